Background: an optimization exercise with open tools, aiming at small area. Do not read the settings as production practice.
RTL that was checked went through simulation tests only; none was proved equivalent to the original.
Order is by start time. A run may have started before the one above it ended, and the first run may already hold edits.
Not every run is shown, and edits may drop behaviour that the tests do not exercise.
No functional check of the RTL was part of runs 3, 4, 6 and 9.
No driver is modelled on the clock port, so clocking that relies on it looks cheaper here than on a real chip.
Power is estimated from default activity; no workload was simulated.

==> design.v <==
`timescale 1ns / 1ps
module ClockDivider(input CLK_IN,input RST,output reg CLK_OUT,output RISE,output FALL);
    parameter DIVISOR = 28'd1000;
    localparam WIDTH = $clog2(DIVISOR);
    reg[WIDTH-1:0] counter;
    wire next_out = ( counter < DIVISOR >> 1 )? 1'b1 : 1'b0;
    assign RISE = next_out & ~CLK_OUT;
    assign FALL = ~next_out & CLK_OUT;
    always @(posedge CLK_IN)
    begin
        if (RST)
        begin
            counter <= {WIDTH{1'b0}};
            CLK_OUT <= 1'b0;
        end
        else
        begin
        counter <= counter + 1'b1;    
        if(counter >= ( DIVISOR-1 ) )  
            counter <= {WIDTH{1'b0}};          
        CLK_OUT <= next_out;  
        end
    end
endmodule
`timescale 1ns / 1ps
module ClockDividerc(input CLK_IN,input RST,output reg CLK_OUT,output RISE,output FALL);
    parameter DIVISOR = 28'd10;
    localparam WIDTH = $clog2(DIVISOR);
    reg[WIDTH-1:0] counter;
    wire next_out = ( counter < DIVISOR >> 1 )? 1'b1 : 1'b0;
    assign RISE = next_out & ~CLK_OUT;
    assign FALL = ~next_out & CLK_OUT;
    always @(posedge CLK_IN)
    begin
        if (RST)
        begin
            counter <= {WIDTH{1'b0}};
            CLK_OUT <= 1'b0;
        end
        else
        begin
        counter <= counter + 1'b1;    
        if(counter >= ( DIVISOR-1 ) )  
            counter <= {WIDTH{1'b0}};          
        CLK_OUT <= next_out;  
        end
    end
endmodule
`timescale 1ns / 1ps
module Graphic_processor(in,clkin,rst,ledr,ledc);
input clkin;
input rst;
input wire [11:0]in;
wire [2:0]x[3:0];
assign x[0] = in[11:9]; 
assign x[1] = in[8:6]; 
assign x[2] = in[2:0]; 
assign x[3] = in[5:3]; 
output reg [7:0]ledr;
output reg [7:0]ledc;
reg [2:0]counter;
wire clkout, clkout_rise, clkout_fall;
ClockDividerc d1(clkin,rst,clkout,clkout_rise,clkout_fall);
always@(posedge clkin)
begin
    if (rst)
    begin
        ledc <= 8'b00000000;
        counter <= 3'd0;
    end
    else if (clkout_rise)
    begin
    case(counter)
    3'd0: ledc <= 8'b10000000;
    3'd1: ledc <= 8'b01000000;
    3'd2: ledc <= 8'b00100000;
    3'd3: ledc <= 8'b00010000;
    3'd4: ledc <= 8'b00001000;
    3'd5: ledc <= 8'b00000100;
    3'd6: ledc <= 8'b00000010;
    3'd7: ledc <= 8'b00000001;
    endcase
    if (counter == 3'd7)
    begin
        counter <= 3'd0;
    end
    else
    begin
        counter <= counter + 3'd1;
    end
    end
end
always@(posedge clkin)
begin
    if (rst)
        ledr <= 8'b11111111;
    else if (clkout_rise)
    case(counter)
        3'd0:
        begin ledr <= 8'b11111111;
            ledr[x[0]-1] <= 0;
            ledr[x[0]] <= 0;
            ledr[x[0]+1] <= 0;
            if (x[3] == 3'd0)
                ledr[x[2]] <= 0;
        end
        3'd1:
        begin ledr <= 8'b11111111;
            if (x[3] == 3'd1)
                ledr[x[2]] <= 0;
        end
        3'd2:
        begin ledr <= 8'b11111111;
            if (x[3] == 3'd2)
                ledr[x[2]] <= 0;
        end
        3'd3:
        begin ledr <= 8'b11111111;
            if (x[3] == 3'd3)
                ledr[x[2]] <= 0;
        end
        3'd4:
        begin ledr <= 8'b11111111;
            if (x[3] == 3'd4)
                ledr[x[2]] <= 0;
        end
        3'd5:
        begin ledr <= 8'b11111111;
            if (x[3] == 3'd5)
                ledr[x[2]] <= 0;
        end
        3'd6:
        begin ledr <= 8'b11111111;
            if (x[3] == 3'd6)
                ledr[x[2]] <= 0;
        end
        3'd7:
        begin ledr <= 8'b11111111;
            ledr[x[1]-1] <= 0;
            ledr[x[1]] <= 0;
            ledr[x[1]+1] <= 0;
            if (x[3] == 3'd7)
                ledr[x[2]] <= 0;
        end
    endcase
end
endmodule
`timescale 1ns / 1ps
module BCD(In,out);
input [3:0]In;
output reg[6:0]out;
always@(In)
begin
case(In)
4'd0: out <= 7'b0000001;
4'd1: out <= 7'b1001111;
4'd2: out <= 7'b0010010;
4'd3: out <= 7'b0000110;
4'd4: out <= 7'b1001100;
4'd5: out <= 7'b0100100;
4'd6: out <= 7'b0100000;
4'd7: out <= 7'b0001111;
4'd8: out <= 7'b0000000;
4'd9: out <= 7'b0000100;
default: out <= 7'b0000100;
endcase
end
endmodule
module ping_pong(up1,up2,down1,down2,start,rst,clkin,ledr,ledc,clkout,outs,en);
input up1,up2,down1,down2,start;
input rst;
input clkin;
output clkout;
reg [11:0]ploc;
reg vx;
reg [1:0]vy;
reg [3:0]score1;
reg [3:0]score2;
output reg [6:0]outs;
output reg [3:0]en;
reg res;
wire clkouts, clkouts_rise, clkouts_fall;
ClockDividerc C2(clkin, rst, clkouts, clkouts_rise, clkouts_fall);
reg resetb;
wire [6:0]ou1,ou2;
BCD B1(score1 , ou1);
BCD B2(score2, ou2);
always@(posedge clkin)
begin
if (rst)
begin
    en <= 4'b1111;
    outs <= 7'b1111111;
    res <= 0;
end
else if (clkouts_rise)
begin
if (res == 0)
begin
    en <= 4'b0111;
    outs <= ou1;
    res <= 1;
end
else if(res == 1)
begin
    en <= 4'b1110;
    outs <= ou2;
    res <= 0;
end
end
end
output [7:0]ledr,ledc;
wire clkout, clkout_rise, clkout_fall;
Graphic_processor G1(ploc,clkin,rst,ledr,ledc);
ClockDivider C1(clkin,rst,clkout,clkout_rise,clkout_fall);
always@(posedge clkin)
begin
    if (rst)
        ploc <= 12'b001001100100;
    else if (clkout_rise)
    begin
    if (start == 1 )
    begin
        if (down1 == 1 & up1 == 1)
        begin
            ploc[11:9] <= ploc[11:9];  
        end
        else
        begin
            if ((down1 == 1) & (ploc[11:9] != 3'd6))
            begin
                ploc[11:9] <= ploc[11:9]+3'd1;           
            end
            if ((up1 == 1) & (ploc[11:9] != 3'd1))
            begin
                ploc[11:9] <= ploc[11:9]-3'd1;         
            end
         end
        if (down2 == 1 & up2 == 1)
        begin
            ploc[8:6] <= ploc[8:6]; 
        end
        else 
        begin 
            if ((down2 == 1) & (ploc[8:6] != 3'd6))
            begin
                ploc[8:6] <= ploc[8:6]+3'd1;
            end
            if ((up2 == 1) & (ploc[8:6] != 3'd1))
            begin
                ploc[8:6] <= ploc[8:6]-3'd1;        
            end
        end
     end
    if ((start == 1) & (resetb==0))
    begin
        if(vx == 0)
        begin
            ploc[5:3] <= ploc[5:3] +1;
        end
        else
        begin 
            ploc[5:3] <= ploc[5:3] - 1;
        end
        if(vy == 2'd0)  
        begin
            ploc[2:0] <= ploc[2:0] +1;
        end
        else if(vy == 2'd1)  
        begin
            ploc[2:0] <= ploc[2:0]-1;
        end
        else
        begin 
            ploc[2:0] <= ploc[2:0];
        end
    end
    else if((start ==1) & (resetb == 1) )
    begin
    ploc[5] <= 0;
    ploc[4]  <= 1;
    ploc[3]  <=1;
    ploc[2]  <=0;
    ploc[1]  <=1;
    ploc[0]  <=1;
    end
    end
end
always@(posedge clkin)
begin
    if (rst)
    begin
        vx <= 1;
        vy <= 2'd2;
        score1 <= 4'd0;
        score2 <= 4'd0;
        resetb <= 0;
    end
    else if (clkout_fall)
    begin
    if (ploc[5:3]== 3'd6)
    begin
        if ((ploc[2:0] == ploc[8:6]) & (ploc[2:0]!= 3'd0) & (ploc[2:0]!= 3'd7))
         begin 
            vy <= 2'd2;
            vx <= 1; 
         end
         else if ((ploc[2:0] == ploc[8:6]+1)& (ploc[2:0]!= 3'd0) & (ploc[2:0]!= 3'd7))
         begin 
            vy <= 2'd0;
            vx <= 1; 
         end
         else if ((ploc[2:0] == ploc[8:6]-1) & (ploc[2:0]!= 3'd0) & (ploc[2:0]!= 3'd7))
         begin 
            vy <= 2'd1;
            vx <= 1; 
         end
         else
         begin
            vx <= 0;
         end
    end
    else 
    if(ploc[5:3]== 3'd1)
    begin
        if ((ploc[2:0] == ploc[11:9]) & (ploc[2:0]!= 3'd0) & (ploc[2:0]!= 3'd7))
         begin 
            vy <= 2'd2;
            vx <= 0;
         end
         else if ((ploc[2:0] == ploc[11:9]+1) & (ploc[2:0]!= 3'd0) & (ploc[2:0]!= 3'd7))
         begin 
            vy <= 2'd0;
            vx <= 0;
         end
         else if ((ploc[2:0] == ploc[11:9]-1) & (ploc[2:0]!= 3'd0) & (ploc[2:0]!= 3'd7))
         begin 
            vy <= 2'd1;
            vx <= 0;
         end
         else
         begin
            vx <= 1;
         end
    end
    if (resetb == 0)
    begin
        if(ploc[5:3]== 3'd7)
        begin
            score1 <= score1+1;
            vx <= 1;
            resetb <=1;
        end
        else if(ploc[5:3]== 3'd0)
        begin
            score2 <= score2+1;
            vx <= 0;
           resetb <= 1;
        end
    end
    else if((resetb == 1))
    begin
    resetb <= 0;
    end
    if(ploc[2:0] == 3'd0)
    begin
        vy <= 2'd0;
    end 
    if(ploc[2:0] == 3'd7)
    begin
        vy <= 2'd1;
    end 
    end
end
endmodule
==> run.sh <==
#!/bin/bash
# synth_recipe.tcl (not shown) runs the flow's synth.tcl, then flattens the netlist and writes it again
# the make line also repeats each setting of config.mk as NAME=value (left out here)
make -C /OpenROAD-flow-scripts/flow DESIGN_CONFIG=/design/flow/config.mk WORK_HOME=/design/flow/orfs CLKGATE_MAP_FILE= SYNTH_SCRIPT=/design/flow/synth_recipe.tcl finish
==> config.mk <==
export PLATFORM = sky130hd
export DESIGN_NAME = ping_pong
export DESIGN_NICKNAME = ping_pong
export VERILOG_FILES = /design/flow/design.v
export SDC_FILE = /design/flow/constraint.sdc
export NUM_CORES = 4
export LEC_CHECK = 0
export CAP_MARGIN = 20
export CORE_MARGIN = 2
export CORE_UTILIZATION = 40
export SLEW_MARGIN = 20
==> constraint.sdc <==
create_clock -name core_clock -period 8.0 [get_ports {clkin}]
set_input_delay 1.6000 -clock core_clock [delete_from_list [all_inputs] [get_ports {clkin}]]
set_output_delay 1.6000 -clock core_clock [all_outputs]
set_load 0.01 [all_outputs]
==> results of run 1 <==
-- cells by family (layout without fill, tap and decap cells) --
group / count (synthesis) / count (layout)
simple gates: 283 / 283
buf+inv: 88 / 95
flops: 88 / 88
xor+xnor: 41 / 41
other cells: 1 / 2
mux: 15 / 15
compound gates: 192 / 192
fa+ha+maj: 67 / 67
-- cell usage in the layout (no fill, tap or decap), drive strengths merged, types with 5 or more instances in the layout --
cell type / instances
dfxtp: 88
nor2: 78
ha: 65
nand2: 61
a21oi: 48
inv: 47
nand3: 32
o21ai: 32
clkdlybuf4s50: 31
xnor2: 30
nor3: 22
nand2b: 20
nor2b: 15
mux2i: 15
a211oi: 12
a211o: 12
xor2: 11
clkbuf: 10
and3: 8
a21o: 7
o31ai: 7
a31oi: 7
o211ai: 7
nand4: 6
or3: 6
a22oi: 6
and2: 6
o22ai: 5
or2: 5
a2111oi: 5
a221oi: 5
-- critical path: stages, from the launching register on --
cell     delay, ns
dfxtp_1       0.74
inv_1         0.23
ha_1          0.39
xnor2_1       0.57
nand3_1       0.19
inv_1         0.09
ha_1          0.28
nor4b_1       0.34
nand3_1       0.13
a21o_1        0.20
or4_1         0.51
a21oi_1       0.18
o31ai_1       0.09
-- flip-flops by register name, indices dropped and copies added, names as in the netlist, 7 cells and up --
| name | flops |
|---|---|
| C1.counter | 10 |
| G1.ledc | 8 |
| G1.ledr | 8 |
| ou1 | 7 |
| ou2 | 7 |
| outs | 7 |
| ploc | 12 |
-- power by group --
part | switching (mW) | internal (mW)
registers | 0.0316 | 0.461
logic | 0.171 | 0.124
clock network | 0.196 | 0.255
-- how the worst max path moves through the flow --
| stage | from | to |
|---|---|---|
| after floorplan | rst | ou1[2] |
| after global placement | ploc[9] | G1.ledr[2] |
| after detailed placement | ploc[9] | G1.ledr[2] |
| after CTS | ploc[9] | G1.ledr[2] |
| after global routing | ploc[9] | G1.ledr[2] |
| final | ploc[9] | G1.ledr[2] |
-- area by class of cell --
class / instances / area, um^2
fillers: 1499 / 8284
flip-flops and latches: 88 / 1762
multi-input cells: 600 / 4135
inverters: 45 / 168.9
well taps: 211 / 264.0
repair buffers: 34 / 330.3
clock inverters: 6 / 75.07
clock buffers: 10 / 239.0
-- per-stage QoR --
step / worst slack [ns] / area (um^2)
final: 3.919 / 6974
after global routing: 3.531 / 6974
after CTS: 3.958 / 6974
after detailed placement: 3.948 / 6660
after global placement: 4.226 / 6660
after floorplan: 4.441 / 6254
-- per-layer routing --
layer,wire (um),share of wire
met1,7566,0.45
met2,8092,0.48
met3,811,0.048
met4,306,0.018
met5,0,0
==> impl_metrics.sql, run 1 <==
INSERT INTO impl_metrics (metric_group, metric, value, unit) VALUES
('run_status', 'run_status', 'complete, no violations', ''),
('sta', 'min_period', '4.081', 'ns'),
('drt', 'drtPass1Iterations', '9', ''),
('sta', 'hold_viol_final', '0', ''),
('synthesis', 'yosys.cell_types.count', '74', ''),
('pwr', 'worst_ir_drop_vdd', '0.1352', 'mV'),
('synthesis', 'synthCells', '775', ''),
('synthesis', 'synth_top_area_cell', 'dfxtp_1', ''),
('synthesis', 'synthXorXnorAreaFrac', '0.05866', ''),
('drt', 'totalWireLength', '16780', 'um'),
('min_path', 'min-delay-path-class', 'reg -> reg', ''),
('die', 'top_level_port_count', '35', ''),
('sta', 'max_slew_margin', '0.4290', ''),
('worst_setup_path', 'worstPathRequired', '8.21', 'ns'),
('finish', 'area_growth', '11.59', '%'),
('cts', 'clock_sink_count', '88', ''),
('global_route', 'grt_use_met3', '0.03784', ''),
('pwr', 'p_per_area', '177.6', 'nW/um^2'),
('drt', 'via_per_inst', '5.643', ''),
('cts', 'bufs_on_longest_clock_path', '2', ''),
('worst_setup_path', 'timing.rr.start', 'ploc[9]', ''),
('min_path', 'hold-path-cell-count', '1', ''),
('worst_setup_path', 'crit_path_start_kind', 'flop', ''),
('synthesis', 'syn_area', '6250', 'um^2'),
('synthesis', 'synth_largest_type_area_fraction', '0.2819', ''),
('min_path', 'min_to', 'C1.counter[0]', ''),
('die', 'placement_rows', '45', ''),
('global_route', 'grt_pass1_vias', '5500', ''),
('synthesis', 'dominant_combinational_cell_family_by_area_after_synthesis', 'simple AND/OR/NAND/NOR gates', ''),
('sta', 'rsz0062_at_grt', 'no', ''),
('die', 'die_area', '16640', 'um^2'),
('place', 'finalWeightedCongestion', '0.9344', ''),
('drt', 'avgRoutedWirePerCell', '16.88', 'um'),
('global_route', 'gr_met1_demand_resource', '0.2651', ''),
('synthesis', 'seq_area_frac_synth', '0.2819', ''),
('worst_setup_path', 'critPathArrivalTime', '4.29', 'ns'),
('synthesis', 'synth_most_common_cell', 'dfxtp_1', ''),
('sta', 'setup_total_negative_slack', '0', 'ns'),
('worst_setup_path', 'end_kind', 'flop', ''),
('global_route', 'first_pass_grt_wire_length', '27410', 'um'),
('drt', 'drc', '0', ''),
('synthesis', 'avgSynthCellArea', '8.064', 'um^2'),
('drt', 'detail_route.iter0.violations', '433', ''),
('pwr', 'report.power.total', '1.239', 'mW'),
('synthesis', 'postSynthRegisterBits', '88', ''),
('sta', 'hold-worst-slack', '0.4511', 'ns'),
('worst_setup_path', 'worst-path-max-fanout', '18', ''),
('global_route', 'grt.total_usage', '0.2077', ''),
('synthesis', 'async_reset_ff_frac', '0', ''),
('synthesis', 'synthSimpleGateAreaFrac', '0.2244', ''),
('cts', 'number_of_buffers_added_to_fix_hold_violations_after_cts', '0', ''),
('place', 'port-buffer-count', '32', ''),
('cts', 'post_cts_buffers', '0', ''),
('place', 'placed_cells_incl_taps', '978', ''),
('finish', 'final-instance-count-excl-fill', '994', ''),
('sta', 'min_period_over_period', '0.5102', ''),
('worst_setup_path', 'worst-setup-path-type', 'reg -> reg', ''),
('synthesis', 'netlist_top_cells_count', 'dfxtp_1 (88), nor2_1 (78), ha_1 (65), nand2_1 (61), a21oi_1 (48)', ''),
('sta', 'report.final.setup_viol', '0', ''),
('finish', 'final_stage_net_count', '852', ''),
('die', 'coreArea', '15260', 'um^2'),
('synthesis', 'synth_enable_flop_cells', '0', ''),
('sta', 'worstMarginPinSlew', '0.8565', 'ns'),
('worst_setup_path', 'regToRegSetupSlack', '3.92', 'ns'),
('finish', 'final_layout_size_suffix_gt1_frac', '0.04598', ''),
('cts', 'cts-root-buf', 'clkbuf_16', ''),
('cts', 'cts_buffers', '9', ''),
('die', 'dieHeight', '129.0', 'um'),
('synthesis', 'synth_area_leaders', 'dfxtp_1 (28%), ha_1 (13%), nor2_1 (4.7%)', ''),
('place', 'dp_hpwl', '12340', 'um'),
('pwr', 'leak', '2.809', 'nW');
==> run 2: changes to the inputs <==
==> design.v (replaced) <==
module ping_pong(up1,up2,down1,down2,start,rst,clkin,ledr,ledc,clkout,outs,en);
input up1,up2,down1,down2,start;
input rst;
input clkin;
output clkout;
output [6:0] outs;
output [3:0] en;
output [7:0] ledr, ledc;
reg       started;       
reg [3:0] dcnt;          
reg [2:0] col;           
reg       clkout;        
reg [5:0] gcnt;          
wire dstep = (dcnt == 4'd0);
wire gwrap = (gcnt == 6'd49);
wire g0    = (gcnt == 6'd0);
wire cap   = dstep & ~clkout & gwrap;    
wire grise = dstep &  clkout & g0;       
wire gfall = dstep & ~clkout & g0;       
always @(posedge clkin) begin
    if (rst) begin
        started <= 1'b0;
        dcnt    <= 4'd0;
        col     <= 3'd7;
        clkout  <= 1'b0;
        gcnt    <= 6'd49;
    end else begin
        started <= 1'b1;
        dcnt    <= (dcnt == 4'd9) ? 4'd0 : dcnt + 4'd1;
        if (dstep) begin
            col <= col + 3'd1;
            if (gwrap) begin
                gcnt   <= 6'd0;
                clkout <= ~clkout;
            end else
                gcnt <= gcnt + 6'd1;
        end
    end
end
reg s_u1, s_d1, s_u2, s_d2, s_st;
always @(posedge clkin)
    if (cap) begin
        s_u1 <= up1; s_d1 <= down1; s_u2 <= up2; s_d2 <= down2; s_st <= start;
    end
reg [2:0] p1, p2;    
reg [2:0] bx, by;    
reg       vx;
reg [1:0] vy;
reg [3:0] score1, score2;
reg       resetb;
always @(posedge clkin) begin
    if (rst) begin
        p1 <= 3'd1; p2 <= 3'd1;
        bx <= 3'd4; by <= 3'd4;
    end else if (grise & s_st) begin
        if (!(s_d1 & s_u1)) begin
            if (s_d1 & (p1 != 3'd6)) p1 <= p1 + 3'd1;
            if (s_u1 & (p1 != 3'd1)) p1 <= p1 - 3'd1;
        end
        if (!(s_d2 & s_u2)) begin
            if (s_d2 & (p2 != 3'd6)) p2 <= p2 + 3'd1;
            if (s_u2 & (p2 != 3'd1)) p2 <= p2 - 3'd1;
        end
        if (!resetb) begin
            bx <= vx ? bx - 3'd1 : bx + 3'd1;
            if (vy == 2'd0) by <= by + 3'd1;
            else if (vy == 2'd1) by <= by - 3'd1;
        end else begin
            bx <= 3'd3; by <= 3'd3;
        end
    end
end
wire edge_row = (by == 3'd0) | (by == 3'd7);
always @(posedge clkin) begin
    if (rst) begin
        vx <= 1'b1;
        vy <= 2'd2;
        score1 <= 4'd0;
        score2 <= 4'd0;
        resetb <= 1'b0;
    end else if (gfall) begin
        if (bx == 3'd6) begin
            if ((by == p2) & ~edge_row) begin vy <= 2'd2; vx <= 1'b1; end
            else if ((by == p2 + 3'd1) & ~edge_row) begin vy <= 2'd0; vx <= 1'b1; end
            else if ((by == p2 - 3'd1) & ~edge_row) begin vy <= 2'd1; vx <= 1'b1; end
            else vx <= 1'b0;
        end else if (bx == 3'd1) begin
            if ((by == p1) & ~edge_row) begin vy <= 2'd2; vx <= 1'b0; end
            else if ((by == p1 + 3'd1) & ~edge_row) begin vy <= 2'd0; vx <= 1'b0; end
            else if ((by == p1 - 3'd1) & ~edge_row) begin vy <= 2'd1; vx <= 1'b0; end
            else vx <= 1'b1;
        end
        if (!resetb) begin
            if (bx == 3'd7) begin
                score1 <= score1 + 4'd1; vx <= 1'b1; resetb <= 1'b1;
            end else if (bx == 3'd0) begin
                score2 <= score2 + 4'd1; vx <= 1'b0; resetb <= 1'b1;
            end
        end else
            resetb <= 1'b0;
        if (by == 3'd0) vy <= 2'd0;
        if (by == 3'd7) vy <= 2'd1;
    end
end
wire [3:0] sc = col[0] ? score2 : score1;
reg  [6:0] seg;
always @(*) begin
    case (sc)
    4'd0: seg = 7'b0000001;
    4'd1: seg = 7'b1001111;
    4'd2: seg = 7'b0010010;
    4'd3: seg = 7'b0000110;
    4'd4: seg = 7'b1001100;
    4'd5: seg = 7'b0100100;
    4'd6: seg = 7'b0100000;
    4'd7: seg = 7'b0001111;
    4'd8: seg = 7'b0000000;
    default: seg = 7'b0000100;
    endcase
end
assign outs = started ? seg : 7'b1111111;
assign en   = started ? (col[0] ? 4'b1110 : 4'b0111) : 4'b1111;
assign ledc = started ? (8'b10000000 >> col) : 8'b00000000;
wire [7:0] prow1 = (8'b00000111 << (p1 - 3'd1));
wire [7:0] prow2 = (8'b00000111 << (p2 - 3'd1));
wire [7:0] ball  = (bx == col) ? (8'b00000001 << by) : 8'b00000000;
wire [7:0] lit   = ball | ((col == 3'd0) ? prow1 : 8'b0) | ((col == 3'd7) ? prow2 : 8'b0);
assign ledr = started ? ~lit : 8'b11111111;
endmodule
==> run 2 against run 1 <==
  * Global-route usage is 4.5 points lower
  * Via count shrank 48%
  * Largest power group unchanged
  * Final cell count shrank 44%
  * Sequential share of layout area down 2.5 points
  * Highest routed layer unchanged
  * Flip-flop and latch count decreased by 44
  * Synthesized cell count fell by 45%
  * Still clean
  * Count of clock-buffer cells in the layout fell by 3
  * Largest cell class unchanged
  * Non-clock buffer count is 1 lower
  * First-iteration DRC count down 49%
  * Wire length down 55%
==> impl_metrics.sql, run 2 <==
INSERT INTO impl_metrics (metric_group, metric, value, unit) VALUES
('synthesis', 'synth_enable_flop_cells', '5', ''),
('synthesis', 'synthCells', '427', ''),
('cts', 'number_of_buffers_added_to_fix_hold_violations_after_cts', '0', ''),
('die', 'coreArea', '8806', 'um^2'),
('synthesis', 'synth_most_common_cell', 'ha_1', ''),
('finish', 'final_cell_area', '4086', 'um^2'),
('sta', 'worstMarginPinSlew', '0.8398', 'ns'),
('cts', 'clock_tree_from_tritoncts', 'done', ''),
('die', 'dieHeight', '99.52', 'um'),
('pwr', 'worst_ir_drop_vdd', '0.08823', 'mV'),
('worst_setup_path', 'critPathArrivalTime', '2.81', 'ns'),
('run_status', 'run_status', 'complete, no violations', ''),
('global_route', 'first_pass_grt_wire_length', '13230', 'um'),
('sta', 'rsz0062_at_grt', 'no', ''),
('drt', 'via_per_inst', '5.320', ''),
('cts', 'clock_sink_count', '44', ''),
('worst_setup_path', 'reg2reg_depth', '9', ''),
('worst_setup_path', 'regToRegEndpoint', 'vy[1]', ''),
('drt', 'detail_route.iter0.violations', '222', ''),
('drt', 'ant_nets', '0', ''),
('sta', 'max_freq', '0.2268', 'GHz'),
('finish', 'final_stage_net_count', '493', ''),
('synthesis', 'ys_warn_count', '1', ''),
('cts', 'bufs_on_longest_clock_path', '2', ''),
('synthesis', 'netlist_top_cells_count', 'ha_1 (41), nand2_1 (40), dfxtp_1 (39), nor2_1 (33), inv_1 (31)', ''),
('worst_setup_path', 'timing.rr.start', 'p1[0]', ''),
('cts', 'cts_buffers', '5', ''),
('worst_setup_path', 'worst-path-max-fanout', '13', ''),
('synthesis', 'synth_area_leaders', 'dfxtp_1 (21%), ha_1 (14%), edfxtp_1 (4.1%)', ''),
('die', 'die_area', '9904', 'um^2'),
('finish', 'largest_register', 'gcnt', ''),
('synthesis', 'syn_area', '3650', 'um^2'),
('cts', 'post_cts_buffers', '0', ''),
('place', 'dp_hpwl', '5772', 'um'),
('min_path', 'min_to', 'vy[0]', ''),
('synthesis', 'ys.flop_type', 'dfxtp_1', ''),
('finish', 'num-fill-cells', '869', ''),
('worst_setup_path', 'worstPathRequired', '6.40', 'ns'),
('finish', 'layout.cells.most_common', 'ha_1', ''),
('sta', 'min_period_over_period', '0.5513', ''),
('sta', 'slew_violations', '0', ''),
('synthesis', 'yosys.cell_types.count', '80', ''),
('drt', 'overall_via_count_from_detail_route', '2942', ''),
('finish', 'largest_register_ff_count', '6', ''),
('synthesis', 'seq_area_frac_synth', '0.2551', ''),
('global_route', 'antenna_found_initial', '0', ''),
('min_path', 'min-delay-path-class', 'reg -> reg', ''),
('sta', 'setup_total_negative_slack', '0', 'ns'),
('drt', 'avgRoutedWirePerCell', '13.75', 'um'),
('drt', 'totalWireLength', '7606', 'um'),
('die', 'top_level_port_count', '35', ''),
('worst_setup_path', 'worst-setup-path-type', 'reg -> out', ''),
('cts', 'insertion_delay_of_the_later_clocked_pin_in_the_worst_skew_pair', '0.30', 'ns'),
('sta', 'min_period', '4.410', 'ns'),
('drt', 'drc', '0', ''),
('cts', 'cts_resizes', '0', ''),
('sta', 'max_slew_margin', '0.4241', ''),
('die', 'die_w', '99.52', 'um'),
('finish', 'fin_util', '0.4641', ''),
('worst_setup_path', 'crit_path_start_kind', 'flop', ''),
('min_path', 'hold-path-cell-count', '2', ''),
('die', 'initial_utilization', '0.4145', ''),
('global_route', 'grt_start_max_net_pins', '30', ''),
('worst_setup_path', 'timing.critical_path.slowest_cell_delay', '0.60', 'ns'),
('place', 'port-buffer-count', '32', ''),
('global_route', 'overflow', '0', ''),
('cts', 'cts-root-buf', 'clkbuf_8', ''),
('finish', 'final_layout_size_suffix_gt1_frac', '0.07191', ''),
('synthesis', 'avgSynthCellArea', '8.547', 'um^2'),
('place', 'finalWeightedCongestion', '0.8355', ''),
('cts', 'clock_transition_at_the_register_clock_pins_on_the_worst_setup_and_hold_paths_after_cts', '0.09', 'ns'),
('sta', 'report.final.setup_viol', '0', ''),
('global_route', 'grt.total_usage', '0.1623', ''),
('synthesis', 'postSynthRegisterBits', '44', ''),
('synthesis', 'synth_top_area_cell', 'dfxtp_1', ''),
('global_route', 'grt_pass1_vias', '2765', ''),
('min_path', 'holdCritStartpoint', 'vy[0]', ''),
('synthesis', 'synth_largest_type_area_fraction', '0.2139', ''),
('cts', 'ctsHtreeMaxLevel', '2', ''),
('worst_setup_path', 'cp_cell_sequence', 'inv_1 -> ha_1 -> inv_1 -> ha_1 -> nand2_1 -> a21boi_0 -> o221ai_1 -> nand2_1 -> clkdlybuf4s50_1', ''),
('die', 'placement_rows', '34', ''),
('worst_setup_path', 'timing.critical_path.slowest_stage_cell', 'dfxtp_1', ''),
('sta', 'skew', '0.002907', 'ns'),
('place', 'detailed_place.area', '3970', 'um^2'),
('pwr', 'p_per_area', '140.7', 'nW/um^2'),
('worst_setup_path', 'regToRegSetupSlack', '5.08', 'ns'),
('sta', 'hold_viol_final', '0', ''),
('finish', 'area_growth', '11.96', '%'),
('worst_setup_path', 'end_kind', 'primary output', ''),
('finish', 'mostFrequentLayoutCells', 'ha_1 (41), nand2_1 (40), dfxtp_1 (39), nor2_1 (33), clkdlybuf4s50_1 (32)', ''),
('pwr', 'leak', '1.619', 'nW'),
('synthesis', 'async_reset_ff_frac', '0', ''),
('drt', 'drtPass1Iterations', '4', ''),
('job', 'reported_max_cap_violation_count', '0', ''),
('finish', 'antenna-diode-count', '0', '');
==> run 2: cell types whose count changed after synthesis, sizes merged, moves of 21 or more <==
cell / change
dfxtp: -49
nor2: -44
a21oi: -31
ha: -24
nand3: -23
clkbuf: -21
==> run 2: logic make-up after synthesis <==
group / Yosys count / synth area share
xor gates and xnor gates: 28 / 0.06719
muxes: 11 / 0.03051
adders and majority gates: 42 / 0.1460
and+or+nand+nor: 159 / 0.2554
buffers and inverters: 55 / 0.07199
DFF: 44 / 0.2551
AOI/OAI and AO/OA: 87 / 0.1728
other: 1 / 0.001027
==> run 2: final cells by class <==
cell class	count	area (um^2)	share of cell area
Multi-Input combinational cell	329	2460	0.6020
Clock inverter	1	8.758	0.002143
Clock buffer	7	107.6	0.02633
Sequential cell	44	930.9	0.2278
Timing Repair Buffer	33	327.8	0.08022
Tap cell	108	135.1	0.03307
Inverter	31	116.4	0.02848
==> run 2: power breakdown <==
group | switching, mW | internal, mW | leakage (nW) | total [mW]
Sequential | 0.0311 | 0.245 | 0.364 | 0.276
Clock | 0.0804 | 0.0896 | 0.0596 | 0.170
Combinational | 0.0637 | 0.0653 | 1.20 | 0.129
==> run 2: how the worst max path moves through the flow <==
stage               cells past startpoint   from  slack, ns      end
detailed placement                      9  p2[0]       3.93  ledr[4]
global placement                        9  p2[0]       3.98  ledr[4]
global route                            9  p2[0]       3.37  ledr[4]
CTS                                     9  p2[0]       3.60  ledr[4]
floorplan                              10  p2[0]       4.55  ledr[7]
finish                                  9  p1[0]       3.59  ledr[5]
==> run 2: metal layers <==
layer	vias to the layer above	track usage	part of all wire
met4	0	0.04742	0.018
met2	47	0.2568	0.44
met1	1363	0.2278	0.51
met3	13	0.02670	0.029
li1	1519	-	-
met5	-	0	0
==> run 2: worst max-delay path: cells and delay by family (launching register included) <==
| family | cells | cell delay [ns] |
|---|---|---|
| compound gates | 2 | 0.33 |
| fa+ha+maj | 2 | 0.57 |
| buf+inv | 3 | 0.76 |
| flops | 1 | 0.60 |
| simple gates | 2 | 0.23 |
==> run 2: metrics by stage <==
stage	hold WS [ns]	power [mW]	setup slack, ns	std cells
final	0.5021	0.5750	3.590	553
after global routing	0.5405	0.6110	3.367	553
after CTS	0.5116	0.5831	3.597	553
after detailed placement	0.4962	0.4107	3.927	545
after global placement	0.4871	0.4078	3.982	545
after floorplan	0.4650	0.3632	4.555	428
==> run 3: changes to the inputs <==
--- a/design.v
+++ b/design.v
@@ -72,4 +72,10 @@
 end
 wire edge_row = (by == 3'd0) | (by == 3'd7);
+wire [2:0] ps   = bx[2] ? p2 : p1;         
+wire [2:0] dy   = by - ps;
+wire hit0 = (dy == 3'd0) & ~edge_row;
+wire hitp = (dy == 3'd1) & ~edge_row;
+wire hitm = (dy == 3'd7) & ~edge_row;
+wire side = (bx == 3'd6) | (bx == 3'd1);
 always @(posedge clkin) begin
     if (rst) begin
@@ -80,14 +86,9 @@
         resetb <= 1'b0;
     end else if (gfall) begin
-        if (bx == 3'd6) begin
-            if ((by == p2) & ~edge_row) begin vy <= 2'd2; vx <= 1'b1; end
-            else if ((by == p2 + 3'd1) & ~edge_row) begin vy <= 2'd0; vx <= 1'b1; end
-            else if ((by == p2 - 3'd1) & ~edge_row) begin vy <= 2'd1; vx <= 1'b1; end
-            else vx <= 1'b0;
-        end else if (bx == 3'd1) begin
-            if ((by == p1) & ~edge_row) begin vy <= 2'd2; vx <= 1'b0; end
-            else if ((by == p1 + 3'd1) & ~edge_row) begin vy <= 2'd0; vx <= 1'b0; end
-            else if ((by == p1 - 3'd1) & ~edge_row) begin vy <= 2'd1; vx <= 1'b0; end
-            else vx <= 1'b1;
+        if (side) begin
+            if (hit0) vy <= 2'd2;
+            else if (hitp) vy <= 2'd0;
+            else if (hitm) vy <= 2'd1;
+            vx <= bx[2] ^ ~(hit0 | hitp | hitm);
         end
         if (!resetb) begin
@@ -122,8 +123,8 @@
 assign en   = started ? (col[0] ? 4'b1110 : 4'b0111) : 4'b1111;
 assign ledc = started ? (8'b10000000 >> col) : 8'b00000000;
-wire [7:0] prow1 = (8'b00000111 << (p1 - 3'd1));
-wire [7:0] prow2 = (8'b00000111 << (p2 - 3'd1));
+wire [2:0] pd    = col[0] ? p2 : p1;     
+wire [7:0] prow  = (8'b00000111 << (pd - 3'd1));
 wire [7:0] ball  = (bx == col) ? (8'b00000001 << by) : 8'b00000000;
-wire [7:0] lit   = ball | ((col == 3'd0) ? prow1 : 8'b0) | ((col == 3'd7) ? prow2 : 8'b0);
+wire [7:0] lit   = ball | (((col == 3'd0) | (col == 3'd7)) ? prow : 8'b0);
 assign ledr = started ? ~lit : 8'b11111111;
 endmodule
==> flow/run.sh (new file) <==
#!/bin/bash
# Layout flow: the standard synthesis, then the combinational logic of the
# synthesized netlist is re-mapped by ABC for area (flip-flops are kept as the
# standard synthesis made them, same instances, names and cells), then the
# standard ORFS flow from floorplan to finish. Each tool logs to its own file.
set -euo pipefail
R=orfs/results/sky130hd/ping_pong/base
L=orfs/logs/sky130hd/ping_pong/base

bash standard.sh synth > log_1_standard_synth.txt 2>&1
cp $R/1_2_yosys.v synth_standard.v

# same dont-use list that the standard synthesis gave ABC
DONTUSE=$(grep -m1 -oE '^abc .*' $L/1_2_yosys.log | grep -oE -- '-dont_use [^ ]+' | tr '\n' ' ')
LIB=$FLOW_HOME/platforms/sky130hd/lib/sky130_fd_sc_hd__tt_025C_1v80.lib
ABCSCRIPT=$(cat flow/abc_script.txt)
cat > reabc.ys <<EOS
read_liberty -ignore_miss_func $LIB
read_verilog synth_standard.v
hierarchy -top $FLOW_TOP
setattr -mod -set blackbox 1 sky130_fd_sc_hd__df* sky130_fd_sc_hd__edf* sky130_fd_sc_hd__sdf* sky130_fd_sc_hd__dl* sky130_fd_sc_hd__conb_1
flatten
opt -purge
abc -liberty $LIB $DONTUSE -script $ABCSCRIPT
opt_clean -purge
hilomap -singleton -hicell sky130_fd_sc_hd__conb_1 HI -locell sky130_fd_sc_hd__conb_1 LO
splitnets
opt_clean -purge
tee -o reabc_stat.txt stat -liberty $LIB
write_verilog -noattr -nohex -nodec synth_reabc.v
EOS
yosys -l log_2_reabc_yosys.txt -q -s reabc.ys > /dev/null 2>&1

# equivalence of the re-mapped netlist with the standard one (flip-flops as black boxes)
cat > equiv.ys <<EOS
read_liberty -ignore_miss_func $LIB
read_verilog synth_standard.v
rename $FLOW_TOP gold
read_verilog synth_reabc.v
rename $FLOW_TOP gate
flatten gold gate
opt_clean
equiv_make gold gate equiv
hierarchy -top equiv
equiv_simple -undef
equiv_induct -undef
equiv_status -assert
EOS
yosys -l log_3_equiv_yosys.txt -q -s equiv.ys > /dev/null 2>&1

cp synth_reabc.v $R/1_2_yosys.v
touch $R/1_2_yosys.v
bash standard.sh finish "BUFFER_PORTS_ARGS=-buffer_cell sky130_fd_sc_hd__buf_1" > log_4_standard_finish.txt 2>&1
==> flow/abc_script.txt (new file) <==
+strash;&get,-n;&deepsyn,-T,30;&put;dch,-f;amap
==> standard.sh (new file) <==
#!/bin/bash
# synth_recipe.tcl (not shown) runs the flow's synth.tcl, then flattens the netlist and writes it again
# the make line also repeats each setting of config.mk as NAME=value (left out here)
make -C /OpenROAD-flow-scripts/flow DESIGN_CONFIG=/design/flow/config.mk WORK_HOME=/design/flow/orfs CLKGATE_MAP_FILE= SYNTH_SCRIPT=/design/flow/synth_recipe.tcl "${@:-finish}"
removed: run.sh
==> run 3 against run 2 <==
  * Setup slack better by 0.025 ns
  * Clock power is 18% lower
  * Fmax is 0.57% higher
  * Wire length is 34% lower
  * Combinational power is 43% lower
  * Count of clock-buffer cells in the layout is 2 lower
  * Sequential share of layout area is 13 points higher
  * Via count is 24% lower
  * Global-route usage is 1.6 points higher
  * Largest cell class unchanged
==> impl_metrics.sql, run 3 <==
INSERT INTO impl_metrics (metric_group, metric, value, unit) VALUES
('die', 'die_area', '6250', 'um^2'),
('worst_setup_path', 'worst-path-max-fanout', '11', ''),
('cts', 'insertion_delay_of_the_later_clocked_pin_in_the_worst_skew_pair', '0.30', 'ns'),
('sta', 'worstMarginPinSlew', '0.5971', 'ns'),
('synthesis', 'avgSynthCellArea', '7.246', 'um^2'),
('finish', 'area_growth', '13.94', '%'),
('worst_setup_path', 'regToRegSetupSlack', '4.55', 'ns'),
('die', 'dieHeight', '79.06', 'um'),
('cts', 'clock_transition_at_the_register_clock_pins_on_the_worst_setup_and_hold_paths_after_cts', '0.09', 'ns'),
('worst_setup_path', 'critPathArrivalTime', '2.79', 'ns'),
('finish', 'sequential_cell_area', '930.9', 'um^2'),
('drt', 'ant_nets', '0', ''),
('worst_setup_path', 'critical_path.most_common_cell', 'clkinv_1', ''),
('global_route', 'overflow', '0', ''),
('cts', 'cts-root-buf', 'clkbuf_8', ''),
('worst_setup_path', 'crit_path_start_kind', 'flop', ''),
('cts', 'number_of_buffers_added_to_fix_hold_violations_after_cts', '0', ''),
('global_route', 'grt.total_usage', '0.1786', ''),
('worst_setup_path', 'worst-setup-path-type', 'reg -> out', ''),
('finish', 'largest_register', 'gcnt', ''),
('sta', 'skew', '0.01109', 'ns'),
('finish', 'multi_input_combinational_cell_area', '1120', 'um^2'),
('synthesis', 'synthCells', '311', ''),
('global_route', 'grt_pass1_vias', '1989', ''),
('synthesis', 'ys_warn_count', '1', ''),
('drt', 'avgRoutedWirePerCell', '11.89', 'um'),
('cts', 'cts_resizes', '0', ''),
('worst_setup_path', 'cp_cell_sequence', 'clkinv_1 -> nor2_1 -> clkinv_1 -> nor3_1 -> a22oi_1 -> o21ai_0 -> clkinv_1 -> a221oi_1 -> buf_1', ''),
('cts', 'cts_buffers', '5', ''),
('job', 'reported_max_cap_violation_count', '0', ''),
('global_route', 'grt.met2_usage', '0.2729', ''),
('die', 'coreArea', '5473', 'um^2'),
('pwr', 'switchingPower', '137.0', 'uW'),
('sta', 'hold-worst-slack', '0.4641', 'ns'),
('worst_setup_path', 'worstPathRequired', '6.40', 'ns'),
('global_route', 'global_route.peak_usage_layer', 'met2', ''),
('worst_setup_path', 'end_kind', 'primary output', ''),
('cts', 'ctsHtreeMaxLevel', '2', ''),
('worst_setup_path', 'regToRegEndpoint', 'score1[3]', ''),
('place', 'port-buffer-count', '32', ''),
('finish', 'mostFrequentLayoutCells', 'nor2_1 (64), clkinv_1 (55), dfxtp_1 (39), buf_1 (32), o21ai_0 (26)', ''),
('sta', 'max_slew_margin', '0.5983', ''),
('pwr', 'sequentialPowerShare', '0.537', ''),
('global_route', 'antenna_found_initial', '0', ''),
('drt', 'via_per_inst', '5.228', ''),
('pwr', 'leak', '0.8221', 'nW'),
('sta', 'slew_violations', '0', ''),
('die', 'top_level_port_count', '35', ''),
('drt', 'overall_via_count_from_detail_route', '2222', ''),
('drt', 'drc', '0', ''),
('worst_setup_path', 'timing.critical_path.slowest_stage_cell', 'dfxtp_1', ''),
('place', 'dp_hpwl', '3799', 'um'),
('drt', 'detail_route.iter0.violations', '125', ''),
('worst_setup_path', 'timing.rr.start', 'dcnt[0]', ''),
('global_route', 'gr_met1_demand_resource', '0.2512', ''),
('cts', 'clock_tree_from_tritoncts', 'done', ''),
('finish', 'antenna-diode-count', '0', ''),
('pwr', 'p_per_area', '179.6', 'nW/um^2'),
('sta', 'hold_viol_final', '0', ''),
('worst_setup_path', 'cp-startpoint', 'col[0]', ''),
('synthesis', 'syn_area', '2253', 'um^2'),
('finish', 'final_stage_net_count', '359', ''),
('pwr', 'worst_ir_drop_vdd', '0.08832', 'mV'),
('sta', 'setup_total_negative_slack', '0', 'ns'),
('cts', 'clock_sink_count', '44', ''),
('global_route', 'grt_use_met3', '0.03523', ''),
('place', 'finalWeightedCongestion', '0.8377', ''),
('die', 'placement_rows', '27', ''),
('finish', 'final_layout_size_suffix_gt1_frac', '0.02550', ''),
('die', 'die_w', '79.06', 'um'),
('drt', 'drtPass1Iterations', '4', ''),
('pwr', 'p_int', '324.2', 'uW'),
('finish', 'largest_register_ff_count', '6', ''),
('global_route', 'grt_start_max_net_pins', '23', ''),
('sta', 'min_period', '4.385', 'ns'),
('worst_setup_path', 'reg2reg_depth', '11', ''),
('worst_setup_path', 'timing.critical_path.slowest_cell_delay', '0.48', 'ns'),
('sta', 'report.final.setup_viol', '0', ''),
('drt', 'totalWireLength', '5054', 'um'),
('finish', 'layout.cells.most_common', 'nor2_1', ''),
('sta', 'rsz0062_at_grt', 'no', ''),
('finish', 'num-fill-cells', '602', ''),
('cts', 'bufs_on_longest_clock_path', '2', ''),
('pwr', 'sw_frac_of_total', '0.2970', ''),
('run_status', 'run_status', 'complete, no violations', ''),
('die', 'initial_utilization', '0.4118', ''),
('pwr', 'power_frac_clock', '0.303', ''),
('sta', 'min_period_over_period', '0.5482', ''),
('cts', 'post_cts_buffers', '0', ''),
('worst_setup_path', 'worst_setup_path_endpoint', 'ledr[3]', ''),
('sta', 'max_freq', '0.2280', 'GHz'),
('pwr', 'combPwrFrac', '0.159', ''),
('global_route', 'first_pass_grt_wire_length', '8976', 'um'),
('min_path', 'min-delay-path-class', 'reg -> reg', '');
[run 3: how the worst min path moves through the flow]
stage / start / end / cells after the start
2_1_floorplan: dcnt[0] / dcnt[0] / 1
3_3_place_gp: dcnt[0] / dcnt[0] / 1
3_5_place_dp: dcnt[0] / dcnt[0] / 1
4_1_cts: gcnt[3] / gcnt[3] / 2
5_1_grt: dcnt[0] / dcnt[0] / 1
6_report: dcnt[0] / dcnt[0] / 1
[run 3: layout make-up]
type                       instances  area share
inverter                          55     0.08041
sequential                        44      0.3626
tap                               72     0.03509
multi-input combinational        213      0.4362
timing repair buffer              33     0.04971
clock inverter                     3    0.009259
clock buffer                       5     0.02680
[run 3: stage by stage]
step	util	power, mW	cell area [um^2]	setup WS, ns	std cells
after global placement	0.4522	0.3254	2475	4.086	417
after global routing	0.4691	0.4925	2567	3.108	425
final	0.4691	0.4611	2567	3.615	425
after CTS	0.4691	0.4694	2567	3.585	425
after floorplan	-	0.3039	2257	4.016	312
after detailed placement	0.4522	0.3268	2475	3.920	417
[run 3: metal layers]
| layer | vias to the layer above | share of wire |
|---|---|---|
| li1 | 1192 | - |
| met1 | 962 | 0.52 |
| met2 | 62 | 0.41 |
| met3 | 6 | 0.050 |
| met4 | 0 | 0.014 |
| met5 | - | 0 |
[run 3: critical path: cells and delay by family (launching register included)]
family | cells | cell delay [ns]
DFF | 1 | 0.48
and+or+nand+nor | 2 | 0.54
buffers and inverters | 4 | 0.80
AOI/OAI and AO/OA | 3 | 0.67
[run 3: power groups by stage]
stage	sequential [mW]	combinational [mW]	clock, mW
6_report	0.248	0.0735	0.140
2_1_floorplan	0.251	0.0531	0
4_1_cts	0.248	0.0741	0.148
3_3_place_gp	0.253	0.0729	0
5_1_grt	0.250	0.0855	0.157
3_5_place_dp	0.253	0.0740	0
==> run 4: changes to the inputs <==
--- a/design.v
+++ b/design.v
@@ -7,25 +7,23 @@
 output [3:0] en;
 output [7:0] ledr, ledc;
-reg       started;       
-reg [3:0] dcnt;          
+reg [3:0] dcnt;
 reg [2:0] col;           
 reg       clkout;        
 reg [5:0] gcnt;          
-wire dstep = (dcnt == 4'd0);
-wire gwrap = (gcnt == 6'd49);
-wire g0    = (gcnt == 6'd0);
-wire cap   = dstep & ~clkout & gwrap;    
-wire grise = dstep &  clkout & g0;       
-wire gfall = dstep & ~clkout & g0;       
+wire dstep   = dcnt[3] & dcnt[0];           
+wire started = ~(dcnt[3] & dcnt[1]);        
+wire gwrap   = gcnt[5] & gcnt[4] & gcnt[0];   
+wire g0      = (gcnt == 6'd0);
+wire orise   = dstep & ~clkout & gwrap;     
+wire grise   = dstep &  clkout & g0;        
+wire gfall   = dstep & ~clkout & g0;        
 always @(posedge clkin) begin
     if (rst) begin
-        started <= 1'b0;
-        dcnt    <= 4'd0;
+        dcnt    <= 4'd11;
         col     <= 3'd7;
         clkout  <= 1'b0;
         gcnt    <= 6'd49;
     end else begin
-        started <= 1'b1;
-        dcnt    <= (dcnt == 4'd9) ? 4'd0 : dcnt + 4'd1;
+        dcnt    <= dstep ? 4'd0 : dcnt + 4'd1;
         if (dstep) begin
             col <= col + 3'd1;
@@ -38,32 +36,37 @@
     end
 end
-reg s_u1, s_d1, s_u2, s_d2, s_st;
+reg smv, sdn;
 always @(posedge clkin)
-    if (cap) begin
-        s_u1 <= up1; s_d1 <= down1; s_u2 <= up2; s_d2 <= down2; s_st <= start;
+    if (orise) begin
+        smv <= start & (up1 ^ down1);
+        sdn <= start & (down1 | ~up1);
     end
+wire s_st = smv | sdn;
+wire s_u1 = smv & ~sdn;
+wire s_d1 = smv &  sdn;
 reg [2:0] p1, p2;    
 reg [2:0] bx, by;    
-reg       vx;
-reg [1:0] vy;
+reg       vx;        
+reg [1:0] vy;        
 reg [3:0] score1, score2;
-reg       resetb;
+reg       resetb;    
+always @(posedge clkin) begin
+    if (rst)
+        p2 <= 3'd1;
+    else if (orise & start & (up2 ^ down2)) begin
+        if (down2 & (p2 != 3'd6)) p2 <= p2 + 3'd1;
+        if (up2 & (p2 != 3'd1)) p2 <= p2 - 3'd1;
+    end
+end
 always @(posedge clkin) begin
     if (rst) begin
-        p1 <= 3'd1; p2 <= 3'd1;
+        p1 <= 3'd1;
         bx <= 3'd4; by <= 3'd4;
     end else if (grise & s_st) begin
-        if (!(s_d1 & s_u1)) begin
-            if (s_d1 & (p1 != 3'd6)) p1 <= p1 + 3'd1;
-            if (s_u1 & (p1 != 3'd1)) p1 <= p1 - 3'd1;
-        end
-        if (!(s_d2 & s_u2)) begin
-            if (s_d2 & (p2 != 3'd6)) p2 <= p2 + 3'd1;
-            if (s_u2 & (p2 != 3'd1)) p2 <= p2 - 3'd1;
-        end
+        if (s_d1 & (p1 != 3'd6)) p1 <= p1 + 3'd1;
+        if (s_u1 & (p1 != 3'd1)) p1 <= p1 - 3'd1;
         if (!resetb) begin
             bx <= vx ? bx - 3'd1 : bx + 3'd1;
-            if (vy == 2'd0) by <= by + 3'd1;
-            else if (vy == 2'd1) by <= by - 3'd1;
+            if (!vy[1]) by <= vy[0] ? by - 3'd1 : by + 3'd1;
         end else begin
             bx <= 3'd3; by <= 3'd3;
--- a/flow/run.sh
+++ b/flow/run.sh
@@ -51,3 +51,5 @@
 cp synth_reabc.v $R/1_2_yosys.v
 touch $R/1_2_yosys.v
-bash standard.sh finish "BUFFER_PORTS_ARGS=-buffer_cell sky130_fd_sc_hd__buf_1" > log_4_standard_finish.txt 2>&1
+# extra ORFS settings for the layout (array EXTRA)
+source flow/settings.sh
+bash standard.sh finish "${EXTRA[@]}" > log_4_standard_finish.txt 2>&1
==> flow/settings.sh (new file) <==
EXTRA=(
  "BUFFER_PORTS_ARGS=-buffer_cell sky130_fd_sc_hd__buf_1"
  "CTS_ARGS=-sink_clustering_enable -repair_clock_nets -dont_use_dummy_load -buf_list sky130_fd_sc_hd__clkbuf_8 -sink_clustering_size 50 -sink_clustering_max_diameter 300"
)
==> run 4 against run 3 <==
  * Still clean
  * Final cell count is 0.24% higher
  * Die area is 3.4% lower
  * Synthesized cell count is 2.3% higher
  * Power is 8.5% lower
  * Via count is 0.32% higher
  * Combinational power is 15% higher
  * Flip-flop and latch count is 4 lower
  * Wire length is 5.2% higher
  * Worst hold slack worse by 0.025 ns
  * Critical endpoint is now ledr[7]
  * Largest cell class unchanged
==> impl_metrics.sql, run 4 <==
INSERT INTO impl_metrics (metric_group, metric, value, unit) VALUES
('synthesis', 'synthCells', '318', ''),
('pwr', 'p_per_area', '172.0', 'nW/um^2'),
('die', 'placement_rows', '26', ''),
('finish', 'largest_register', 'gcnt', ''),
('cts', 'bufs_on_longest_clock_path', '2', ''),
('min_path', 'min-delay-path-class', 'reg -> reg', ''),
('sta', 'max_freq', '0.2258', 'GHz'),
('job', 'reported_max_cap_violation_count', '0', ''),
('pwr', 'leak', '0.8044', 'nW'),
('sta', 'report.final.setup_viol', '0', ''),
('global_route', 'first_pass_grt_wire_length', '9149', 'um'),
('worst_setup_path', 'cp-startpoint', 'dcnt[1]', ''),
('worst_setup_path', 'crit_path_start_kind', 'flop', ''),
('drt', 'avgRoutedWirePerCell', '12.48', 'um'),
('drt', 'via_per_inst', '5.232', ''),
('finish', 'multi_input_combinational_cell_area', '1161', 'um^2'),
('sta', 'rsz0062_at_grt', 'no', ''),
('global_route', 'grt.total_usage', '0.1849', ''),
('worst_setup_path', 'reg2reg_depth', '12', ''),
('cts', 'cts_buffers', '5', ''),
('drt', 'totalWireLength', '5315', 'um'),
('global_route', 'antenna_found_initial', '0', ''),
('sta', 'min_period_over_period', '0.5535', ''),
('worst_setup_path', 'worst_setup_path_endpoint', 'ledr[7]', ''),
('worst_setup_path', 'timing.critical_path.slowest_stage_cell', 'dfxtp_1', ''),
('place', 'dp_hpwl', '4061', 'um'),
('finish', 'area_growth', '12.90', '%'),
('cts', 'ctsHtreeMaxLevel', '2', ''),
('worst_setup_path', 'timing.critical_path.slowest_cell_delay', '0.35', 'ns'),
('sta', 'hold_viol_final', '0', ''),
('drt', 'ant_nets', '0', ''),
('worst_setup_path', 'regToRegEndpoint', 'score2[3]', ''),
('finish', 'layout.cells.most_common', 'nor2_1', ''),
('die', 'coreArea', '5172', 'um^2'),
('cts', 'number_of_buffers_added_to_fix_hold_violations_after_cts', '0', ''),
('cts', 'cts-root-buf', 'clkbuf_8', ''),
('die', 'dieHeight', '77.71', 'um'),
('pwr', 'worst_ir_drop_vdd', '0.1300', 'mV'),
('finish', 'antenna-diode-count', '0', ''),
('worst_setup_path', 'worstPathRequired', '6.40', 'ns'),
('die', 'initial_utilization', '0.4202', ''),
('finish', 'largest_register_ff_count', '6', ''),
('worst_setup_path', 'worst-setup-path-type', 'reg -> out', ''),
('drt', 'drtPass1Iterations', '4', ''),
('finish', 'num-fill-cells', '537', ''),
('global_route', 'grt_pass1_vias', '2069', ''),
('finish', 'final_stage_net_count', '365', ''),
('worst_setup_path', 'end_kind', 'primary output', ''),
('global_route', 'overflow', '0', ''),
('synthesis', 'syn_area', '2173', 'um^2'),
('sta', 'skew', '0.01907', 'ns'),
('place', 'port-buffer-count', '32', ''),
('die', 'die_area', '6039', 'um^2'),
('global_route', 'grt_start_max_net_pins', '21', ''),
('run_status', 'run_status', 'complete, no violations', ''),
('worst_setup_path', 'critical_path.most_common_cell', 'clkinv_1', ''),
('finish', 'final_layout_size_suffix_gt1_frac', '0.01404', ''),
('finish', 'sequential_cell_area', '820.8', 'um^2'),
('die', 'top_level_port_count', '35', ''),
('cts', 'post_cts_buffers', '0', ''),
('cts', 'insertion_delay_of_the_later_clocked_pin_in_the_worst_skew_pair', '0.29', 'ns'),
('cts', 'clock_transition_at_the_register_clock_pins_on_the_worst_setup_and_hold_paths_after_cts', '0.08', 'ns'),
('drt', 'drc', '0', ''),
('worst_setup_path', 'cp.depth', '12', ''),
('worst_setup_path', 'cp_cell_sequence', 'clkinv_1 -> nor2_1 -> clkinv_1 -> nand2_1 -> nor3_1 -> a22oi_1 -> clkinv_1 -> nor2_1 -> clkinv_1 -> nor2_1 -> o32a_1 -> buf_1', ''),
('drt', 'detail_route.iter0.violations', '110', ''),
('finish', 'mostFrequentLayoutCells', 'nor2_1 (75), clkinv_1 (52), dfxtp_1 (38), buf_1 (32), nand2_1 (29)', ''),
('sta', 'slew_violations', '0', ''),
('worst_setup_path', 'worst-path-max-fanout', '7', ''),
('synthesis', 'avgSynthCellArea', '6.834', 'um^2'),
('worst_setup_path', 'worst_path_dominant_cell_family', 'simple AND/OR/NAND/NOR gates', ''),
('die', 'die_w', '77.71', 'um'),
('worst_setup_path', 'critPathBufInv', '5', ''),
('sta', 'setup_total_negative_slack', '0', 'ns'),
('place', 'finalWeightedCongestion', '0.8599', ''),
('sta', 'worstMarginPinSlew', '0.8874', 'ns'),
('sta', 'min_period', '4.428', 'ns'),
('worst_setup_path', 'critPathArrivalTime', '2.83', 'ns'),
('cts', 'cts_resizes', '0', ''),
('sta', 'max_slew_margin', '0.4084', ''),
('finish', 'fin_util', '0.4744', ''),
('cts', 'clock_tree_from_tritoncts', 'done', ''),
('worst_setup_path', 'timing.rr.start', 'dcnt[0]', ''),
('cts', 'clock_sink_count', '40', ''),
('worst_setup_path', 'regToRegSetupSlack', '4.95', 'ns'),
('drt', 'overall_via_count_from_detail_route', '2229', ''),
('synthesis', 'ys_warn_count', '1', '');
-- run 4: layout make-up --
type | count | share of cell area
clock buffer | 5 | 0.02805
inverter | 52 | 0.07955
multi-input combinational | 227 | 0.4732
sequential | 40 | 0.3345
tap | 70 | 0.03570
timing repair buffer | 32 | 0.04895
-- run 4: worst min path at each step --
stage	cells past startpoint	start	endpoint	slack (ns)
2_1_floorplan	1	dcnt[0]	dcnt[0]	0.39
3_3_place_gp	1	dcnt[0]	dcnt[0]	0.41
3_5_place_dp	1	dcnt[0]	dcnt[0]	0.41
4_1_cts	1	dcnt[0]	dcnt[0]	0.43
5_1_grt	1	score1[3]	score1[3]	0.47
6_report	1	dcnt[0]	dcnt[0]	0.44
-- run 4: report_power, final --
part           total (mW)  internal, mW  switching, mW
logic              0.0845        0.0280         0.0566
registers           0.221         0.211         0.0101
clock network       0.117        0.0562         0.0605
total               0.422         0.295          0.127
-- run 4: metrics by stage --
stage / std cells / area (um^2) / power [mW] / hold slack (ns) / worst slack, ns
floorplan: 319 / 2177 / 0.2822 / 0.3924 / 4.270
global placement: 421 / 2385 / 0.3085 / 0.4077 / 4.067
detailed placement: 421 / 2385 / 0.3092 / 0.4103 / 3.928
CTS: 426 / 2454 / 0.4273 / 0.4325 / 3.588
global route: 426 / 2454 / 0.4485 / 0.4714 / 3.244
finish: 426 / 2454 / 0.4220 / 0.4388 / 3.572
-- run 4: metal layers --
metal / part of all wire / GRT usage / vias to the layer above
met3: 0.036 / 0.03488 / 4
met4: 0.0056 / 0.04286 / 0
li1: - / - / 1195
met1: 0.49 / 0.2364 / 989
met5: 0 / 0 / -
met2: 0.47 / 0.3207 / 41
==> run 5: changes to the inputs <==
--- a/design.v
+++ b/design.v
@@ -9,28 +9,25 @@
 reg [3:0] dcnt;
 reg [2:0] col;           
-reg       clkout;        
-reg [5:0] gcnt;          
+reg [4:0] h;             
 wire dstep   = dcnt[3] & dcnt[0];           
 wire started = ~(dcnt[3] & dcnt[1]);        
-wire gwrap   = gcnt[5] & gcnt[4] & gcnt[0];   
-wire g0      = (gcnt == 6'd0);
-wire orise   = dstep & ~clkout & gwrap;     
-wire grise   = dstep &  clkout & g0;        
-wire gfall   = dstep & ~clkout & g0;        
+wire c3      = col[1] & col[0];
+wire hwrap   = h[4] & h[3];                 
+wire h0      = (h == 5'd0);
+wire h12     = h[3] & h[2] & ~h[1] & ~h[0];
+wire orise   = dstep & hwrap & c3;                     
+wire grise   = dstep & h0 & ~col[1] & ~col[0];         
+wire gfall   = dstep & h12 & col[1] & ~col[0];         
+assign clkout = ~h[4] & (~(h[3] & h[2]) | (~h[1] & ~h[0] & ~col[1]));    
 always @(posedge clkin) begin
     if (rst) begin
         dcnt    <= 4'd11;
         col     <= 3'd7;
-        clkout  <= 1'b0;
-        gcnt    <= 6'd49;
+        h       <= 5'd24;
     end else begin
         dcnt    <= dstep ? 4'd0 : dcnt + 4'd1;
         if (dstep) begin
             col <= col + 3'd1;
-            if (gwrap) begin
-                gcnt   <= 6'd0;
-                clkout <= ~clkout;
-            end else
-                gcnt <= gcnt + 6'd1;
+            if (c3) h <= hwrap ? 5'd0 : h + 5'd1;
         end
     end
@@ -55,6 +52,6 @@
         p2 <= 3'd1;
     else if (orise & start & (up2 ^ down2)) begin
-        if (down2 & (p2 != 3'd6)) p2 <= p2 + 3'd1;
-        if (up2 & (p2 != 3'd1)) p2 <= p2 - 3'd1;
+        if (down2 & ~(p2[2] & p2[1])) p2 <= p2 + 3'd1;
+        if (up2 & (p2[2] | p2[1])) p2 <= p2 - 3'd1;
     end
 end
@@ -64,6 +61,6 @@
         bx <= 3'd4; by <= 3'd4;
     end else if (grise & s_st) begin
-        if (s_d1 & (p1 != 3'd6)) p1 <= p1 + 3'd1;
-        if (s_u1 & (p1 != 3'd1)) p1 <= p1 - 3'd1;
+        if (s_d1 & ~(p1[2] & p1[1])) p1 <= p1 + 3'd1;
+        if (s_u1 & (p1[2] | p1[1])) p1 <= p1 - 3'd1;
         if (!resetb) begin
             bx <= vx ? bx - 3'd1 : bx + 3'd1;
@@ -127,5 +124,13 @@
 assign ledc = started ? (8'b10000000 >> col) : 8'b00000000;
 wire [2:0] pd    = col[0] ? p2 : p1;     
-wire [7:0] prow  = (8'b00000111 << (pd - 3'd1));
+wire [7:0] prow;
+assign prow[0] = ~pd[2] & ~pd[1];
+assign prow[1] = ~pd[2] & ~(pd[1] & pd[0]);
+assign prow[2] = ~pd[2];
+assign prow[3] = (pd == 3'd2) | (pd == 3'd3) | (pd == 3'd4);
+assign prow[4] = (pd == 3'd3) | (pd == 3'd4) | (pd == 3'd5);
+assign prow[5] = pd[2];
+assign prow[6] = pd[2] & (pd[1] | pd[0]);
+assign prow[7] = pd[2] & pd[1];
 wire [7:0] ball  = (bx == col) ? (8'b00000001 << by) : 8'b00000000;
 wire [7:0] lit   = ball | (((col == 3'd0) | (col == 3'd7)) ? prow : 8'b0);
==> run 5 against run 4 <==
  * Critical path depth shrank 3
  * Fmax shrank 0.52%
  * Via count shrank 2.7%
  * Clock skew grew 0.0014 ns
  * Core utilization shrank 0.76 points
  * Register-to-register slack gained 0.28 ns
  * Still clean
  * Largest power group unchanged
  * Final area shrank 3.5%
  * Setup slack lost 0.023 ns
  * Critical path type unchanged
  * Area after synthesis shrank 4.3%
  * Sequential share of layout area shrank 0.49 points
  * Synthesized cell count shrank 6.3%
==> impl_metrics.sql, run 5 <==
INSERT INTO impl_metrics (metric_group, metric, value, unit) VALUES
('run_status', 'run_status', 'complete, no violations', ''),
('cts', 'number_of_buffers_added_to_fix_hold_violations_after_cts', '0', ''),
('worst_setup_path', 'critPathArrivalTime', '2.85', 'ns'),
('job', 'reported_max_cap_violation_count', '0', ''),
('worst_setup_path', 'cp-startpoint', 'col[1]', ''),
('finish', 'largest_register', 'h', ''),
('worst_setup_path', 'regToRegSetupSlack', '5.23', 'ns'),
('synthesis', 'avgSynthCellArea', '6.982', 'um^2'),
('cts', 'ctsHtreeMaxLevel', '2', ''),
('finish', 'final_cell_area', '2369', 'um^2'),
('cts', 'cts-root-buf', 'clkbuf_8', ''),
('worst_setup_path', 'worst_path_dominant_cell_family', 'simple AND/OR/NAND/NOR gates', ''),
('cts', 'cts_buffers', '5', ''),
('sta', 'worstMarginPinSlew', '0.5775', 'ns'),
('sta', 'skew', '0.02049', 'ns'),
('die', 'coreArea', '5075', 'um^2'),
('min_path', 'hold-path-cell-count', '1', ''),
('finish', 'layout.cells.most_common', 'nor2_1', ''),
('worst_setup_path', 'crit_path_start_kind', 'flop', ''),
('worst_setup_path', 'worstPathRequired', '6.40', 'ns'),
('min_path', 'holdCritStartpoint', 'dcnt[0]', ''),
('place', 'detailed_place.area', '2300', 'um^2'),
('sta', 'min_period_over_period', '0.5564', ''),
('finish', 'antenna-diode-count', '0', ''),
('global_route', 'overflow', '0', ''),
('cts', 'post_cts_buffers', '0', ''),
('finish', 'multi_input_combinational_cell_area', '1116', 'um^2'),
('die', 'top_level_port_count', '35', ''),
('synthesis', 'synthCells', '298', ''),
('global_route', 'grt_start_max_net_pins', '25', ''),
('worst_setup_path', 'timing.critical_path.slowest_stage_cell', 'dfxtp_1', ''),
('worst_setup_path', 'timing.rr.start', 'dcnt[0]', ''),
('pwr', 'p_per_area', '178.4', 'nW/um^2'),
('min_path', 'min_to', 'dcnt[0]', ''),
('place', 'dp_hpwl', '3842', 'um'),
('synthesis', 'syn_area', '2081', 'um^2'),
('cts', 'clock_sink_count', '38', ''),
('worst_setup_path', 'regToRegEndpoint', 'score1[3]', ''),
('finish', 'largest_register_ff_count', '5', ''),
('die', 'dieHeight', '76.13', 'um'),
('finish', 'final-instance-count-excl-fill', '407', ''),
('drt', 'totalWireLength', '4946', 'um'),
('global_route', 'grt_pass1_vias', '1943', ''),
('synthesis', 'ys_warn_count', '1', ''),
('place', 'port-buffer-count', '32', ''),
('finish', 'final_layout_size_suffix_gt1_frac', '0.01780', ''),
('worst_setup_path', 'cp_cell_sequence', 'clkinv_1 -> nor3_1 -> a22oi_1 -> o21ai_0 -> a21oi_1 -> nor4_1 -> nor2_1 -> a21oi_1 -> buf_1', ''),
('drt', 'via_per_inst', '5.327', ''),
('global_route', 'grt.total_usage', '0.1814', ''),
('finish', 'final_stage_net_count', '346', ''),
('sta', 'rsz0062_at_grt', 'no', ''),
('pwr', 'report.power.total', '422.5', 'uW'),
('pwr', 'leak', '0.7502', 'nW'),
('min_path', 'min-delay-path-class', 'reg -> reg', ''),
('die', 'die_area', '5795', 'um^2'),
('worst_setup_path', 'end_kind', 'primary output', ''),
('finish', 'mostFrequentLayoutCells', 'nor2_1 (54), clkinv_1 (50), dfxtp_1 (36), buf_1 (32), nor3_1 (23)', ''),
('cts', 'insertion_delay_of_the_later_clocked_pin_in_the_worst_skew_pair', '0.29', 'ns'),
('place', 'finalWeightedCongestion', '0.7996', ''),
('cts', 'cts_resizes', '0', ''),
('finish', 'area_growth', '13.83', '%'),
('sta', 'hold_viol_final', '0', ''),
('drt', 'avgRoutedWirePerCell', '12.15', 'um'),
('drt', 'overall_via_count_from_detail_route', '2168', ''),
('sta', 'setup_total_negative_slack', '0', 'ns'),
('worst_setup_path', 'critPathBufInv', '2', ''),
('global_route', 'antenna_found_initial', '0', ''),
('global_route', 'first_pass_grt_wire_length', '8659', 'um'),
('drt', 'drtPass1Iterations', '4', ''),
('finish', 'sequential_cell_area', '780.7', 'um^2'),
('die', 'placement_rows', '26', ''),
('drt', 'detail_route.iter0.violations', '131', ''),
('drt', 'ant_nets', '0', ''),
('sta', 'max_slew_margin', '0.6096', ''),
('cts', 'clock_transition_at_the_register_clock_pins_on_the_worst_setup_and_hold_paths_after_cts', '0.08', 'ns'),
('die', 'die_w', '76.13', 'um'),
('pwr', 'worst_ir_drop_vdd', '0.09491', 'mV'),
('sta', 'max_freq', '0.2247', 'GHz'),
('sta', 'slew_violations', '0', ''),
('die', 'initial_utilization', '0.4100', ''),
('sta', 'report.final.setup_viol', '0', ''),
('worst_setup_path', 'critical_path.most_common_cell', 'a21oi_1', ''),
('worst_setup_path', 'reg2reg_depth', '11', ''),
('cts', 'clock_tree_from_tritoncts', 'done', ''),
('worst_setup_path', 'worst-path-max-fanout', '11', ''),
('finish', 'num-fill-cells', '549', ''),
('cts', 'bufs_on_longest_clock_path', '2', ''),
('worst_setup_path', 'worst-setup-path-type', 'reg -> out', ''),
('place', 'placed_cells_incl_taps', '402', ''),
('worst_setup_path', 'timing.critical_path.slowest_cell_delay', '0.55', 'ns'),
('sta', 'min_period', '4.451', 'ns'),
('drt', 'drc', '0', '');
run 5: changes by cell type in the layout (fill, tap and decap cells not counted), moves of 2 or more:
cell      delta
a31oi_1      +6
a22oi_1      +2
o32ai_1      -2
o32a_1       -2
nor2_1      -21
nand2_1      -9
a221oi_1     -4
or2_0        -2
clkinv_1     -2
a21oi_1      +3
dfxtp_1      -2
o221ai_1     -2
nor3_1       +9
a21boi_0     +2
run 5: area by class of cell:
type / instances / share of cell area
Inverter: 50 / 0.07924
Timing Repair Buffer: 33 / 0.05388
Multi-Input combinational cell: 211 / 0.4712
Tap cell: 70 / 0.03698
Clock buffer: 5 / 0.02905
Sequential cell: 38 / 0.3296
run 5: how the worst max path moves through the flow:
| stage | endpoint | slack, ns | depth (start not counted) |
|---|---|---|---|
| global route | ledr[6] | 3.19 | 9 |
| detailed placement | ledr[6] | 3.92 | 9 |
| global placement | ledr[6] | 3.95 | 9 |
| floorplan | outs[1] | 4.18 | 10 |
| CTS | ledr[6] | 3.59 | 9 |
| finish | ledr[6] | 3.55 | 9 |
run 5: layer usage:
layer / global-route usage / vias to the layer above / wire (um)
met1: 0.2498 / 980 / 2416
met2: 0.2884 / 50 / 2278
met3: 0.02488 / 2 / 221
li1: - / 1136 / -
met4: 0.07273 / 0 / 29
met5: 0 / - / 0
run 5: per-stage QoR:
stage / worst slack [ns] / utilization / hold slack, ns
floorplan: 4.183 / - / 0.3838
global placement: 3.947 / 0.4532 / 0.3987
detailed placement: 3.924 / 0.4532 / 0.4008
CTS: 3.592 / 0.4667 / 0.4205
global route: 3.193 / 0.4667 / 0.4775
finish: 3.549 / 0.4667 / 0.4212
run 5: power breakdown:
part	total, mW	leakage (nW)	internal (mW)	switching [mW]
Clock	0.114	0.0359	0.0561	0.0583
Combinational	0.0962	0.402	0.0314	0.0648
Sequential	0.212	0.312	0.201	0.0111
Total	0.422	0.750	0.288	0.134
==> run 6: changes to the inputs <==
==> design.v (replaced) <==
module ping_pong(up1,up2,down1,down2,start,rst,clkin,ledr,ledc,clkout,outs,en);
input up1,up2,down1,down2,start;
input rst;
input clkin;
output clkout;
output [6:0] outs;
output [3:0] en;
output [7:0] ledr, ledc;
reg [3:0] dcnt;
reg [2:0] col;           
reg [4:0] h;             
wire dstep   = dcnt[3] & dcnt[0];           
wire started = ~(dcnt[3] & dcnt[1]);        
wire c3      = col[1] & col[0];
wire hwrap   = h[4] & h[3];                 
wire h0      = ~(h[4] | h[3] | h[2] | h[1] | h[0]);
wire h12     = h[3] & h[2] & ~h[1] & ~h[0];
wire orise   = dstep & hwrap & c3;                     
wire grise   = dstep & h0 & ~col[1] & ~col[0];         
wire gfall   = dstep & h12 & col[1] & ~col[0];         
assign clkout = ~h[4] & (~(h[3] & h[2]) | (~h[1] & ~h[0] & ~col[1]));    
wire [3:0] dcnt_n;
assign dcnt_n[0] = ~dcnt[0];
assign dcnt_n[1] = ~dcnt[3] & (dcnt[1] ^ dcnt[0]);
assign dcnt_n[2] = ~dcnt[3] & (dcnt[2] ^ (dcnt[1] & dcnt[0]));
assign dcnt_n[3] = (dcnt[3] & ~dcnt[0]) | (dcnt[2] & dcnt[1] & dcnt[0]);
wire       hstep = dstep & c3;
wire [2:0] col_t = {dstep & c3, dstep & col[0], dstep};
wire [4:0] h_t   = {hstep & h[3] & h[2] & h[1] & h[0], hstep & h[2] & h[1] & h[0],
                    hstep & h[1] & h[0], hstep & h[0], hstep};
always @(posedge clkin) begin
    if (rst) begin
        dcnt    <= 4'd11;
        col     <= 3'd7;
        h       <= 5'd24;
    end else begin
        dcnt    <= dcnt_n;
        col     <= col ^ col_t;
        h       <= (hstep & hwrap) ? 5'd0 : h ^ h_t;
    end
end
reg smv, sdn;
always @(posedge clkin)
    if (orise) begin
        smv <= start & (up1 ^ down1);
        sdn <= start & (down1 | ~up1);
    end
wire s_st = smv | sdn;
reg [2:0] p1, p2;    
reg [2:0] bx, by;    
reg       vx;        
reg [1:0] vy;        
reg [3:0] score1, score2;
reg       resetb;    
wire p2_mv = orise & start & ((down2 & ~up2 & ~(p2[2] & p2[1])) | (up2 & ~down2 & (p2[2] | p2[1])));
wire [2:0] p2_t = {p2_mv & (down2 ? (p2[1] & p2[0]) : (~p2[1] & ~p2[0])),
                   p2_mv & ~(down2 ^ p2[0]),
                   p2_mv};
wire p1_mv = grise & smv & (sdn ? ~(p1[2] & p1[1]) : (p1[2] | p1[1]));
wire [2:0] p1_t = {p1_mv & (sdn ? (p1[1] & p1[0]) : (~p1[1] & ~p1[0])),
                   p1_mv & ~(sdn ^ p1[0]),
                   p1_mv};
wire       bmove = grise & s_st;
wire [2:0] bx_t = {vx ? (~bx[1] & ~bx[0]) : (bx[1] & bx[0]), bx[0] ^ vx, 1'b1};
wire [2:0] by_t = {~vy[1] & (vy[0] ? (~by[1] & ~by[0]) : (by[1] & by[0])),
                   ~vy[1] & (by[0] ^ vy[0]),
                   ~vy[1]};
always @(posedge clkin) begin
    if (rst) begin
        p1 <= 3'd1; p2 <= 3'd1;
        bx <= 3'd4; by <= 3'd4;
    end else begin
        p2 <= p2 ^ p2_t;
        p1 <= p1 ^ p1_t;
        if (bmove) begin
            bx <= resetb ? 3'd3 : bx ^ bx_t;
            by <= resetb ? 3'd3 : by ^ by_t;
        end
    end
end
wire edge_row = (by == 3'd0) | (by == 3'd7);
wire [2:0] ps   = bx[2] ? p2 : p1;         
wire hit0 = (by == ps) & ~edge_row;
wire hitp = (by == ps + 3'd1) & ~edge_row;
wire hitm = (by == ps - 3'd1) & ~edge_row;
wire hit  = hit0 | hitp | hitm;
wire side = (bx == 3'd6) | (bx == 3'd1);
wire sc1  = ~resetb & (bx == 3'd7);
wire sc2  = ~resetb & (bx == 3'd0);
always @(posedge clkin) begin
    if (rst) begin
        vx <= 1'b1;
        vy <= 2'd2;
        score1 <= 4'd0;
        score2 <= 4'd0;
        resetb <= 1'b0;
    end else begin
        score1 <= score1 ^ ({score1[2] & score1[1] & score1[0], score1[1] & score1[0], score1[0], 1'b1} & {4{gfall & sc1}});
        score2 <= score2 ^ ({score2[2] & score2[1] & score2[0], score2[1] & score2[0], score2[0], 1'b1} & {4{gfall & sc2}});
        if (gfall) begin
            resetb <= sc1 | sc2;
            if (sc1 | sc2) vx <= sc1;
            else if (side) vx <= bx[2] ^ ~hit;
            if (edge_row) vy <= {1'b0, by[0]};
            else if (side & hit) vy <= hit0 ? 2'd2 : {1'b0, hitm};
        end
    end
end
wire [3:0] sc = col[0] ? score2 : score1;
reg  [6:0] seg;
always @(*) begin
    case (sc)
    4'd0: seg = 7'b0000001;
    4'd1: seg = 7'b1001111;
    4'd2: seg = 7'b0010010;
    4'd3: seg = 7'b0000110;
    4'd4: seg = 7'b1001100;
    4'd5: seg = 7'b0100100;
    4'd6: seg = 7'b0100000;
    4'd7: seg = 7'b0001111;
    4'd8: seg = 7'b0000000;
    default: seg = 7'b0000100;
    endcase
end
assign outs = started ? seg : 7'b1111111;
assign en   = {~started | col[0], 2'b11, ~started | ~col[0]};
assign ledc = started ? (8'b10000000 >> col) : 8'b00000000;
wire [2:0] pd    = col[0] ? p2 : p1;     
wire [7:0] prow;
assign prow[0] = ~pd[2] & ~pd[1];
assign prow[1] = ~pd[2] & ~(pd[1] & pd[0]);
assign prow[2] = ~pd[2];
assign prow[3] = (pd == 3'd2) | (pd == 3'd3) | (pd == 3'd4);
assign prow[4] = (pd == 3'd3) | (pd == 3'd4) | (pd == 3'd5);
assign prow[5] = pd[2];
assign prow[6] = pd[2] & (pd[1] | pd[0]);
assign prow[7] = pd[2] & pd[1];
wire bm = started & (bx == col);
wire pm = started & (col[2] ~^ col[1]) & (col[1] ~^ col[0]);    
wire [7:0] ball = {8{bm}} & (8'b00000001 << by);
assign ledr = ~(ball | ({8{pm}} & prow));
endmodule
==> flow/run.sh (replaced) <==
#!/bin/bash
# Layout flow: the standard synthesis, then the combinational logic of the
# synthesized netlist is re-mapped by ABC for area (flip-flops are kept as the
# standard synthesis made them, same instances, names and cells), then the
# standard ORFS flow from floorplan to finish, with small port buffers and a
# clock net split over a few buffers (flow/clkgroups.tcl) instead of CTS's tree.
# Each tool logs to its own file in this folder.
set -euo pipefail
R=orfs/results/sky130hd/ping_pong/base
L=orfs/logs/sky130hd/ping_pong/base

bash standard.sh synth > log_1_standard_synth.txt 2>&1
cp $R/1_2_yosys.v synth_standard.v

# same dont-use list that the standard synthesis gave ABC
DONTUSE=$(grep -m1 -oE '^abc .*' $L/1_2_yosys.log | grep -oE -- '-dont_use [^ ]+' | tr '\n' ' ')
LIB=$FLOW_HOME/platforms/sky130hd/lib/sky130_fd_sc_hd__tt_025C_1v80.lib

# several ABC scripts; the smallest result that proves equivalent is used
SCRIPTS=(
  "+strash;&get,-n;&deepsyn,-T,30,-S,1;&put;dch,-f;amap"
  "+strash;&get,-n;&deepsyn,-T,30,-S,2;&put;dch,-f;amap"
  "+strash;&get,-n;&deepsyn,-T,30,-S,3;&put;dch,-f;amap"
  "+strash;&get,-n;&deepsyn,-T,30,-S,4;&put;dch,-f;amap"
  "+strash;dc2;dch,-f;amap"
)
for i in "${!SCRIPTS[@]}"; do
cat > reabc_$i.ys <<EOS
read_liberty -ignore_miss_func $LIB
read_verilog synth_standard.v
hierarchy -top $FLOW_TOP
setattr -mod -set blackbox 1 sky130_fd_sc_hd__df* sky130_fd_sc_hd__edf* sky130_fd_sc_hd__sdf* sky130_fd_sc_hd__dl* sky130_fd_sc_hd__conb_1
flatten
opt -purge
abc -liberty $LIB $DONTUSE -script ${SCRIPTS[$i]}
opt_clean -purge
hilomap -singleton -hicell sky130_fd_sc_hd__conb_1 HI -locell sky130_fd_sc_hd__conb_1 LO
splitnets
opt_clean -purge
tee -o reabc_stat_$i.txt stat -liberty $LIB
write_verilog -noattr -nohex -nodec synth_reabc_$i.v
EOS
( yosys -l log_2_reabc_yosys_$i.txt -q -s reabc_$i.ys > /dev/null 2>&1 || true ) &
done
wait

# equivalence of a re-mapped netlist with the standard one
equiv() {
cat > equiv_$1.ys <<EOS
read_liberty -ignore_miss_func $LIB
read_verilog synth_standard.v
rename $FLOW_TOP gold
read_verilog synth_reabc_$1.v
rename $FLOW_TOP gate
flatten gold gate
opt_clean
equiv_make gold gate equiv
hierarchy -top equiv
equiv_simple -undef
equiv_induct -undef
equiv_status -assert
EOS
yosys -l log_3_equiv_yosys_$1.txt -q -s equiv_$1.ys > /dev/null 2>&1
}
CHOSEN=""
for i in $(for i in "${!SCRIPTS[@]}"; do [[ -f reabc_stat_$i.txt ]] && echo "$(grep 'Chip area' reabc_stat_$i.txt | awk '{print $NF}') $i"; done | sort -n | awk '{print $2}'); do
  if equiv $i; then CHOSEN=$i; break; fi
done
if [[ -z "$CHOSEN" ]]; then
  echo "no re-mapped netlist proved equivalent; using the standard synthesis" > reabc_choice.txt
else
  echo "chosen: $CHOSEN ${SCRIPTS[$CHOSEN]} $(grep 'Chip area' reabc_stat_$CHOSEN.txt)" > reabc_choice.txt
  cp synth_reabc_$CHOSEN.v $R/1_2_yosys.v
  touch $R/1_2_yosys.v
fi

# extra ORFS settings for the layout (array EXTRA)
source flow/settings.sh
bash standard.sh finish "${EXTRA[@]}" > log_4_standard_finish.txt 2>&1
==> flow/clkgroups.tcl (new file) <==
# Clock distribution (run before CTS, which then finds the clock already buffered): the clock sinks are split into NG groups along x, each
# driven by one buffer of type CBUF at the group's centroid; the clock port
# drives the NG buffers directly.
foreach {v d} {CLKNET clkin NG 3 CBUF sky130_fd_sc_hd__clkbuf_8} {
  if {![info exists ::env(CLK_$v)]} { set ::env(CLK_$v) $d }
}
set block [ord::get_db_block]
set dbu [[ord::get_db_tech] getDbUnitsPerMicron]
set sinks {}
foreach it [[$block findNet $::env(CLK_CLKNET)] getITerms] {
  if {![$it isInputSignal]} { continue }
  set b [[$it getInst] getBBox]
  lappend sinks [list [expr {([$b xMin] + [$b xMax]) / 2}] [expr {([$b yMin] + [$b yMax]) / 2}] [[$it getInst] getName]/[[$it getMTerm] getName]]
}
set sinks [lsort -integer -index 0 $sinks]
set n [llength $sinks]
set ng $::env(CLK_NG)
for {set g 0} {$g < $ng} {incr g} {
  set lo [expr {$g * $n / $ng}]; set hi [expr {($g + 1) * $n / $ng - 1}]
  set grp [lrange $sinks $lo $hi]
  set xs 0; set ys 0; set pins {}
  foreach s $grp { set xs [expr {$xs + [lindex $s 0]}]; set ys [expr {$ys + [lindex $s 1]}]; lappend pins [get_pins [lindex $s 2]] }
  set k [llength $grp]
  insert_buffer -buffer_cell $::env(CLK_CBUF) -net $::env(CLK_CLKNET) -load_pins $pins -location [list [expr {$xs/$k/double($dbu)}] [expr {$ys/$k/double($dbu)}]] -buffer_name clkbuf_g$g -net_name clknet_g$g
}
==> flow/settings.sh (replaced) <==
EXTRA=(
  "BUFFER_PORTS_ARGS=-buffer_cell sky130_fd_sc_hd__buf_1"
  "PRE_CTS_TCL=$PWD/flow/clkgroups.tcl"
  "CTS_ARGS=-sink_clustering_enable -repair_clock_nets -dont_use_dummy_load -buf_list sky130_fd_sc_hd__clkbuf_8 -sink_clustering_size 50 -sink_clustering_max_diameter 300"
)
removed: flow/abc_script.txt
==> run 6 against run 5 <==
  * Register-to-register slack worse by 0.39 ns
  * Via count down 0.32%
  * Wire length up 4.7%
  * Setup slack better by 0.14 ns
  * Die area up 0.91%
  * Sequential power down 3%
  * First-iteration DRC count up 20%
  * Worst hold slack better by 0.011 ns
  * Clock skew down 0.0081 ns
  * Largest cell class unchanged
==> impl_metrics.sql, run 6 <==
INSERT INTO impl_metrics (metric_group, metric, value, unit) VALUES
('cts', 'number_of_buffers_added_to_fix_hold_violations_after_cts', '0', ''),
('cts', 'post_cts_buffers', '0', ''),
('pwr', 'sw_frac_of_total', '0.2817', ''),
('drt', 'overall_via_count_from_detail_route', '2161', ''),
('sta', 'report.final.setup_viol', '0', ''),
('job', 'reported_max_cap_violation_count', '0', ''),
('drt', 'via_per_inst', '5.297', ''),
('worst_setup_path', 'worst-setup-path-type', 'reg -> out', ''),
('sta', 'hold_viol_final', '0', ''),
('place', 'dp_hpwl', '4012', 'um'),
('min_path', 'min-delay-path-class', 'reg -> reg', ''),
('place', 'placed_cells_incl_taps', '405', ''),
('finish', 'final-instance-count-excl-fill', '408', ''),
('sta', 'skew', '0.01241', 'ns'),
('die', 'coreArea', '5075', 'um^2'),
('finish', 'layout.cells.most_common', 'nor2_1', ''),
('finish', 'largest_register', 'h', ''),
('finish', 'final_stage_net_count', '347', ''),
('global_route', 'grt_pass1_vias', '1984', ''),
('synthesis', 'syn_area', '2101', 'um^2'),
('finish', 'final_cell_area', '2354', 'um^2'),
('sta', 'max_freq', '0.2318', 'GHz'),
('finish', 'final_layout_size_suffix_gt1_frac', '0.008876', ''),
('pwr', 'leak', '0.7272', 'nW'),
('die', 'top_level_port_count', '35', ''),
('drt', 'drc', '0', ''),
('global_route', 'antenna_found_initial', '0', ''),
('worst_setup_path', 'end_kind', 'primary output', ''),
('drt', 'drtPass1Iterations', '4', ''),
('sta', 'rsz0062_at_grt', 'no', ''),
('sta', 'worstMarginPinSlew', '1.081', 'ns'),
('worst_setup_path', 'worst-path-max-fanout', '11', ''),
('cts', 'insertion_delay_of_the_later_clocked_pin_in_the_worst_skew_pair', '0.15', 'ns'),
('pwr', 'combPwrFrac', '0.181', ''),
('pwr', 'power_frac_clock', '0.237', ''),
('pwr', 'worst_ir_drop_vdd', '0.1332', 'mV'),
('sta', 'slew_violations', '0', ''),
('sta', 'hold-worst-slack', '0.4322', 'ns'),
('global_route', 'grt.total_usage', '0.1840', ''),
('finish', 'largest_registers', 'h x5, score1 x4, score2 x4', ''),
('cts', 'cts_resizes', '0', ''),
('place', 'detailed_place.area', '2312', 'um^2'),
('synthesis', 'avgSynthCellArea', '6.956', 'um^2'),
('place', 'port-buffer-count', '32', ''),
('global_route', 'first_pass_grt_wire_length', '9259', 'um'),
('die', 'initial_utilization', '0.4140', ''),
('drt', 'totalWireLength', '5177', 'um'),
('sta', 'min_period', '4.314', 'ns'),
('pwr', 'switchingPower', '99.32', 'uW'),
('pwr', 'report.power.total', '352.6', 'uW'),
('worst_setup_path', 'critPathArrivalTime', '2.71', 'ns'),
('place', 'finalWeightedCongestion', '0.8939', ''),
('global_route', 'overflow', '0', ''),
('drt', 'avgRoutedWirePerCell', '12.69', 'um'),
('sta', 'setup_total_negative_slack', '0', 'ns'),
('finish', 'fin_util', '0.4638', ''),
('drt', 'detail_route.iter0.violations', '157', ''),
('die', 'placement_rows', '26', ''),
('global_route', 'grt_start_max_net_pins', '21', ''),
('die', 'die_w', '76.47', 'um'),
('pwr', 'p_int', '253.3', 'uW'),
('finish', 'largest_register_ff_count', '5', ''),
('sta', 'max_slew_margin', '0.2793', ''),
('worst_setup_path', 'worstPathRequired', '6.40', 'ns'),
('synthesis', 'synthCells', '302', ''),
('pwr', 'p_per_area', '149.8', 'nW/um^2'),
('die', 'dieHeight', '76.47', 'um'),
('cts', 'clock_transition_at_the_register_clock_pins_on_the_worst_setup_and_hold_paths_after_cts', '0.09', 'ns'),
('run_status', 'run_status', 'complete, no violations', ''),
('drt', 'ant_nets', '0', ''),
('worst_setup_path', 'regToRegSetupSlack', '4.84', 'ns'),
('finish', 'mostFrequentLayoutCells', 'nor2_1 (56), clkinv_1 (50), dfxtp_1 (36), buf_1 (32), nand2_1 (29)', ''),
('sta', 'setup_slack', '3.686', 'ns'),
('finish', 'area_growth', '12.03', '%'),
('place', 'dp_slack', '3.902', 'ns'),
('finish', 'antenna-diode-count', '0', ''),
('sta', 'min_period_over_period', '0.5392', ''),
('worst_setup_path', 'crit_path_start_kind', 'flop', ''),
('die', 'die_area', '5848', 'um^2'),
('pwr', 'sequentialPowerShare', '0.582', ''),
('synthesis', 'ys_warn_count', '1', '');
run 6: final timing paths:
kind,from,endpoint,depth (start not counted)
worst max-delay path,col[0],ledr[1],9
worst min-delay path,dcnt[0],dcnt[0],1
worst max register to register,col[0],p2[2],10
worst min register to register,dcnt[0],dcnt[0],1
run 6: final cells by class, without the clock buffers:
class,count,area [um^2]
fillers,542,2721
multi-input cells,215,1136
flip-flops and latches,38,780.7
inverters,50,187.7
repair buffers,32,120.1
well taps,70,87.58
run 6: layer usage:
| metal | wire, um | track usage |
|---|---|---|
| met5 | 0 | 0 |
| met1 | 2468 | 0.2471 |
| met3 | 211 | 0.01185 |
| met2 | 2459 | 0.3372 |
| met4 | 38 | 0.01455 |
run 6: worst max-delay path: stages, from the launching register on:
cell,delay [ns]
dfxtp_1,0.54
clkinv_1,0.33
nand2_1,0.24
nor3_1,0.10
a22oi_1,0.42
o21ai_0,0.30
nor2_1,0.19
and2_0,0.17
o22a_1,0.13
buf_1,0.14
run 6: power by group through the flow:
stage	registers, mW	clock network, mW	logic (mW)
6_report	0.205	0.0836	0.0637
5_1_grt	0.207	0.0926	0.0726
4_1_cts	0.210	0.0627	0.0640
3_5_place_dp	0.210	0	0.0637
3_3_place_gp	0.210	0	0.0636
2_1_floorplan	0.208	0	0.0437
==> run 7: changes to the inputs <==
==> design.v (replaced) <==
module ping_pong(up1,up2,down1,down2,start,rst,clkin,ledr,ledc,clkout,outs,en);
input up1,up2,down1,down2,start;
input rst;
input clkin;
output clkout;
output [6:0] outs;
output [3:0] en;
output [7:0] ledr, ledc;
reg [3:0] dcnt;
reg [2:0] col;           
reg [4:0] h;             
wire dstep   = dcnt[3] & dcnt[0];           
wire started = ~(dcnt[3] & dcnt[1]);        
wire c3      = col[1] & col[0];
wire hwrap   = h[4] & h[3];                 
wire h0      = (h == 5'd0);
wire h12     = h[3] & h[2] & ~h[1] & ~h[0];
wire orise   = dstep & hwrap & c3;                     
wire grise   = dstep & h0 & ~col[1] & ~col[0];         
wire gfall   = dstep & h12 & col[1] & ~col[0];         
assign clkout = ~h[4] & (~(h[3] & h[2]) | (~h[1] & ~h[0] & ~col[1]));    
always @(posedge clkin) begin
    if (rst) begin
        dcnt    <= 4'd11;
        col     <= 3'd7;
        h       <= 5'd24;
    end else begin
        dcnt    <= dstep ? 4'd0 : dcnt + 4'd1;
        if (dstep) begin
            col <= col + 3'd1;
            if (c3) h <= hwrap ? 5'd0 : h + 5'd1;
        end
    end
end
reg smv, sdn;
always @(posedge clkin)
    if (orise) begin
        smv <= start & (up1 ^ down1);
        sdn <= start & (down1 | ~up1);
    end
wire s_st = smv | sdn;
wire s_u1 = smv & ~sdn;
wire s_d1 = smv &  sdn;
reg [2:0] p1, p2;    
reg [2:0] bx, by;    
reg       vx;        
reg [1:0] vy;        
reg [3:0] score1, score2;
reg       resetb;    
always @(posedge clkin) begin
    if (rst)
        p2 <= 3'd1;
    else if (orise & start & (up2 ^ down2)) begin
        if (down2 & ~(p2[2] & p2[1])) p2 <= p2 + 3'd1;
        if (up2 & (p2[2] | p2[1])) p2 <= p2 - 3'd1;
    end
end
always @(posedge clkin) begin
    if (rst) begin
        p1 <= 3'd1;
        bx <= 3'd4; by <= 3'd4;
    end else if (grise & s_st) begin
        if (s_d1 & ~(p1[2] & p1[1])) p1 <= p1 + 3'd1;
        if (s_u1 & (p1[2] | p1[1])) p1 <= p1 - 3'd1;
        if (!resetb) begin
            bx <= vx ? bx - 3'd1 : bx + 3'd1;
            if (!vy[1]) by <= vy[0] ? by - 3'd1 : by + 3'd1;
        end else begin
            bx <= 3'd3; by <= 3'd3;
        end
    end
end
wire edge_row = (by == 3'd0) | (by == 3'd7);
wire [2:0] ps   = bx[2] ? p2 : p1;         
wire [2:0] dy   = by - ps;
wire hit  = ~(dy[2] ^ dy[1]) & (~dy[1] | dy[0]) & ~edge_row;    
wire side = (bx == 3'd6) | (bx == 3'd1);
always @(posedge clkin) begin
    if (rst) begin
        vx <= 1'b1;
        vy <= 2'd2;
        score1 <= 4'd0;
        score2 <= 4'd0;
        resetb <= 1'b0;
    end else if (gfall) begin
        if (side) begin
            if (hit) vy <= {~dy[0], dy[2]};
            vx <= bx[2] ^ ~hit;
        end
        if (!resetb) begin
            if (bx == 3'd7) begin
                score1 <= score1 + 4'd1; vx <= 1'b1; resetb <= 1'b1;
            end else if (bx == 3'd0) begin
                score2 <= score2 + 4'd1; vx <= 1'b0; resetb <= 1'b1;
            end
        end else
            resetb <= 1'b0;
        if (by == 3'd0) vy <= 2'd0;
        if (by == 3'd7) vy <= 2'd1;
    end
end
wire [3:0] sc = col[0] ? score2 : score1;
reg  [6:0] seg;
always @(*) begin
    case (sc)
    4'd0: seg = 7'b0000001;
    4'd1: seg = 7'b1001111;
    4'd2: seg = 7'b0010010;
    4'd3: seg = 7'b0000110;
    4'd4: seg = 7'b1001100;
    4'd5: seg = 7'b0100100;
    4'd6: seg = 7'b0100000;
    4'd7: seg = 7'b0001111;
    4'd8: seg = 7'b0000000;
    default: seg = 7'b0000100;
    endcase
end
assign outs = started ? seg : 7'b1111111;
assign en   = started ? (col[0] ? 4'b1110 : 4'b0111) : 4'b1111;
assign ledc = started ? (8'b10000000 >> col) : 8'b00000000;
wire [2:0] pd    = col[0] ? p2 : p1;     
wire [7:0] prow;
assign prow[0] = ~pd[2] & ~pd[1];
assign prow[1] = ~pd[2] & ~(pd[1] & pd[0]);
assign prow[2] = ~pd[2];
assign prow[3] = (pd == 3'd2) | (pd == 3'd3) | (pd == 3'd4);
assign prow[4] = (pd == 3'd3) | (pd == 3'd4) | (pd == 3'd5);
assign prow[5] = pd[2];
assign prow[6] = pd[2] & (pd[1] | pd[0]);
assign prow[7] = pd[2] & pd[1];
wire [7:0] ball  = (bx == col) ? (8'b00000001 << by) : 8'b00000000;
wire [7:0] lit   = ball | ((ledc[7] | ledc[0]) ? prow : 8'b0);    
assign ledr = started ? ~lit : 8'b11111111;
endmodule
--- a/flow/run.sh
+++ b/flow/run.sh
@@ -18,11 +18,8 @@
 
 # several ABC scripts; the smallest result that proves equivalent is used
-SCRIPTS=(
-  "+strash;&get,-n;&deepsyn,-T,30,-S,1;&put;dch,-f;amap"
-  "+strash;&get,-n;&deepsyn,-T,30,-S,2;&put;dch,-f;amap"
-  "+strash;&get,-n;&deepsyn,-T,30,-S,3;&put;dch,-f;amap"
-  "+strash;&get,-n;&deepsyn,-T,30,-S,4;&put;dch,-f;amap"
-  "+strash;dc2;dch,-f;amap"
-)
+SCRIPTS=("+strash;dc2;dch,-f;amap")
+for seed in 1 2 3 4 5 6 7 8; do
+  SCRIPTS+=("+strash;&get,-n;&deepsyn,-T,30,-S,$seed;&put;dch,-f;amap")
+done
 for i in "${!SCRIPTS[@]}"; do
 cat > reabc_$i.ys <<EOS
@@ -42,4 +39,5 @@
 EOS
 ( yosys -l log_2_reabc_yosys_$i.txt -q -s reabc_$i.ys > /dev/null 2>&1 || true ) &
+if (( (i + 1) % ${NUM_CORES:-4} == 0 )); then wait; fi
 done
 wait
--- a/flow/clkgroups.tcl
+++ b/flow/clkgroups.tcl
@@ -2,5 +2,5 @@
 # driven by one buffer of type CBUF at the group's centroid; the clock port
 # drives the NG buffers directly.
-foreach {v d} {CLKNET clkin NG 3 CBUF sky130_fd_sc_hd__clkbuf_8} {
+foreach {v d} {CLKNET clkin NG 2 CBUF sky130_fd_sc_hd__clkbuf_8} {
   if {![info exists ::env(CLK_$v)]} { set ::env(CLK_$v) $d }
 }
==> run 7 against run 6 <==
  * Area after synthesis is 3.7% lower
  * Still clean on timing, DRC and antenna
  * Combinational power grew 21%
  * Synthesized cell count shrank 5.6%
  * Sequential share of layout area grew 1.4 points
  * Power up 2.2%
  * Critical path depth up 3
  * Sequential power grew 2%
  * First-iteration DRC count down 15%
  * Clock skew decreased by 0.0079 ns
==> impl_metrics.sql, run 7 <==
INSERT INTO impl_metrics (metric_group, metric, value, unit) VALUES
('global_route', 'antenna_found_initial', '0', ''),
('drt', 'detail_route.iter0.violations', '133', ''),
('synthesis', 'avgSynthCellArea', '7.099', 'um^2'),
('finish', 'largest_register_ff_count', '5', ''),
('sta', 'report.final.setup_viol', '0', ''),
('worst_setup_path', 'worst-setup-path-type', 'reg -> out', ''),
('run_status', 'run_status', 'complete, no violations', ''),
('die', 'coreArea', '4786', 'um^2'),
('sta', 'max_freq', '0.2313', 'GHz'),
('global_route', 'grt_pass1_vias', '1826', ''),
('worst_setup_path', 'cp-startpoint', 'col[0]', ''),
('global_route', 'grt_start_max_net_pins', '22', ''),
('place', 'dp_hpwl', '3861', 'um'),
('die', 'initial_utilization', '0.4227', ''),
('job', 'reported_max_cap_violation_count', '0', ''),
('place', 'port-buffer-count', '32', ''),
('synthesis', 'synthCells', '285', ''),
('synthesis', 'ys_warn_count', '1', ''),
('finish', 'mostFrequentLayoutCells', 'nor2_1 (57), clkinv_1 (41), dfxtp_1 (36), buf_1 (32), nand2_1 (23)', ''),
('cts', 'clock_transition_at_the_register_clock_pins_on_the_worst_setup_and_hold_paths_after_cts', '0.11', 'ns'),
('worst_setup_path', 'crit_path_start_kind', 'flop', ''),
('worst_setup_path', 'cp_cell_sequence', 'clkinv_1 -> nand2_1 -> nor3_1 -> a22oi_1 -> clkinv_1 -> nor2_1 -> clkinv_1 -> nor2_1 -> or3_1 -> nor2_1 -> a21oi_1 -> buf_1', ''),
('die', 'top_level_port_count', '35', ''),
('finish', 'area_growth', '11.63', '%'),
('finish', 'layout.cells.most_common', 'nor2_1', ''),
('place', 'dp_slack', '3.949', 'ns'),
('drt', 'totalWireLength', '5036', 'um'),
('finish', 'num-fill-cells', '488', ''),
('worst_setup_path', 'timing.critical_path.slowest_cell_delay', '0.56', 'ns'),
('sta', 'min_period_over_period', '0.5404', ''),
('drt', 'drtPass1Iterations', '4', ''),
('min_path', 'holdCritStartpoint', 'dcnt[0]', ''),
('drt', 'ant_nets', '0', ''),
('sta', 'slew_violations', '0', ''),
('global_route', 'first_pass_grt_wire_length', '8487', 'um'),
('sta', 'max_slew_margin', '0.4654', ''),
('cts', 'number_of_buffers_added_to_fix_hold_violations_after_cts', '0', ''),
('finish', 'largest_register', 'h', ''),
('worst_setup_path', 'end_kind', 'primary output', ''),
('finish', 'final_layout_size_suffix_gt1_frac', '0.006250', ''),
('sta', 'hold_viol_final', '0', ''),
('cts', 'insertion_delay_of_the_later_clocked_pin_in_the_worst_skew_pair', '0.17', 'ns'),
('global_route', 'overflow', '0', ''),
('sta', 'setup_slack', '3.677', 'ns'),
('die', 'placement_rows', '25', ''),
('sta', 'skew', '0.004475', 'ns'),
('worst_setup_path', 'worst-path-max-fanout', '11', ''),
('pwr', 'p_per_area', '159.6', 'nW/um^2'),
('drt', 'avgRoutedWirePerCell', '13.01', 'um'),
('die', 'die_area', '5643', 'um^2'),
('cts', 'cts_resizes', '0', ''),
('pwr', 'report.power.total', '360.5', 'uW'),
('global_route', 'grt.total_usage', '0.1867', ''),
('worst_setup_path', 'timing.rr.start', 'col[0]', ''),
('sta', 'rsz0062_at_grt', 'no', ''),
('finish', 'antenna-diode-count', '0', ''),
('sta', 'hold-worst-slack', '0.4396', 'ns'),
('drt', 'overall_via_count_from_detail_route', '2068', ''),
('place', 'finalWeightedCongestion', '0.8959', ''),
('synthesis', 'syn_area', '2023', 'um^2'),
('drt', 'via_per_inst', '5.344', ''),
('sta', 'worstMarginPinSlew', '0.8019', 'ns'),
('min_path', 'min-delay-path-class', 'reg -> reg', ''),
('die', 'dieHeight', '75.12', 'um'),
('pwr', 'worst_ir_drop_vdd', '0.1386', 'mV'),
('cts', 'post_cts_buffers', '0', ''),
('die', 'die_w', '75.12', 'um'),
('drt', 'drc', '0', ''),
('sta', 'min_period', '4.323', 'ns'),
('sta', 'setup_total_negative_slack', '0', 'ns'),
('worst_setup_path', 'worstPathRequired', '6.40', 'ns'),
('pwr', 'leak', '0.7948', 'nW'),
('finish', 'final_stage_net_count', '329', ''),
('worst_setup_path', 'timing.critical_path.slowest_stage_cell', 'dfxtp_1', ''),
('worst_setup_path', 'critPathArrivalTime', '2.72', 'ns');
run 7: routing by layer:
metal  share of wire  GRT usage  vias up
met2            0.45     0.3070       48
li1                -          -     1095
met3           0.040    0.01205        9
met1            0.49     0.2700      916
met5               0          0        -
met4           0.019    0.03968        0
run 7: path summary, 6_finish.rpt:
| check | end | slack [ns] | depth (start not counted) |
|---|---|---|---|
| max | ledr[3] | 3.68 | 12 |
| min | dcnt[0] | 0.44 | 1 |
| max reg2reg | p2[1] | 5.35 | 11 |
| min reg2reg | dcnt[0] | 0.44 | 1 |
run 7: area by class of cell, without the clock buffers:
cell class                      count  area [um^2]  share of cell area
Inverter                           41        153.9             0.06814
Tap cell                           67        83.83             0.03712
Sequential cell                    38        780.7              0.3457
Multi-Input combinational cell    207         1092              0.4837
Timing Repair Buffer               32        120.1             0.05319
run 7: worst max-delay path: cells and delay by family, from the launching register on:
family,cells,cell delay (ns)
AND/OR/NAND/NOR,6,0.88
buffers and inverters,4,0.73
flip-flops,1,0.56
AO/OA/AOI/OAI,2,0.39
run 7: stage by stage:
stage	utilization	instances	instance area, um^2
global route	0.4719	387	2258
finish	0.4719	387	2258
floorplan	-	286	2027
CTS	0.4719	387	2258
global placement	0.4661	385	2231
detailed placement	0.4661	385	2231
run 7: power breakdown:
part | switching (mW) | internal [mW]
Combinational | 0.0520 | 0.0249
Clock | 0.0500 | 0.0235
Sequential | 0.0106 | 0.199
Total | 0.113 | 0.248
==> run 8: changes to the inputs <==
--- a/flow/run.sh
+++ b/flow/run.sh
@@ -19,5 +19,5 @@
 # several ABC scripts; the smallest result that proves equivalent is used
 SCRIPTS=("+strash;dc2;dch,-f;amap")
-for seed in 1 2 3 4 5 6 7 8; do
+for seed in 1 2 3 4 5 6 7 8 9 10 11 12; do
   SCRIPTS+=("+strash;&get,-n;&deepsyn,-T,30,-S,$seed;&put;dch,-f;amap")
 done
==> run 8 against run 7 <==
  * Fmax unchanged
  * Sequential power about the same
  * Largest power group unchanged
  * Via count unchanged
  * Clock skew unchanged
  * Critical path depth unchanged
  * First-iteration DRC count unchanged
  * Largest cell class unchanged
==> impl_metrics.sql, run 8 <==
INSERT INTO impl_metrics (metric_group, metric, value, unit) VALUES
('finish', 'num-fill-cells', '488', ''),
('cts', 'post_cts_buffers', '0', ''),
('sta', 'max_freq', '0.2313', 'GHz'),
('drt', 'totalWireLength', '5036', 'um'),
('sta', 'worstMarginPinSlew', '0.8019', 'ns'),
('worst_setup_path', 'worst-path-max-fanout', '11', ''),
('global_route', 'grt.total_usage', '0.1867', ''),
('pwr', 'worst_ir_drop_vdd', '0.1386', 'mV'),
('finish', 'final_stage_net_count', '329', ''),
('worst_setup_path', 'critPathArrivalTime', '2.72', 'ns'),
('worst_setup_path', 'timing.critical_path.slowest_stage_cell', 'dfxtp_1', ''),
('place', 'port-buffer-count', '32', ''),
('min_path', 'min-delay-path-class', 'reg -> reg', ''),
('pwr', 'leak', '0.7948', 'nW'),
('min_path', 'holdCritStartpoint', 'dcnt[0]', ''),
('synthesis', 'synthCells', '285', ''),
('sta', 'min_period_over_period', '0.5404', ''),
('global_route', 'overflow', '0', ''),
('sta', 'slew_violations', '0', ''),
('synthesis', 'avgSynthCellArea', '7.099', 'um^2'),
('die', 'dieHeight', '75.12', 'um'),
('pwr', 'power_frac_clock', '0.204', ''),
('finish', 'antenna-diode-count', '0', ''),
('cts', 'clock_transition_at_the_register_clock_pins_on_the_worst_setup_and_hold_paths_after_cts', '0.11', 'ns'),
('sta', 'skew', '0.004475', 'ns'),
('sta', 'setup_slack', '3.677', 'ns'),
('die', 'die_area', '5643', 'um^2'),
('run_status', 'run_status', 'complete, no violations', ''),
('drt', 'detail_route.iter0.violations', '133', ''),
('drt', 'overall_via_count_from_detail_route', '2068', ''),
('worst_setup_path', 'regToRegEndpoint', 'p2[1]', ''),
('sta', 'min_period', '4.323', 'ns'),
('drt', 'drtPass1Iterations', '4', ''),
('global_route', 'grt_pass1_vias', '1826', ''),
('worst_setup_path', 'reg2reg_depth', '11', ''),
('die', 'die_w', '75.12', 'um'),
('die', 'initial_utilization', '0.4227', ''),
('place', 'finalWeightedCongestion', '0.8959', ''),
('sta', 'max_slew_margin', '0.4654', ''),
('worst_setup_path', 'cp_cell_sequence', 'clkinv_1 -> nand2_1 -> nor3_1 -> a22oi_1 -> clkinv_1 -> nor2_1 -> clkinv_1 -> nor2_1 -> or3_1 -> nor2_1 -> a21oi_1 -> buf_1', ''),
('min_path', 'hold-path-cell-count', '1', ''),
('drt', 'avgRoutedWirePerCell', '13.01', 'um'),
('cts', 'number_of_buffers_added_to_fix_hold_violations_after_cts', '0', ''),
('global_route', 'grt_start_max_net_pins', '22', ''),
('finish', 'largest_register_ff_count', '5', ''),
('job', 'reported_max_cap_violation_count', '0', ''),
('cts', 'insertion_delay_of_the_later_clocked_pin_in_the_worst_skew_pair', '0.17', 'ns'),
('pwr', 'p_per_area', '159.6', 'nW/um^2'),
('cts', 'cts_resizes', '0', ''),
('worst_setup_path', 'timing.critical_path.slowest_cell_delay', '0.56', 'ns'),
('sta', 'report.final.setup_viol', '0', ''),
('pwr', 'p_int', '247.8', 'uW'),
('global_route', 'antenna_found_initial', '0', ''),
('pwr', 'combPwrFrac', '0.213', ''),
('pwr', 'sw_frac_of_total', '0.3125', ''),
('sta', 'hold_viol_final', '0', ''),
('worst_setup_path', 'crit_path_start_kind', 'flop', ''),
('worst_setup_path', 'worstPathRequired', '6.40', 'ns'),
('global_route', 'first_pass_grt_wire_length', '8487', 'um'),
('drt', 'drc', '0', ''),
('worst_setup_path', 'worst_path_dominant_cell_family', 'simple AND/OR/NAND/NOR gates', ''),
('die', 'coreArea', '4786', 'um^2'),
('pwr', 'switchingPower', '112.6', 'uW'),
('drt', 'via_per_inst', '5.344', ''),
('synthesis', 'syn_area', '2023', 'um^2'),
('min_path', 'min_to', 'dcnt[0]', ''),
('finish', 'largest_register', 'h', ''),
('sta', 'setup_total_negative_slack', '0', 'ns'),
('finish', 'layout.cells.most_common', 'nor2_1', ''),
('die', 'placement_rows', '25', ''),
('finish', 'final_layout_size_suffix_gt1_frac', '0.006250', ''),
('place', 'dp_hpwl', '3861', 'um'),
('pwr', 'sequentialPowerShare', '0.583', ''),
('worst_setup_path', 'end_kind', 'primary output', ''),
('worst_setup_path', 'regToRegSetupSlack', '5.35', 'ns'),
('synthesis', 'ys_warn_count', '1', ''),
('worst_setup_path', 'timing.rr.start', 'col[0]', ''),
('finish', 'mostFrequentLayoutCells', 'nor2_1 (57), clkinv_1 (41), dfxtp_1 (36), buf_1 (32), nand2_1 (23)', ''),
('worst_setup_path', 'critPathBufInv', '4', ''),
('place', 'dp_slack', '3.949', 'ns'),
('worst_setup_path', 'worst-setup-path-type', 'reg -> out', ''),
('finish', 'area_growth', '11.63', '%'),
('die', 'top_level_port_count', '35', ''),
('drt', 'ant_nets', '0', ''),
('sta', 'rsz0062_at_grt', 'no', '');
## run 8: worst max path at each step
stage | start | endpoint | slack (ns) | cells past startpoint
CTS | col[0] | ledr[3] | 3.94 | 12
global route | col[0] | ledr[3] | 3.30 | 12
floorplan | dcnt[1] | ledr[3] | 4.24 | 13
detailed placement | col[0] | ledr[3] | 3.95 | 12
global placement | col[0] | ledr[4] | 4.09 | 12
finish | col[0] | ledr[3] | 3.68 | 12
## run 8: through the flow
step / instance area, um^2 / utilization / hold slack (ns) / cells / power (mW)
6_report: 2258 / 0.4719 / 0.4396 / 387 / 0.3605
4_1_cts: 2258 / 0.4719 / 0.4128 / 387 / 0.3430
5_1_grt: 2258 / 0.4719 / 0.4618 / 387 / 0.3798
2_1_floorplan: 2027 / - / 0.3924 / 286 / 0.2646
3_5_place_dp: 2231 / 0.4661 / 0.4116 / 385 / 0.2909
3_3_place_gp: 2231 / 0.4661 / 0.4149 / 385 / 0.2905
## run 8: power by group through the flow
stage | sequential (mW) | clock [mW] | combinational, mW
2_1_floorplan | 0.211 | 0 | 0.0532
3_3_place_gp | 0.214 | 0 | 0.0763
3_5_place_dp | 0.214 | 0 | 0.0767
4_1_cts | 0.214 | 0.0517 | 0.0770
5_1_grt | 0.212 | 0.0814 | 0.0868
6_report | 0.210 | 0.0735 | 0.0769
## run 8: cell type report, without the clock buffers
class	count	area, um^2	share of cell area
Tap cell	67	83.83	0.03712
Inverter	41	153.9	0.06814
Multi-Input combinational cell	207	1092	0.4837
Sequential cell	38	780.7	0.3457
Timing Repair Buffer	32	120.1	0.05319
## run 8: per-layer routing
layer  track usage  vias up  share of wire
met1        0.2700      916           0.49
met3       0.01205        9          0.040
met4       0.03968        0          0.019
met5             0        -              0
met2        0.3070       48           0.45
li1              -     1095              -
==> run 9: changes to the inputs <==
--- a/design.v
+++ b/design.v
@@ -42,5 +42,8 @@
 wire s_u1 = smv & ~sdn;
 wire s_d1 = smv &  sdn;
-reg [2:0] p1, p2;    
+reg [2:0] p2_n;
+wire [2:0] p2 = ~p2_n;
+reg [2:0] p1_n;
+wire [2:0] p1 = ~p1_n;    
 reg [2:0] bx, by;    
 reg       vx;        
@@ -50,17 +53,17 @@
 always @(posedge clkin) begin
     if (rst)
-        p2 <= 3'd1;
+        p2_n <= ~(3'd1);
     else if (orise & start & (up2 ^ down2)) begin
-        if (down2 & ~(p2[2] & p2[1])) p2 <= p2 + 3'd1;
-        if (up2 & (p2[2] | p2[1])) p2 <= p2 - 3'd1;
+        if (down2 & ~(p2[2] & p2[1])) p2_n <= ~(p2 + 3'd1);
+        if (up2 & (p2[2] | p2[1])) p2_n <= ~(p2 - 3'd1);
     end
 end
 always @(posedge clkin) begin
     if (rst) begin
-        p1 <= 3'd1;
+        p1_n <= ~(3'd1);
         bx <= 3'd4; by <= 3'd4;
     end else if (grise & s_st) begin
-        if (s_d1 & ~(p1[2] & p1[1])) p1 <= p1 + 3'd1;
-        if (s_u1 & (p1[2] | p1[1])) p1 <= p1 - 3'd1;
+        if (s_d1 & ~(p1[2] & p1[1])) p1_n <= ~(p1 + 3'd1);
+        if (s_u1 & (p1[2] | p1[1])) p1_n <= ~(p1 - 3'd1);
         if (!resetb) begin
             bx <= vx ? bx - 3'd1 : bx + 3'd1;
--- a/flow/run.sh
+++ b/flow/run.sh
@@ -19,5 +19,5 @@
 # several ABC scripts; the smallest result that proves equivalent is used
 SCRIPTS=("+strash;dc2;dch,-f;amap")
-for seed in 1 2 3 4 5 6 7 8 9 10 11 12; do
+for seed in $(seq 1 20); do
   SCRIPTS+=("+strash;&get,-n;&deepsyn,-T,30,-S,$seed;&put;dch,-f;amap")
 done
==> flow/settings.sh (replaced) <==
EXTRA=(
  "BUFFER_PORTS_ARGS=-buffer_cell sky130_fd_sc_hd__buf_1"
  "SKIP_REPAIR_TIE_FANOUT=1"
  "PRE_CTS_TCL=$PWD/flow/clkgroups.tcl"
  "CTS_ARGS=-sink_clustering_enable -repair_clock_nets -dont_use_dummy_load -buf_list sky130_fd_sc_hd__clkbuf_8 -sink_clustering_size 50 -sink_clustering_max_diameter 300"
)
==> run 9 against run 8 <==
  * Final cell count is the same
  * Register-to-register slack lost 0.40 ns
  * Fmax down 5.0%
  * Clock power hardly changed
  * Worst hold slack better by 0.00059 ns
  * Critical endpoint unchanged
  * Largest power group unchanged
==> impl_metrics.sql, run 9 <==
INSERT INTO impl_metrics (metric_group, metric, value, unit) VALUES
('die', 'initial_utilization', '0.4213', ''),
('min_path', 'holdCritStartpoint', 'dcnt[0]', ''),
('worst_setup_path', 'reg2reg_depth', '12', ''),
('finish', 'largest_register_ff_count', '5', ''),
('sta', 'worstMarginPinSlew', '0.5543', 'ns'),
('drt', 'drtPass1Iterations', '4', ''),
('place', 'dp_hpwl', '3808', 'um'),
('global_route', 'grt_pass1_vias', '1849', ''),
('global_route', 'antenna_found_initial', '0', ''),
('finish', 'num-fill-cells', '503', ''),
('drt', 'via_per_inst', '5.411', ''),
('pwr', 'sequentialPowerShare', '0.573', ''),
('finish', 'final-instance-count-excl-fill', '387', ''),
('global_route', 'grt_start_max_net_pins', '21', ''),
('place', 'placed_cells_incl_taps', '385', ''),
('drt', 'overall_via_count_from_detail_route', '2094', ''),
('worst_setup_path', 'cp_cell_sequence', 'clkinv_1 -> o21ai_0 -> nor3_1 -> a22oi_1 -> clkinv_1 -> nor2_1 -> clkinv_1 -> a311oi_1 -> nor3_1 -> a21oi_1 -> buf_1', ''),
('finish', 'layout.cells.most_common', 'nor2_1', ''),
('drt', 'drc', '0', ''),
('worst_setup_path', 'timing.rr.start', 'dcnt[3]', ''),
('global_route', 'grt.total_usage', '0.1822', ''),
('synthesis', 'ys_warn_count', '1', ''),
('worst_setup_path', 'critical_path.most_common_cell', 'clkinv_1', ''),
('cts', 'cts_resizes', '0', ''),
('job', 'reported_max_cap_violation_count', '0', ''),
('sta', 'slew_violations', '0', ''),
('finish', 'mostFrequentLayoutCells', 'nor2_1 (60), clkinv_1 (48), dfxtp_1 (36), buf_1 (32), nor3_1 (19)', ''),
('worst_setup_path', 'regToRegSetupSlack', '4.95', 'ns'),
('worst_setup_path', 'regToRegEndpoint', 'score1[3]', ''),
('cts', 'number_of_buffers_added_to_fix_hold_violations_after_cts', '0', ''),
('sta', 'hold_viol_final', '0', ''),
('finish', 'final_layout_size_suffix_gt1_frac', '0.009375', ''),
('drt', 'totalWireLength', '4960', 'um'),
('worst_setup_path', 'worst-path-max-fanout', '13', ''),
('sta', 'min_period', '4.552', 'ns'),
('sta', 'setup_total_negative_slack', '0', 'ns'),
('pwr', 'power_frac_clock', '0.202', ''),
('worst_setup_path', 'end_kind', 'primary output', ''),
('place', 'port-buffer-count', '32', ''),
('cts', 'insertion_delay_of_the_later_clocked_pin_in_the_worst_skew_pair', '0.17', 'ns'),
('run_status', 'run_status', 'complete, no violations', ''),
('die', 'coreArea', '4817', 'um^2'),
('place', 'finalWeightedCongestion', '0.8308', ''),
('min_path', 'min-delay-path-class', 'reg -> reg', ''),
('finish', 'final_stage_net_count', '329', ''),
('worst_setup_path', 'timing.critical_path.slowest_stage_cell', 'dfxtp_1', ''),
('worst_setup_path', 'crit_path_start_kind', 'flop', ''),
('synthesis', 'avgSynthCellArea', '7.121', 'um^2'),
('min_path', 'hold-path-cell-count', '1', ''),
('die', 'die_w', '75.23', 'um'),
('synthesis', 'synthCells', '285', ''),
('sta', 'skew', '0.003525', 'ns'),
('worst_setup_path', 'worstPathRequired', '6.40', 'ns'),
('die', 'top_level_port_count', '35', ''),
('pwr', 'leak', '0.7601', 'nW'),
('finish', 'antenna-diode-count', '0', ''),
('place', 'dp_slack', '3.681', 'ns'),
('pwr', 'combPwrFrac', '0.225', ''),
('min_path', 'min_to', 'dcnt[0]', ''),
('global_route', 'first_pass_grt_wire_length', '8362', 'um'),
('sta', 'setup_slack', '3.448', 'ns'),
('sta', 'max_slew_margin', '0.6282', ''),
('worst_setup_path', 'timing.critical_path.slowest_cell_delay', '0.61', 'ns'),
('pwr', 'p_per_area', '159.8', 'nW/um^2'),
('drt', 'detail_route.iter0.violations', '143', ''),
('sta', 'rsz0062_at_grt', 'no', ''),
('pwr', 'switchingPower', '113.7', 'uW'),
('die', 'dieHeight', '75.23', 'um'),
('die', 'die_area', '5660', 'um^2'),
('sta', 'max_freq', '0.2197', 'GHz'),
('die', 'placement_rows', '25', ''),
('pwr', 'p_int', '248.7', 'uW'),
('cts', 'clock_transition_at_the_register_clock_pins_on_the_worst_setup_and_hold_paths_after_cts', '0.12', 'ns'),
('worst_setup_path', 'worst-setup-path-type', 'reg -> out', ''),
('worst_setup_path', 'critPathArrivalTime', '2.95', 'ns'),
('sta', 'report.final.setup_viol', '0', ''),
('pwr', 'report.power.total', '362.4', 'uW'),
('finish', 'largest_register', 'h', ''),
('sta', 'min_period_over_period', '0.5690', ''),
('global_route', 'overflow', '0', ''),
('drt', 'avgRoutedWirePerCell', '12.82', 'um'),
('pwr', 'worst_ir_drop_vdd', '0.1543', 'mV'),
('drt', 'ant_nets', '0', ''),
('cts', 'post_cts_buffers', '0', ''),
('synthesis', 'syn_area', '2029', 'um^2'),
('finish', 'area_growth', '11.78', '%'),
('pwr', 'sw_frac_of_total', '0.3137', '');
==> run 9: changes by cell type in the layout (fill, tap and decap cells not counted), moves of 2 or more <==
cell,delta
nand2_1,-14
o21ai_0,-2
o21a_1,-3
o32ai_1,+2
and3_1,-2
nor3_1,+4
o221ai_1,+4
a31oi_1,+3
nand4_1,-2
clkinv_1,+7
nor2_1,+3
a21oi_1,+2
==> run 9: layer usage <==
metal,vias to the layer above,part of all wire,track usage
li1,1111,-,-
met1,951,0.47,0.2555
met2,30,0.48,0.3216
met3,2,0.039,0.009371
met4,0,0.0063,0.01949
met5,-,0,0
==> run 9: critical path: cells and delay by family (launching register included) <==
kind / cells / cell delay [ns]
AOI/OAI and AO/OA: 4 / 1.03
buffers and inverters: 4 / 0.74
DFF: 1 / 0.61
and+or+nand+nor: 3 / 0.40
==> run 9: cell type report, without the clock buffers <==
type / count / area, um^2 / area share
inverter: 48 / 180.2 / 0.07943
tap: 67 / 83.83 / 0.03696
multi-input combinational: 199 / 1069 / 0.4710
sequential: 38 / 780.7 / 0.3442
timing repair buffer: 33 / 127.6 / 0.05626
==> run 9: power by group through the flow <==
stage	Combinational, mW	Sequential, mW	Clock, mW
3_3_place_gp	0.0811	0.212	0
2_1_floorplan	0.0564	0.209	0
5_1_grt	0.0925	0.210	0.0826
6_report	0.0815	0.208	0.0733
4_1_cts	0.0818	0.212	0.0517
3_5_place_dp	0.0815	0.212	0
==> run 9: metrics by stage <==
step	hold slack [ns]	cell area, um^2	utilization
2_1_floorplan	0.3937	2029	-
3_3_place_gp	0.4124	2241	0.4652
3_5_place_dp	0.4129	2241	0.4652
4_1_cts	0.4119	2268	0.4709
5_1_grt	0.4794	2268	0.4709
6_report	0.4402	2268	0.4709
==> run 9: worst max path at each step <==
stage	slack [ns]	end	start
finish	3.45	ledr[3]	col[0]
global route	3.05	ledr[3]	col[0]
CTS	3.65	ledr[3]	col[0]
detailed placement	3.68	ledr[3]	col[0]
global placement	3.80	ledr[3]	col[0]
floorplan	3.98	ledr[3]	col[0]
==> run 10: changes to the inputs <==
--- a/design.v
+++ b/design.v
@@ -42,8 +42,5 @@
 wire s_u1 = smv & ~sdn;
 wire s_d1 = smv &  sdn;
-reg [2:0] p2_n;
-wire [2:0] p2 = ~p2_n;
-reg [2:0] p1_n;
-wire [2:0] p1 = ~p1_n;    
+reg [2:0] p1, p2;    
 reg [2:0] bx, by;    
 reg       vx;        
@@ -53,17 +50,17 @@
 always @(posedge clkin) begin
     if (rst)
-        p2_n <= ~(3'd1);
+        p2 <= 3'd1;
     else if (orise & start & (up2 ^ down2)) begin
-        if (down2 & ~(p2[2] & p2[1])) p2_n <= ~(p2 + 3'd1);
-        if (up2 & (p2[2] | p2[1])) p2_n <= ~(p2 - 3'd1);
+        if (down2 & ~(p2[2] & p2[1])) p2 <= p2 + 3'd1;
+        if (up2 & (p2[2] | p2[1])) p2 <= p2 - 3'd1;
     end
 end
 always @(posedge clkin) begin
     if (rst) begin
-        p1_n <= ~(3'd1);
+        p1 <= 3'd1;
         bx <= 3'd4; by <= 3'd4;
     end else if (grise & s_st) begin
-        if (s_d1 & ~(p1[2] & p1[1])) p1_n <= ~(p1 + 3'd1);
-        if (s_u1 & (p1[2] | p1[1])) p1_n <= ~(p1 - 3'd1);
+        if (s_d1 & ~(p1[2] & p1[1])) p1 <= p1 + 3'd1;
+        if (s_u1 & (p1[2] | p1[1])) p1 <= p1 - 3'd1;
         if (!resetb) begin
             bx <= vx ? bx - 3'd1 : bx + 3'd1;
--- a/flow/run.sh
+++ b/flow/run.sh
@@ -21,4 +21,5 @@
 for seed in $(seq 1 20); do
   SCRIPTS+=("+strash;&get,-n;&deepsyn,-T,30,-S,$seed;&put;dch,-f;amap")
+  SCRIPTS+=("+strash;&get,-n;&deepsyn,-T,30,-S,$seed;&put;dch,-f;amap,-m")
 done
 for i in "${!SCRIPTS[@]}"; do
==> run 10 against run 9 <==
  * Still clean
  * Critical endpoint unchanged
  * Worst hold slack worse by 0.0049 ns
  * Sequential share of layout area increased by 0.25 points
  * Critical path type unchanged
  * Via count is 0.67% lower
==> impl_metrics.sql, run 10 <==
INSERT INTO impl_metrics (metric_group, metric, value, unit) VALUES
('cts', 'cts_resizes', '0', ''),
('worst_setup_path', 'worst-path-max-fanout', '11', ''),
('sta', 'min_period_over_period', '0.5617', ''),
('worst_setup_path', 'timing.critical_path.slowest_cell_delay', '0.56', 'ns'),
('die', 'initial_utilization', '0.4222', ''),
('drt', 'drc', '0', ''),
('sta', 'worstMarginPinSlew', '0.8050', 'ns'),
('sta', 'skew', '0.01330', 'ns'),
('die', 'coreArea', '4786', 'um^2'),
('synthesis', 'ys_warn_count', '1', ''),
('finish', 'largest_register', 'h', ''),
('pwr', 'leak', '0.7799', 'nW'),
('global_route', 'grt.total_usage', '0.1821', ''),
('finish', 'num-fill-cells', '524', ''),
('synthesis', 'avgSynthCellArea', '7.166', 'um^2'),
('place', 'port-buffer-count', '32', ''),
('global_route', 'antenna_found_initial', '0', ''),
('drt', 'drtPass1Iterations', '4', ''),
('sta', 'slew_violations', '0', ''),
('pwr', 'worst_ir_drop_vdd', '0.1045', 'mV'),
('finish', 'area_growth', '11.46', '%'),
('cts', 'post_cts_buffers', '0', ''),
('drt', 'overall_via_count_from_detail_route', '2080', ''),
('min_path', 'holdCritStartpoint', 'dcnt[0]', ''),
('worst_setup_path', 'regToRegEndpoint', 'score1[3]', ''),
('sta', 'rsz0062_at_grt', 'no', ''),
('drt', 'met2WireLength', '2377', 'um'),
('drt', 'ant_nets', '0', ''),
('worst_setup_path', 'cp_cell_sequence', 'clkinv_1 -> o21ai_0 -> nor3_1 -> a22oi_1 -> clkinv_1 -> nor2_1 -> clkinv_1 -> nor2_1 -> or3_1 -> nor2_1 -> a21oi_1 -> buf_1', ''),
('finish', 'mostFrequentLayoutCells', 'nor2_1 (58), clkinv_1 (39), dfxtp_1 (36), buf_1 (32), o21ai_0 (20)', ''),
('worst_setup_path', 'critPathBufInv', '4', ''),
('die', 'placement_rows', '25', ''),
('drt', 'dr.max_layer_used', 'met4', ''),
('global_route', 'grt_pass1_vias', '1845', ''),
('finish', 'largest_register_ff_count', '5', ''),
('worst_setup_path', 'reg2reg_depth', '12', ''),
('global_route', 'grt_start_max_net_pins', '22', ''),
('place', 'placed_cells_incl_taps', '381', ''),
('min_path', 'hold-path-cell-count', '1', ''),
('cts', 'clock_transition_at_the_register_clock_pins_on_the_worst_setup_and_hold_paths_after_cts', '0.11', 'ns'),
('drt', 'detail_route.iter0.violations', '149', ''),
('finish', 'antenna-diode-count', '0', ''),
('drt', 'met3WireLength', '142', 'um'),
('worst_setup_path', 'worst-setup-path-type', 'reg -> out', ''),
('cts', 'number_of_buffers_added_to_fix_hold_violations_after_cts', '0', ''),
('drt', 'via_per_inst', '5.431', ''),
('global_route', 'overflow', '0', ''),
('pwr', 'p_per_area', '160.0', 'nW/um^2'),
('cts', 'insertion_delay_of_the_later_clocked_pin_in_the_worst_skew_pair', '0.17', 'ns'),
('sta', 'max_slew_margin', '0.4633', ''),
('place', 'dp_hpwl', '3748', 'um'),
('worst_setup_path', 'end_kind', 'primary output', ''),
('min_path', 'min_to', 'dcnt[0]', ''),
('sta', 'max_freq', '0.2226', 'GHz'),
('finish', 'fin_util', '0.4706', ''),
('die', 'top_level_port_count', '35', ''),
('sta', 'min_period', '4.493', 'ns'),
('finish', 'multi_input_combinational_cell_area', '1094', 'um^2'),
('sta', 'report.final.setup_viol', '0', ''),
('synthesis', 'synthCells', '282', ''),
('worst_setup_path', 'worst_path_dominant_cell_family', 'buffers and inverters', ''),
('job', 'reported_max_cap_violation_count', '0', ''),
('sta', 'setup_total_negative_slack', '0', 'ns'),
('pwr', 'report.power.total', '360.4', 'uW'),
('global_route', 'first_pass_grt_wire_length', '8349', 'um'),
('sta', 'hold_viol_final', '0', ''),
('finish', 'final_stage_net_count', '325', ''),
('die', 'dieHeight', '75.08', 'um'),
('worst_setup_path', 'timing.rr.start', 'dcnt[3]', ''),
('finish', 'final-instance-count-excl-fill', '383', ''),
('finish', 'layout.cells.most_common', 'nor2_1', ''),
('place', 'finalWeightedCongestion', '0.8205', ''),
('sta', 'hold-worst-slack', '0.4353', 'ns'),
('die', 'die_w', '75.08', 'um'),
('finish', 'sequential_cell_area', '780.7', 'um^2'),
('run_status', 'run_status', 'complete, no violations', ''),
('worst_setup_path', 'crit_path_start_kind', 'flop', ''),
('drt', 'totalWireLength', '4957', 'um'),
('drt', 'met1Wirelength', '2399', 'um'),
('worst_setup_path', 'critPathArrivalTime', '2.89', 'ns'),
('worst_setup_path', 'worstPathRequired', '6.40', 'ns'),
('synthesis', 'syn_area', '2021', 'um^2'),
('worst_setup_path', 'timing.critical_path.slowest_stage_cell', 'dfxtp_1', ''),
('worst_setup_path', 'regToRegSetupSlack', '5.44', 'ns'),
('min_path', 'min-delay-path-class', 'reg -> reg', ''),
('die', 'die_area', '5636', 'um^2'),
('finish', 'final_layout_size_suffix_gt1_frac', '0.006329', ''),
('drt', 'avgRoutedWirePerCell', '12.94', 'um');
==> run 10: layout make-up, without the clock buffers <==
| type | instances | share of cell area |
|---|---|---|
| inverters | 39 | 0.06500 |
| flip-flops and latches | 38 | 0.3467 |
| repair buffers | 32 | 0.05333 |
| multi-input cells | 205 | 0.4856 |
| well taps | 67 | 0.03722 |
==> run 10: how the worst max path moves through the flow <==
stage,startpoint,endpoint,slack [ns],depth (start not counted)
final,col[0],ledr[3],3.51,12
after global routing,col[0],ledr[4],3.10,12
after CTS,col[0],ledr[4],3.74,12
after detailed placement,col[0],ledr[4],3.74,12
after global placement,col[0],ledr[4],3.97,12
after floorplan,col[0],ledr[3],4.08,11
==> run 10: layer usage <==
layer | GRT usage | vias to the layer above
li1 | - | 1088
met2 | 0.3333 | 28
met4 | 0.01984 | 0
met5 | 0 | -
met1 | 0.2408 | 960
met3 | 0.01473 | 4
==> run 10: power by group <==
| part | switching (mW) | total (mW) | internal, mW |
|---|---|---|---|
| Combinational | 0.0519 | 0.0774 | 0.0255 |
| Clock | 0.0501 | 0.0736 | 0.0235 |
| Sequential | 0.00995 | 0.209 | 0.199 |
==> run 10: stage by stage <==
stage                     setup WS [ns]  area [um^2]
after floorplan                   4.076         2021
after global placement            3.968         2225
after detailed placement          3.737         2225
after CTS                         3.735         2252
after global routing              3.103         2252
final                             3.507         2252
==> run 11: changes to the inputs <==
--- a/flow/clkgroups.tcl
+++ b/flow/clkgroups.tcl
@@ -2,5 +2,5 @@
 # driven by one buffer of type CBUF at the group's centroid; the clock port
 # drives the NG buffers directly.
-foreach {v d} {CLKNET clkin NG 2 CBUF sky130_fd_sc_hd__clkbuf_8} {
+foreach {v d} {CLKNET clkin NG 3 CBUF sky130_fd_sc_hd__clkbuf_8} {
   if {![info exists ::env(CLK_$v)]} { set ::env(CLK_$v) $d }
 }
==> run 11 against run 10 <==
  * Register-to-register slack lost 0.03 ns
  * Power up 3.5%
  * Final cell count is 0.26% higher
  * Worst hold slack lost 0.0078 ns
  * Flip-flop and latch count stayed put
  * Area after synthesis stayed put
  * Fmax grew 0.24%
==> impl_metrics.sql, run 11 <==
INSERT INTO impl_metrics (metric_group, metric, value, unit) VALUES
('global_route', 'first_pass_grt_wire_length', '8411', 'um'),
('drt', 'totalWireLength', '4984', 'um'),
('drt', 'ant_nets', '0', ''),
('worst_setup_path', 'cp-startpoint', 'col[0]', ''),
('place', 'finalWeightedCongestion', '0.8205', ''),
('synthesis', 'ys_warn_count', '1', ''),
('pwr', 'leak', '0.7871', 'nW'),
('sta', 'worstMarginPinSlew', '0.7953', 'ns'),
('drt', 'detail_route.iter0.violations', '98', ''),
('sta', 'max_slew_margin', '0.4698', ''),
('drt', 'drtPass1Iterations', '4', ''),
('sta', 'slew_violations', '0', ''),
('sta', 'min_period_over_period', '0.5603', ''),
('place', 'dp_hpwl', '3748', 'um'),
('sta', 'setup_total_negative_slack', '0', 'ns'),
('finish', 'antenna-diode-count', '0', ''),
('drt', 'overall_via_count_from_detail_route', '2105', ''),
('die', 'placement_rows', '25', ''),
('drt', 'via_per_inst', '5.482', ''),
('die', 'die_w', '75.08', 'um'),
('worst_setup_path', 'crit_path_start_kind', 'flop', ''),
('finish', 'final_layout_size_suffix_gt1_frac', '0.009464', ''),
('finish', 'final_cell_area', '2266', 'um^2'),
('sta', 'min_period', '4.482', 'ns'),
('worst_setup_path', 'critPathArrivalTime', '2.88', 'ns'),
('worst_setup_path', 'regToRegEndpoint', 'score1[3]', ''),
('finish', 'largest_register', 'h', ''),
('finish', 'mostFrequentLayoutCells', 'nor2_1 (58), clkinv_1 (39), dfxtp_1 (36), buf_1 (32), o21ai_0 (20)', ''),
('sta', 'max_freq', '0.2231', 'GHz'),
('die', 'coreArea', '4786', 'um^2'),
('worst_setup_path', 'reg2reg_depth', '12', ''),
('cts', 'cts_resizes', '0', ''),
('sta', 'hold-worst-slack', '0.4274', 'ns'),
('worst_setup_path', 'end_kind', 'primary output', ''),
('synthesis', 'syn_area', '2021', 'um^2'),
('job', 'reported_max_cap_violation_count', '0', ''),
('place', 'port-buffer-count', '32', ''),
('global_route', 'grt_start_max_net_pins', '22', ''),
('place', 'detailed_place.area', '2225', 'um^2'),
('finish', 'final-instance-count-excl-fill', '384', ''),
('worst_setup_path', 'timing.rr.start', 'dcnt[3]', ''),
('finish', 'layout.cells.most_common', 'nor2_1', ''),
('run_status', 'run_status', 'complete, no violations', ''),
('cts', 'clock_transition_at_the_register_clock_pins_on_the_worst_setup_and_hold_paths_after_cts', '0.10', 'ns'),
('global_route', 'grt_pass1_vias', '1866', ''),
('finish', 'largest_register_ff_count', '5', ''),
('place', 'placed_cells_incl_taps', '381', ''),
('cts', 'post_cts_buffers', '0', ''),
('cts', 'number_of_buffers_added_to_fix_hold_violations_after_cts', '0', ''),
('pwr', 'worst_ir_drop_vdd', '0.1403', 'mV'),
('worst_setup_path', 'worst-path-max-fanout', '11', ''),
('worst_setup_path', 'worstPathRequired', '6.40', 'ns'),
('worst_setup_path', 'worst-setup-path-type', 'reg -> out', ''),
('die', 'die_area', '5636', 'um^2'),
('sta', 'hold_viol_final', '0', ''),
('cts', 'insertion_delay_of_the_later_clocked_pin_in_the_worst_skew_pair', '0.16', 'ns'),
('synthesis', 'synthCells', '282', ''),
('finish', 'area_growth', '12.14', '%'),
('sta', 'rsz0062_at_grt', 'no', ''),
('die', 'top_level_port_count', '35', ''),
('synthesis', 'avgSynthCellArea', '7.166', 'um^2'),
('worst_setup_path', 'worst_setup_path_endpoint', 'ledr[3]', ''),
('die', 'dieHeight', '75.08', 'um'),
('drt', 'drc', '0', ''),
('global_route', 'overflow', '0', ''),
('global_route', 'grt.total_usage', '0.1832', ''),
('pwr', 'p_per_area', '164.7', 'nW/um^2'),
('die', 'initial_utilization', '0.4222', ''),
('sta', 'report.final.setup_viol', '0', ''),
('worst_setup_path', 'regToRegSetupSlack', '5.41', 'ns'),
('sta', 'skew', '0.02085', 'ns'),
('finish', 'final_stage_net_count', '326', ''),
('min_path', 'min-delay-path-class', 'reg -> reg', ''),
('finish', 'fin_util', '0.4735', ''),
('global_route', 'antenna_found_initial', '0', ''),
('drt', 'avgRoutedWirePerCell', '12.98', 'um');
run 11: cell type report, without the clock buffers:
type / count / area (um^2)
Sequential cell: 38 / 780.7
Inverter: 39 / 146.4
Multi-Input combinational cell: 205 / 1094
Fill cell: 521 / 2520
Timing Repair Buffer: 32 / 120.1
Tap cell: 67 / 83.83
run 11: worst max-delay path, cell delays in order (launching register included):
cell and delay (ns):
dfxtp_1 0.56, clkinv_1 0.34, o21ai_0 0.30, nor3_1 0.19, a22oi_1 0.29, clkinv_1 0.13, nor2_1 0.16, clkinv_1 0.10
nor2_1 0.18, or3_1 0.16, nor2_1 0.04, a21oi_1 0.11, buf_1 0.16
run 11: per-stage QoR:
step | total power [mW] | setup WS (ns)
global placement | 0.2908 | 3.968
global route | 0.3947 | 3.125
floorplan | 0.2650 | 4.076
CTS | 0.3544 | 3.735
detailed placement | 0.2914 | 3.737
finish | 0.3731 | 3.518
run 11: power by group:
part	internal (mW)	leakage [nW]	switching, mW
registers	0.199	0.312	0.00993
clock network	0.0346	0.0216	0.0518
logic	0.0255	0.454	0.0521
run 11: worst min-delay path by stage:
stage / depth (start not counted) / start / slack, ns / to
2_1_floorplan: 1 / dcnt[0] / 0.39 / dcnt[0]
3_5_place_dp: 1 / dcnt[0] / 0.41 / dcnt[0]
3_3_place_gp: 1 / dcnt[0] / 0.41 / dcnt[0]
5_1_grt: 1 / dcnt[0] / 0.45 / dcnt[0]
6_report: 1 / dcnt[0] / 0.43 / dcnt[0]
4_1_cts: 1 / dcnt[0] / 0.41 / dcnt[0]
run 11: routing by layer:
layer,track usage,wire (um),vias to the layer above
met3,0.01606,169,2
met1,0.2391,2373,978
met4,0.01786,30,0
met5,0,0,-
li1,-,-,1090
met2,0.3392,2410,35

-- what the ideal ports hide --
How much do the figures lean on ideal ports? The routed layouts below were timed once more, with nothing changed but the port constraints. Step 1 (the two cells are an assumption about what drives the block):
set clk [get_ports {clkin}]
set_driving_cell -lib_cell sky130_fd_sc_hd__clkbuf_16 $clk
set_driving_cell -lib_cell sky130_fd_sc_hd__buf_2 [delete_from_list [all_inputs] $clk]
Step 2, shift: input delay + t, output delay - t, t = (earliest + latest rising clock arrival at the registers) / 2. This alone moves slack from input paths to output paths. Slacks: ideal / step 1 / step 2; pairs: ideal / step 1.
run | shift t [ns] | setup slack, ns | hold WS [ns] | latest minus earliest clock arrival (ns) | pins driven straight from the clock port
run 1 | 0.394 | 3.919 / 3.919 / 3.919 | 0.451 / 0.451 / 0.451 | 0.009 / 0.010 | 1
run 2 | 0.328 | 3.590 / 3.561 / 3.889 | 0.502 / 0.502 / 0.502 | 0.003 / 0.003 | 1
run 3 | 0.319 | 3.615 / 3.588 / 3.907 | 0.464 / 0.464 / 0.464 | 0.012 / 0.011 | 1
run 4 | 0.308 | 3.572 / 3.544 / 3.853 | 0.439 / 0.439 / 0.439 | 0.019 / 0.019 | 1
run 5 | 0.307 | 3.549 / 3.521 / 3.829 | 0.421 / 0.421 / 0.421 | 0.021 / 0.021 | 1
run 6 | 0.186 | 3.686 / 3.642 / 3.828 | 0.432 / 0.432 / 0.432 | 0.012 / 0.013 | 3
run 7 | 0.208 | 3.677 / 3.637 / 3.846 | 0.440 / 0.440 / 0.440 | 0.004 / 0.005 | 2
run 8 | 0.208 | 3.677 / 3.637 / 3.846 | 0.440 / 0.440 / 0.440 | 0.004 / 0.005 | 2
run 9 | 0.207 | 3.448 / 3.410 / 3.617 | 0.440 / 0.440 / 0.440 | 0.003 / 0.004 | 2
run 10 | 0.207 | 3.507 / 3.468 / 3.674 | 0.435 / 0.435 / 0.435 | 0.014 / 0.013 | 2
run 11 | 0.191 | 3.518 / 3.474 / 3.664 | 0.427 / 0.427 / 0.427 | 0.021 / 0.021 | 3
After both steps every run listed still meets setup and hold.
